What follows belongs to an exercise in optimizing a design on an open flow for small area, a short achievable clock period and few clock cycles; a production flow would make more cautious choices. In this exercise RTL edits were held to simulation tests only and were not proved equivalent to the original. The runs stand in the order in which they began. Some may have run side by side, so a run need not build on the results above it, and the first need not be the original design. Some runs may be left out. An edit can pass the tests and still lose a function that they never use.

==> config.mk <==
export PLATFORM = sky130hd
export DESIGN_NAME = nzaa_layer
export DESIGN_NICKNAME = nzaa_layer
export VERILOG_FILES = /design/flow/design.v
export SDC_FILE = /design/flow/constraint.sdc
export NUM_CORES = 4
export LEC_CHECK = 0
export CAP_MARGIN = 20
export CORE_MARGIN = 2
export CORE_UTILIZATION = 40
export PLACE_DENSITY = 0.6
export SLEW_MARGIN = 20
==> constraint.sdc <==
create_clock -name core_clock -period 10.0 [get_ports {clk}]
set_input_delay 2.0000 -clock core_clock [delete_from_list [all_inputs] [get_ports {clk}]]
set_output_delay 2.0000 -clock core_clock [all_outputs]
set_load 0.01 [all_outputs]
==> design.v <==
module multiple(a,b,product,clk,rst,en,done);
  input[15:0] a;
  input[15:0] b;
  input clk;
  input rst;
  input en;
  output done;
  output reg [31:0] product;
  reg[31:0] tmp_p;
  reg[1:0] current_state;
  reg[1:0] next_state;
  parameter IDLE = 2'b00, MUL = 2'b01, CPS = 2'b10, OUT = 2'b11;
  assign done = (current_state == OUT);
  always @(posedge clk or negedge rst)
    begin
      if (!rst)
        current_state <= IDLE;
      else
        current_state <= next_state;
    end
  always @(current_state,en)
    begin
      next_state = IDLE;
      case (current_state)
        IDLE:
          if (en)
            next_state = MUL;
          else
            next_state = IDLE;
        MUL:
          next_state = CPS;
        CPS:
          next_state = OUT;
        OUT:
          next_state = IDLE;
      endcase
    end
  always @(posedge clk or negedge rst)
    begin
      if (!rst)
        begin
          tmp_p <= 32'h00000000;
          product <= 32'h00000000;
        end
      else
        begin
          case (next_state)
            MUL:
              begin
                tmp_p <= a[14:0]*b[14:0];
              end
            CPS:
              begin
                tmp_p[31] <= a[15] ^ b[15];
              end
            OUT:
              product <= tmp_p;
            default: ;
          endcase
        end
    end
  endmodule
module adder (a,b,cin,cout,sum,clk,rst,en,done);
  input [31:0] a,b;
  input cin;
  input clk;
  input rst;
  input en;
  output cout;
  output done;
  output reg [31:0] sum;
  reg[31:0] c_a;
  reg[31:0] c_b;
  reg sig;
  reg [2:0] current_state;
  reg [2:0] next_state;
  reg [31:0] c_sum;
  parameter IDLE = 3'b000, CPS1 = 3'b001, ADD = 3'b010, CPS2 = 3'b011, OUT = 3'b100;
  assign cout = sig;
  assign done = (current_state == OUT);
  always @(posedge clk or negedge rst)
    begin
      if(!rst)
        current_state <= IDLE;
      else
        current_state <= next_state;
    end
  always @(current_state,en)
    begin
      next_state = IDLE;
      case (current_state)
        IDLE:
          begin
            if (en)
              next_state = CPS1;
            else
              next_state = IDLE;
          end
        CPS1: next_state = ADD;
        ADD:  next_state = CPS2;
        CPS2: next_state = OUT;
        OUT:  next_state = IDLE;
        default: next_state = IDLE;
      endcase
    end
  always @(posedge clk or negedge rst)
    begin
      if (!rst)
        begin
          sum <= 32'h0;
          c_a <= 32'h0;
          c_b <= 32'h0;
          c_sum <= 32'h0;
          sig <= 1'b0;
        end
      else
        begin
          case (next_state)
              CPS1:  
                begin
                  if (a[31])
                    c_a <= 1'b1 + {1'b1,~a[30:0]};
                  else c_a <= a;
                  if (b[31])
                    c_b <= 1'b1 + {1'b1,~b[30:0]};
                  else c_b <= b;
                end
              ADD:
                begin
                  {sig,c_sum} <= c_a + c_b + cin;
                end
              CPS2:  
                begin
                  if (c_sum[31])
                    sum <= 1'b1 + {1'b1,~c_sum[30:0]};
                  else sum <= c_sum;
                end
              default: ;
            endcase
        end
    end
  endmodule
module fifo (clk,rst,r_en,w_en,data_in,data_out,fifo_empty,fifo_full);
  parameter CAP_WIDTH = 2;
  parameter D_WIDTH = 36;
  input clk;
  input rst;
  input r_en;
  input w_en;
  input[D_WIDTH-1:0] data_in;
  output reg[D_WIDTH-1:0] data_out;
  output wire fifo_empty;
  output wire fifo_full;
  reg[CAP_WIDTH-1:0] read_ptr,write_ptr;
  reg[CAP_WIDTH:0] counter;
  reg[D_WIDTH-1:0] data_mem [2**CAP_WIDTH-1:0];
  wire do_w = w_en && !fifo_full;
  wire do_r = r_en && !fifo_empty;
  always @(posedge clk or negedge rst)
  begin
    if (!rst)
      begin
        read_ptr <= 0;
        write_ptr <= 0;
        counter <= 0;
        data_out <= 0;
      end
    else
      begin
        if (do_w)
          write_ptr <= write_ptr + 1'b1;
        if (do_r)
          begin
            data_out <= data_mem[read_ptr];
            read_ptr <= read_ptr + 1'b1;
          end
        counter <= counter + do_w - do_r;
      end
  end
  always @(posedge clk)
  begin
    if (do_w)
      data_mem[write_ptr] <= data_in;
  end
  assign fifo_empty = (counter == 0);
  assign fifo_full = (counter == 2**CAP_WIDTH);
endmodule
module process_unit(
  clk,
  rst,
  fetch_enable,    
  read_buffer_en,  
  q_data,          
  dest_data_in,    
  row_out,
  dest_data_out,
  write_en,
  busy
);
parameter IDLE = 3'b000, FETCH = 3'b001, GET = 3'b010, MUL = 3'b011, ACC = 3'b100;
input clk;
input rst;
input fetch_enable;
output read_buffer_en;
input[35:0] q_data;
input[31:0] dest_data_in;
output reg[3:0] row_out;
output[31:0] dest_data_out;
output write_en;
output busy;
reg[2:0] current_state;
reg[2:0] next_state;
reg[15:0] a_m;
reg[15:0] b_m;
reg[31:0] sum_m;
wire[31:0] product_m;
wire[31:0] sum_o;
wire cout;
wire mul_done, add_done;
reg mul_en;
assign busy = (current_state != IDLE);
assign read_buffer_en = (current_state == IDLE) && fetch_enable;
wire acc_en = (current_state == MUL) && mul_done;
assign write_en = (current_state == ACC) && add_done;
assign dest_data_out = sum_o;
always @(posedge clk or negedge rst)
begin
  if (!rst)
    current_state <= IDLE;
  else
    current_state <= next_state;
end
always @(*)
begin
  next_state = current_state;
  case (current_state)
    IDLE:  if (fetch_enable) next_state = FETCH;
    FETCH: next_state = GET;
    GET:   next_state = MUL;
    MUL:   if (mul_done) next_state = ACC;
    ACC:   if (add_done) next_state = IDLE;
    default: next_state = IDLE;
  endcase
end
always @(posedge clk or negedge rst)
begin
  if (!rst)
    begin
      a_m <= 16'h0;
      b_m <= 16'h0;
      sum_m <= 32'h0;
      row_out <= 4'h0;
      mul_en <= 1'b0;
    end
  else
    begin
      mul_en <= 1'b0;
      case (current_state)
        FETCH:
        begin
          a_m <= q_data[35:20];
          b_m <= q_data[19:4];
          row_out <= q_data[3:0];
        end
        GET:
        begin
          sum_m <= dest_data_in;
          mul_en <= 1'b1;
        end
        default: ;
      endcase
    end
end
multiple mul1 (.a(a_m),.b(b_m),.product(product_m),.clk(clk),.rst(rst),.en(mul_en),.done(mul_done));
adder add1(.a(sum_m),.b(product_m),.cin(1'b0),.cout(cout),.sum(sum_o),.clk(clk),.rst(rst),.en(acc_en),.done(add_done));
endmodule
module nzaa_layer(
  clk,
  rst_n,
  ld_en,
  ld_sel,
  ld_addr,
  ld_data,
  start,
  n_in,
  a_in,
  bias,
  need_act,
  done,
  y
);
  parameter IDLE = 3'd0, COL = 3'd1, FETCH_VZ = 3'd2, SEND = 3'd3, WAIT = 3'd4, DONE = 3'd5;
  input clk;
  input rst_n;
  input ld_en;
  input[1:0] ld_sel;      
  input[4:0] ld_addr;
  input[15:0] ld_data;
  input start;
  input[4:0] n_in;        
  input[255:0] a_in;      
  input[15:0] bias;
  input need_act;
  output reg done;
  output[255:0] y;        
  reg[15:0] v_ram [0:31];
  reg[3:0]  z_ram [0:31];
  reg[5:0]  p_ram [0:16];
  reg[31:0] acc   [0:15];
  reg[255:0] a_reg;
  reg[4:0] ncol;
  reg act;
  reg[2:0] state;
  reg[4:0] col;
  reg[5:0] k;
  reg[5:0] kend;
  reg[3:0] r;        
  reg[3:0] row;
  reg[15:0] v_r;
  wire[3:0] empty, full, pop, wr, busy;
  wire[35:0] qd0, qd1, qd2, qd3;
  wire[3:0] row0, row1, row2, row3;
  wire[31:0] wd0, wd1, wd2, wd3;
  wire[15:0] a_col = a_reg[col[3:0]*16 +: 16];
  wire[35:0] item = {a_col, v_r, row};
  wire send_ok = (state == SEND) && !full[row[1:0]];
  wire[3:0] push = send_ok ? (4'b0001 << row[1:0]) : 4'b0000;
  wire accept = start && (state == IDLE || state == DONE);
  always @(posedge clk)
  begin
    if (ld_en && ld_sel == 2'd0)
      v_ram[ld_addr] <= ld_data;
    if (ld_en && ld_sel == 2'd1)
      z_ram[ld_addr] <= ld_data[3:0];
    if (ld_en && ld_sel == 2'd2 && ld_addr <= 5'd16)
      p_ram[ld_addr] <= ld_data[5:0];
  end
  always @(posedge clk or negedge rst_n)
  begin
    if (!rst_n)
      begin
        state <= IDLE;
        done <= 1'b0;
        col <= 5'd0;
        k <= 6'd0;
        kend <= 6'd0;
        r <= 4'd15;
        row <= 4'd0;
        v_r <= 16'd0;
        ncol <= 5'd0;
        act <= 1'b0;
      end
    else
      begin
        if (accept)
          begin
            ncol <= n_in;
            act <= need_act;
            col <= 5'd0;
            done <= 1'b0;
            state <= COL;
          end
        else
          case (state)
            COL:
              if (col == ncol)
                state <= WAIT;
              else
                begin
                  k <= p_ram[col];
                  kend <= p_ram[col + 1'b1];
                  r <= 4'd15;
                  state <= FETCH_VZ;
                end
            FETCH_VZ:
              if (k == kend)
                begin
                  col <= col + 1'b1;
                  state <= COL;
                end
              else
                begin
                  row <= r + 4'd1 + z_ram[k[4:0]];
                  v_r <= v_ram[k[4:0]];
                  state <= SEND;
                end
            SEND:
              if (send_ok)
                begin
                  r <= row;
                  k <= k + 1'b1;
                  state <= FETCH_VZ;
                end
            WAIT:
              if (&empty && !(|busy))
                begin
                  done <= 1'b1;
                  state <= DONE;
                end
            default: ;
          endcase
      end
  end
  always @(posedge clk)
  begin
    if (accept)
      a_reg <= a_in;
  end
  integer i;
  always @(posedge clk)
  begin
    for (i = 0; i < 16; i = i + 1)
      begin
        if (accept)
          acc[i] <= {bias[15], 7'b0, bias[14:0], 9'b0};
        else if (wr[i % 4] && ((i % 4 == 0 ? row0 : i % 4 == 1 ? row1 : i % 4 == 2 ? row2 : row3) == i))
          acc[i] <= (i % 4 == 0 ? wd0 : i % 4 == 1 ? wd1 : i % 4 == 2 ? wd2 : wd3);
      end
  end
  genvar j;
  generate
    for (j = 0; j < 16; j = j + 1)
      begin : out
        assign y[16*j +: 16] = (act && acc[j][31]) ? 16'h0000 : {acc[j][31], acc[j][23:9]};
      end
  endgenerate
  fifo PU0_buffer(.clk(clk),.rst(rst_n),.w_en(push[0]),.data_in(item),.data_out(qd0),.fifo_full(full[0]),.fifo_empty(empty[0]),.r_en(pop[0]));
  fifo PU1_buffer(.clk(clk),.rst(rst_n),.w_en(push[1]),.data_in(item),.data_out(qd1),.fifo_full(full[1]),.fifo_empty(empty[1]),.r_en(pop[1]));
  fifo PU2_buffer(.clk(clk),.rst(rst_n),.w_en(push[2]),.data_in(item),.data_out(qd2),.fifo_full(full[2]),.fifo_empty(empty[2]),.r_en(pop[2]));
  fifo PU3_buffer(.clk(clk),.rst(rst_n),.w_en(push[3]),.data_in(item),.data_out(qd3),.fifo_full(full[3]),.fifo_empty(empty[3]),.r_en(pop[3]));
  process_unit PU0(.clk(clk),.rst(rst_n),.fetch_enable(~empty[0]),.read_buffer_en(pop[0]),.q_data(qd0),.dest_data_in(acc[{row0[3:2], 2'd0}]),.row_out(row0),.dest_data_out(wd0),.write_en(wr[0]),.busy(busy[0]));
  process_unit PU1(.clk(clk),.rst(rst_n),.fetch_enable(~empty[1]),.read_buffer_en(pop[1]),.q_data(qd1),.dest_data_in(acc[{row1[3:2], 2'd1}]),.row_out(row1),.dest_data_out(wd1),.write_en(wr[1]),.busy(busy[1]));
  process_unit PU2(.clk(clk),.rst(rst_n),.fetch_enable(~empty[2]),.read_buffer_en(pop[2]),.q_data(qd2),.dest_data_in(acc[{row2[3:2], 2'd2}]),.row_out(row2),.dest_data_out(wd2),.write_en(wr[2]),.busy(busy[2]));
  process_unit PU3(.clk(clk),.rst(rst_n),.fetch_enable(~empty[3]),.read_buffer_en(pop[3]),.q_data(qd3),.dest_data_in(acc[{row3[3:2], 2'd3}]),.row_out(row3),.dest_data_out(wd3),.write_en(wr[3]),.busy(busy[3]));
endmodule
==> run.sh <==
#!/bin/bash
# synth_recipe.tcl (not shown) runs the flow's synth.tcl, then flattens the netlist and writes it again
# the make line also repeats each setting of config.mk as NAME=value (left out here)
make -C /OpenROAD-flow-scripts/flow DESIGN_CONFIG=/design/flow/config.mk WORK_HOME=/design/flow/orfs CLKGATE_MAP_FILE= SYNTH_SCRIPT=/design/flow/synth_recipe.tcl finish
==> results.ini, run 1 <==
[outcome]
status=timing/DRC/antenna clean

[floorplan]
floorplan.initialDensity_pct=40.2
design.die.area_mm2=0.442
floorplan.die.height_um=665
io-pin-count=562
core_region_area_mm2=0.435
die_width_um=665
rows=242

[routing]
via_count=107115
drt-pass1-iter-count=5
drtAntennaViolNets=0
wl_per_cell_um=22.3
routed-wl-met3_um=24700
post_drt_via_cell_ratio=5.25
route.met2.wl_um=208000
top_layer=met5
wl_met1_um=208000
remaining_drc_errors=0
totalWireLength_um=455000
initialDrtViolationCount=8168

[sta]
grt_setup_unrepaired=false
worstMarginPinSlew_ns=1.26
timing.final.max_slew_violations=0
count_of_endpoints_failing_hold_in_the_final_timing_report=0
setup_viol_count_final=0
fin_tns_setup_ns=0
clock-skew-final_ns=0.0495
period_needed_ns=6.82
worst_slew_margin_rel_pct=16.0
layout_setup_ws_ns=3.18
clock.fmax_mhz=147
post_route_fraction_of_the_period_consumed_by_the_critical_path_pct=68.2

[logic_synthesis]
synth.cells.most_frequent=sky130_fd_sc_hd__nand2_1 (2041), sky130_fd_sc_hd__edfxtp_1 (1830), sky130_fd_sc_hd__dfrtp_1 (1287)
post_synth.cell_area_avg_um2=12.5
yosysTopAreaCellShare_pct=31.5
synth_area_leader_cell=sky130_fd_sc_hd__edfxtp_1
yosysMostFrequentCell=sky130_fd_sc_hd__nand2_1
ys.warnings.count=7
post_synth_main_area_contributors=sky130_fd_sc_hd__edfxtp_1 (31%), sky130_fd_sc_hd__dfrtp_1 (18%), sky130_fd_sc_hd__fa_1 (7.8%), sky130_fd_sc_hd__mux4_2 (7.3%), sky130_fd_sc_hd__nand2_1 (4.4%)
synth-seq-area-share_pct=52.9
synth_async_sr_flop_share_pct=38.2
most_used_flip_flop_cell_after_synthesis=sky130_fd_sc_hd__edfxtp_1
synthDistinctLibCells=83
mapped_area_mm2=0.175
postSynthRegisterBits=3377
post_synth_inst_count=13915
synth-edff-count=1830

[clocking]
cts-buffers-inserted=361
h-tree-depth=5
cts.repair.resized=0
tritoncts=done
cts_sinks=3377
cts_root_buf=sky130_fd_sc_hd__clkbuf_16
worst_setup_hold_path_clk_slew_ns=0.06
holdBufCountCts=0
clock_tree.buffer_depth=4
cts.repair_timing.setup_buffer_count=0
worst_skew_pair.late_latency_ns=0.94

[global_routing]
grt_overflow=0
initial_antenna_violation_count=23
grt_pass1_vias=107210
grt_first_pass_wirelength_um=692000
grt_use_total_pct=20.4
grt_start_max_net_pins=170

[critical_path]
timing.critical_path.to_type=flip-flop
crit_required_ns=10.81
r2r_cells=23
startpoint_type=flip-flop
worstReg2RegEnd=PU0.mul1.tmp_p[26]
critical_path.startpoint=PU0.b_m[0]
worstPathBufferInverterCount=6
critical_path.cell_chain=and2_1, fa_1, inv_1, fa_1, inv_1, fa_1, inv_1, fa_1, inv_1, fa_1, inv_1, fa_1, inv_1, ha_1, o21a_1, o21ai_0, o311ai_1, a221oi_1, o211ai_1, o211ai_1, o311ai_1, xor2_1, mux2_2
worst_path_max_delay_cell=sky130_fd_sc_hd__o311ai_1
worst-endpoint-arrival_ns=7.63
worst-path-max-fanout=16
startpoint_of_the_worst_register_to_register_path=PU0.b_m[0]
largest_stage_delay_on_the_critical_path_ns=0.57
ff2ff_setup_slack_ns=3.18
setup.worst_path.class=reg2reg
worst_path_top_cell_family_by_delay=adder cells

[min_path]
whs_endpoint=acc[3][24]
min_path_cells=2
hold_path_class=reg2reg
worst_hold_startpoint=acc[3][24]

[placed_design]
place_hpwl_um=321000
finalWeightedCongestion=0.909
numPortBuffers=561
placement.setup.worst_slack_ns=3.18

[finish]
multi_input_area_mm2=0.0763
area.growth.synth_to_final_pct=13.8
register_area_mm2=0.0924
nNetsFinal=15888
fillerInstances=38997
drive_above_1_share_pct=14.2

[job]
max_cap_viol_count=0

worst max-delay path by stage:
stage | to | slack [ns] | cells after the start
5_1_grt | PU0.mul1.tmp_p[26] | 2.74 | 23
2_1_floorplan | a_reg[0] | 2.94 | 7
4_1_cts | PU0.mul1.tmp_p[26] | 3.15 | 23
6_report | PU0.mul1.tmp_p[26] | 3.18 | 23
3_3_place_gp | PU0.mul1.tmp_p[26] | 3.18 | 23
3_5_place_dp | PU0.mul1.tmp_p[26] | 3.18 | 23
kinds of logic after synthesis:
group           after synthesis  synth area share, %
simple gates               3899                 10.3
compound gates             1805                 6.07
fa+ha+maj                  1242                 11.8
buf+inv                    1631                 3.51
xor+xnor                    588                 2.95
flops                      3377                 52.9
mux                        1373                 12.4
final cells by class:
class	instances	area share, %
Antenna cell	15	0.0189
Clock buffer	509	5.20
Clock inverter	154	0.868
Inverter	956	1.81
Multi-Input combinational cell	8907	38.4
Sequential cell	3377	46.5
Tap cell	5734	3.61
Timing Repair Buffer	738	3.55
layout by cell type (no fill, tap or decap), types with 29 or more instances in the layout:
cell                                 n
sky130_fd_sc_hd__a211oi_1           29
sky130_fd_sc_hd__a21o_1            112
sky130_fd_sc_hd__a21oi_1           638
sky130_fd_sc_hd__and2_1            762
sky130_fd_sc_hd__buf_4             165
sky130_fd_sc_hd__clkbuf_1           88
sky130_fd_sc_hd__clkbuf_16         374
sky130_fd_sc_hd__clkbuf_8           47
sky130_fd_sc_hd__clkdlybuf4s50_1   547
sky130_fd_sc_hd__clkinv_2           59
sky130_fd_sc_hd__dfrtp_1          1265
sky130_fd_sc_hd__dfxtp_1           256
sky130_fd_sc_hd__edfxtp_1         1830
sky130_fd_sc_hd__fa_1              677
sky130_fd_sc_hd__ha_1              564
sky130_fd_sc_hd__inv_1             953
sky130_fd_sc_hd__mux2_2            639
sky130_fd_sc_hd__mux2i_1           170
sky130_fd_sc_hd__mux4_2            564
sky130_fd_sc_hd__nand2_1          2036
sky130_fd_sc_hd__nand2b_1           45
sky130_fd_sc_hd__nand3_1            75
sky130_fd_sc_hd__nand4_1            34
sky130_fd_sc_hd__nor2_1            515
sky130_fd_sc_hd__nor2b_1            50
sky130_fd_sc_hd__nor3_1             62
sky130_fd_sc_hd__o21ai_0           618
sky130_fd_sc_hd__o31ai_1           113
sky130_fd_sc_hd__o41ai_1            47
sky130_fd_sc_hd__or3_1              59
sky130_fd_sc_hd__or4_1              71
sky130_fd_sc_hd__xnor2_1           166
sky130_fd_sc_hd__xor2_1            422
routing by layer:
layer	global-route usage (%)	vias up
met4	5.88	14
li1	-	49580
met3	3.08	591
met2	32.2	2719
met1	29.2	54211
met5	0	-
per-stage QoR:
stage	cells	cell area, um2	utilization [%]	hold WS [ns]
CTS	20373	199000	45.7	0.450
floorplan	13915	175000	-	0.429
global route	20382	199000	45.7	0.470
detailed placement	19710	186000	42.9	0.443
global placement	19710	186000	42.9	0.435
finish	20390	199000	45.7	0.450
tightest hold or removal path, stage by stage (launching register included):
cell and delay (ns):
sky130_fd_sc_hd__dfxtp_1 0.31, sky130_fd_sc_hd__nand2_1 0.05, sky130_fd_sc_hd__a21oi_1 0.05
Testbench counts, summed over its fixed seeds: cycles 24,210.
Power of run 1 is not shown: default switching activity piles up to over one toggle a cycle in this logic, so the estimate is an artifact.
==> inputs of run 2 (changes only) <==
==> design.v (replaced) <==
module multiple(a, b, product);
  input  [14:0] a;
  input  [14:0] b;
  output [29:0] product;
  assign product = a * b;
endmodule
module adder(acc, hit, sign, mag, sum);
  input  [31:0] acc;
  input         hit;
  input         sign;
  input  [29:0] mag;
  output [31:0] sum;
  wire s = hit & sign;
  wire [31:0] b = hit ? {s, s, mag ^ {30{s}}} : 32'd0;
  wire [32:0] t = {acc, 1'b1} + {b, s};
  assign sum = t[32:1];
endmodule
module process_unit(acc, act, y);
  input  [31:0] acc;
  input         act;
  output [15:0] y;
  wire neg = acc[31];
  wire [14:0] dec = acc[23:9] - {14'd0, (acc[8:0] == 9'd0)};
  wire [14:0] mag = neg ? ~dec : acc[23:9];
  assign y = (act && neg) ? 16'h0000 : {neg, mag};
endmodule
module nzaa_layer(
  clk,
  rst_n,
  ld_en,
  ld_sel,
  ld_addr,
  ld_data,
  start,
  n_in,
  a_in,
  bias,
  need_act,
  done,
  y
);
  input clk;
  input rst_n;
  input ld_en;
  input[1:0] ld_sel;      
  input[4:0] ld_addr;
  input[15:0] ld_data;
  input start;
  input[4:0] n_in;        
  input[255:0] a_in;      
  input[15:0] bias;
  input need_act;
  output reg done;
  output[255:0] y;        
  reg[15:0] v_ram [0:31];
  reg[3:0]  z_ram [0:31];
  reg[5:0]  p_ram [0:16];
  always @(posedge clk)
  begin
    if (ld_en && ld_sel == 2'd0)
      v_ram[ld_addr] <= ld_data;
    if (ld_en && ld_sel == 2'd1)
      z_ram[ld_addr] <= ld_data[3:0];
    if (ld_en && ld_sel == 2'd2 && ld_addr <= 5'd16)
      p_ram[ld_addr] <= ld_data[5:0];
  end
  reg busy;               
  reg pre;                
  reg fetching;
  reg[255:0] a_reg;
  reg[4:0] ncol;
  reg act;
  reg[15:0] breg;
  reg[2:0] g;             
  reg[3:0] pmask;         
  reg[3:0] r_prev;        
  reg[3:0] c_prev;        
  wire accept = start && !busy;
  wire[5:0] p0 = p_ram[0];
  wire[5:0] pe = p_ram[ncol];
  reg[15:0] colm;         
  integer i;
  always @(*)
    for (i = 0; i < 16; i = i + 1)
      colm[i] = (i < ncol);
  wire[4:0] kl0 = {g, 2'd0};
  wire[4:0] kl1 = {g, 2'd1};
  wire[4:0] kl2 = {g, 2'd2};
  wire[4:0] kl3 = {g, 2'd3};
  wire[19:0] kk = {kl3, kl2, kl1, kl0};
  reg[3:0]  lv;           
  reg[3:0]  first;        
  reg[15:0] col;          
  reg[15:0] row;
  reg[3:0]  ep, iss;
  reg[3:0]  rp, cp, cnt, zk;
  reg[4:0]  kx;
  reg cs, cf, blk;
  integer l, m;
  always @(*)
  begin
    rp = r_prev;
    cp = c_prev;
    blk = 1'b0;
    for (l = 0; l < 4; l = l + 1)
      begin
        kx = kk[5*l +: 5];
        lv[l] = ({1'b0, kx} >= p0) && ({1'b0, kx} < pe);
        first[l] = ({1'b0, kx} == p0);
        cnt = 4'd0;
        for (i = 1; i < 16; i = i + 1)
          if (colm[i] && p_ram[i] <= {1'b0, kx})
            cnt = cnt + 4'd1;
        col[4*l +: 4] = cnt;
        cs = first[l] || (cnt != cp);
        zk = z_ram[kx];
        row[4*l +: 4] = cs ? zk : rp + 4'd1 + zk;
        rp = row[4*l +: 4];
        cp = cnt;
      end
    ep = pmask & lv;
    for (l = 0; l < 4; l = l + 1)
      begin
        cf = 1'b0;
        for (m = 0; m < l; m = m + 1)
          if (ep[m] && row[4*m +: 4] == row[4*l +: 4])
            cf = 1'b1;
        blk = blk | (ep[l] & cf);
        iss[l] = ep[l] & ~blk;
      end
  end
  wire grp_done = (ep & ~iss) == 4'd0;
  wire[5:0] nk = {g + 3'd1, 2'd0} + (g == 3'd7 ? 6'd32 : 6'd0);
  wire last_grp = (nk >= pe);
  wire emit_last = fetching && grp_done && last_grp;
  always @(posedge clk or negedge rst_n)
  begin
    if (!rst_n)
      begin
        busy <= 1'b0;
        pre <= 1'b0;
        fetching <= 1'b0;
        done <= 1'b0;
        g <= 3'd0;
        pmask <= 4'd0;
        r_prev <= 4'd0;
        c_prev <= 4'd0;
        ncol <= 5'd0;
        act <= 1'b0;
      end
    else
      begin
        pre <= accept;
        if (accept)
          begin
            busy <= 1'b1;
            done <= 1'b0;
            fetching <= 1'b1;
            ncol <= (n_in > 5'd16) ? 5'd16 : n_in;
            act <= need_act;
            g <= p_ram[0][5] ? 3'd7 : p_ram[0][4:2];
            pmask <= 4'hf;
          end
        else
          begin
            if (fetching)
              begin
                if (grp_done)
                  begin
                    g <= g + 3'd1;
                    pmask <= 4'hf;
                    r_prev <= row[15:12];
                    c_prev <= col[15:12];
                    if (last_grp)
                      fetching <= 1'b0;
                  end
                else
                  pmask <= ep & ~iss;
              end
            if (plast)
              begin
                busy <= 1'b0;
                done <= 1'b1;
              end
          end
      end
  end
  always @(posedge clk)
  begin
    if (accept)
      begin
        a_reg <= a_in;
        breg <= bias;
      end
  end
  reg[3:0] mvld;
  reg mlast;
  reg[59:0] ma, mb;
  reg[3:0] ms;
  reg[15:0] mr;
  reg[15:0] al, vl;
  always @(posedge clk or negedge rst_n)
  begin
    if (!rst_n)
      begin
        mvld <= 4'd0;
        mlast <= 1'b0;
      end
    else
      begin
        mvld <= fetching ? iss : 4'd0;
        mlast <= emit_last;
      end
  end
  always @(posedge clk)
  begin
    for (l = 0; l < 4; l = l + 1)
      begin
        al = a_reg[16*col[4*l +: 4] +: 16];
        vl = v_ram[kk[5*l +: 5]];
        ma[15*l +: 15] <= al[14:0];
        mb[15*l +: 15] <= vl[14:0];
        ms[l] <= al[15] ^ vl[15];
      end
    mr <= row;
  end
  reg[3:0] pvld;
  reg plast;
  reg[119:0] pp;
  reg[3:0] ps;
  reg[15:0] pr;
  wire[29:0] prod0, prod1, prod2, prod3;
  multiple mul0(.a(ma[14:0]),  .b(mb[14:0]),  .product(prod0));
  multiple mul1(.a(ma[29:15]), .b(mb[29:15]), .product(prod1));
  multiple mul2(.a(ma[44:30]), .b(mb[44:30]), .product(prod2));
  multiple mul3(.a(ma[59:45]), .b(mb[59:45]), .product(prod3));
  always @(posedge clk or negedge rst_n)
  begin
    if (!rst_n)
      begin
        pvld <= 4'd0;
        plast <= 1'b0;
      end
    else
      begin
        pvld <= mvld;
        plast <= mlast;
      end
  end
  always @(posedge clk)
  begin
    pp <= {prod3, prod2, prod1, prod0};
    ps <= ms;
    pr <= mr;
  end
  wire[31:0] bmag = {8'd0, breg[14:0], 9'd0};
  wire[31:0] btc = breg[15] ? (~bmag + 32'd1) : bmag;
  reg[31:0] acc [0:15];
  genvar j;
  generate
    for (j = 0; j < 16; j = j + 1)
      begin : rows
        wire[3:0] h;
        assign h[0] = pvld[0] && pr[3:0]   == j;
        assign h[1] = pvld[1] && pr[7:4]   == j;
        assign h[2] = pvld[2] && pr[11:8]  == j;
        assign h[3] = pvld[3] && pr[15:12] == j;
        wire hit = |h;
        wire sg = |(h & ps);
        wire[29:0] mg = ({30{h[0]}} & pp[29:0]) | ({30{h[1]}} & pp[59:30]) |
                        ({30{h[2]}} & pp[89:60]) | ({30{h[3]}} & pp[119:90]);
        wire[31:0] sum;
        adder add(.acc(acc[j]), .hit(hit), .sign(sg), .mag(mg), .sum(sum));
        always @(posedge clk)
          acc[j] <= pre ? btc : sum;
        process_unit outc(.acc(acc[j]), .act(act), .y(y[16*j +: 16]));
      end
  endgenerate
endmodule
==> results.ini, run 2 <==
[routing]
top_layer=met5
via_count=126621
post_drt_via_cell_ratio=5.96
wl_per_cell_um=26.4
remaining_drc_errors=0
routed-wl-met3_um=58400
totalWireLength_um=560000
drtAntennaViolNets=0
route.met2.wl_um=242000
drt-pass1-iter-count=10
wl_met1_um=225000
initialDrtViolationCount=13891

[finish]
register_area_mm2=0.0499
drive_above_1_share_pct=15.4
layout_commonest_cell=sky130_fd_sc_hd__nand2_1
fin_area_mm2=0.180
nNetsFinal=18094
final_cell_mix=sky130_fd_sc_hd__nand2_1 (1263), sky130_fd_sc_hd__inv_1 (1120), sky130_fd_sc_hd__edfxtp_1 (1104)
area.growth.synth_to_final_pct=19.5
fillerInstances=34449
layout.cells.non_filler=21247
multi_input_area_mm2=0.0967

[clocking]
worst_skew_pair.late_latency_ns=1.01
worst_setup_hold_path_clk_slew_ns=0.06
clock_tree.buffer_depth=4
tritoncts=done
h-tree-depth=4
cts_root_buf=sky130_fd_sc_hd__clkbuf_16
cts_sinks=1931
cts-buffers-inserted=224

[logic_synthesis]
synth-seq-area-share_pct=33.1
synth.cells.most_frequent=sky130_fd_sc_hd__nand2_1 (1313), sky130_fd_sc_hd__inv_1 (1144), sky130_fd_sc_hd__edfxtp_1 (1104)
synth_async_sr_flop_share_pct=1.81
synth-edff-count=1104
synth_area_leader_cell=sky130_fd_sc_hd__edfxtp_1
synthDistinctLibCells=103
post_synth_main_area_contributors=sky130_fd_sc_hd__edfxtp_1 (22%), sky130_fd_sc_hd__dfxtp_1 (11%), sky130_fd_sc_hd__fa_1 (9.1%), sky130_fd_sc_hd__ha_1 (8.7%), sky130_fd_sc_hd__xnor2_1 (5.5%)
yosysMostFrequentCell=sky130_fd_sc_hd__nand2_1
mapped_area_mm2=0.151
postSynthRegisterBits=1931
ys.warnings.count=3
post_synth_inst_count=15089
most_used_flip_flop_cell_after_synthesis=sky130_fd_sc_hd__edfxtp_1
yosysTopAreaCellShare_pct=22.0
post_synth.cell_area_avg_um2=10.0

[sta]
grt_setup_unrepaired=true
worstMarginPinSlew_ns=1.20
layout_setup_ws_ns=-3.81
setup_viol_count_final=100
worst_slew_margin_rel_pct=20.3
period_needed_ns=13.81
timing.final.max_slew_violations=0
whs_ns=0.306
post_route_fraction_of_the_period_consumed_by_the_critical_path_pct=138
clock-skew-final_ns=0.181
count_of_endpoints_failing_hold_in_the_final_timing_report=0
clock.fmax_mhz=72.4

[global_routing]
grt_pass1_vias=120400
grt_first_pass_wirelength_um=808000
grt_start_max_net_pins=177
grt_overflow=0
initial_antenna_violation_count=38
grt_use_total_pct=28.2

[outcome]
failed_layout_checks=setup timing
status=complete, but fails checks

[placed_design]
finalWeightedCongestion=0.986
place_hpwl_um=389000
numPortBuffers=561
post-place-cells=20531
post_dp_cell_area_mm2=0.166

[critical_path]
largest_stage_delay_on_the_critical_path_ns=0.51
crit_required_ns=10.86
startpoint_type=flip-flop
worst-endpoint-arrival_ns=14.67
worstPathBufferInverterCount=54
setup.worst_path.class=reg2reg
worst-path-max-fanout=12
cp_common_cell=sky130_fd_sc_hd__buf_4
worst_path_max_delay_cell=sky130_fd_sc_hd__a211oi_1
timing.critical_path.to_type=flip-flop
worst_path_top_cell_family_by_delay=buffers and inverters

[floorplan]
io-pin-count=562
core_region_area_mm2=0.376
floorplan.initialDensity_pct=40.2
floorplan.die.height_um=618
rows=225
design.die.area_mm2=0.382
die_width_um=618

[job]
max_cap_viol_count=0

[min_path]
hold_path_class=reg2reg

==> run 2: cell count changes in the layout (fill, tap and decap cells not counted), moves of 485 or more <==
cell,delta
sky130_fd_sc_hd__mux2_2,-631
sky130_fd_sc_hd__buf_4,+786
sky130_fd_sc_hd__dfxtp_1,+528
sky130_fd_sc_hd__edfxtp_1,-726
sky130_fd_sc_hd__xnor2_1,+765
sky130_fd_sc_hd__a22o_1,+485
sky130_fd_sc_hd__a221oi_1,+513
sky130_fd_sc_hd__dfrtp_1,-1237
sky130_fd_sc_hd__nand2_1,-773
==> run 2: stage by stage <==
| stage | setup TNS (ns) | util [%] | setup slack (ns) |
|---|---|---|---|
| after floorplan | -312.92 | - | -4.44 |
| after global placement | -182.00 | 44.3 | -3.93 |
| after detailed placement | -191.54 | 44.3 | -4.05 |
| after CTS | -103.69 | 47.4 | -3.39 |
| after global routing | -161.86 | 48.0 | -4.29 |
| final | -123.20 | 48.0 | -3.81 |
==> run 2: area by class of cell <==
cell class,count,share of cell area (%)
repair buffers,1665,8.61
multi-input cells,11071,53.6
well taps,4994,3.46
flip-flops and latches,1931,27.7
diodes,10,0.0139
clock buffers,287,3.37
clock inverters,128,0.800
inverters,1161,2.43
==> run 2: worst reg2reg max path: cells and delay by family, from the launching register on <==
kind	cells	cell delay [ns]
buf+inv	54	6.74
fa+ha+maj	5	1.70
mux	6	1.58
compound gates	6	1.24
xor+xnor	6	1.23
simple gates	5	0.93
flops	1	0.43
==> run 2: worst paths after layout <==
path / slack, ns / to / cells after the start / from
max in group asynchronous: 8.07 / g[0] / 2 / rst_n
setup / recovery: -3.81 / c_prev[0] / 82 / g[1]
hold / removal: 0.31 / pr[6] / 0 / mr[6]
setup reg to reg: -3.81 / c_prev[0] / 82 / g[1]
hold reg to reg: 0.31 / pr[6] / 0 / mr[6]
min in group asynchronous: 1.18 / act / 2 / rst_n
==> run 2: routing by layer <==
metal | up-vias | GRT usage, %
li1 | 56530 | -
met1 | 62035 | 36.9
met2 | 6432 | 42.9
met3 | 1606 | 7.47
met4 | 18 | 14.4
met5 | - | 0.189
==> run 2: kinds of logic after synthesis <==
family	Yosys count	share of synthesized area, %
buf+inv	2176	5.43
other cells	1	0.00249
mux	577	6.69
xor+xnor	1262	7.70
compound gates	3741	17.3
flops	1931	33.1
fa+ha+maj	1735	17.8
simple gates	3666	12.0
==> run 2: repair_timing <==
| item | 4_1_cts | 5_1_grt |
|---|---|---|
| buffers inserted | 193 | 85 |
| resized for setup | 436 | 278 |
| hold buffers | 0 | 0 |
| cloned | 32 | 12 |
| setup endpoints to repair | 98 | 100 |
| pin swaps | 205 | 174 |
Testbench counts for the RTL of run 2, summed over its fixed seeds: cycles 2,370.
Power of run 2 is left out for the same reason.
==> inputs of run 3 (changes only) <==
==> design.v (replaced) <==
module multiple(a, s1, s2, ng, sum, carry);
  input  [14:0] a;
  input  [7:0] s1;
  input  [7:0] s2;
  input  [7:0] ng;
  output [29:0] sum;
  output [29:0] carry;
  wire pp_0_0 = ((s1[0] & a[0]) | (s2[0] & 1'b0)) ^ ng[0];
  wire pp_0_1 = ((s1[0] & a[1]) | (s2[0] & a[0])) ^ ng[0];
  wire pp_0_2 = ((s1[0] & a[2]) | (s2[0] & a[1])) ^ ng[0];
  wire pp_0_3 = ((s1[0] & a[3]) | (s2[0] & a[2])) ^ ng[0];
  wire pp_0_4 = ((s1[0] & a[4]) | (s2[0] & a[3])) ^ ng[0];
  wire pp_0_5 = ((s1[0] & a[5]) | (s2[0] & a[4])) ^ ng[0];
  wire pp_0_6 = ((s1[0] & a[6]) | (s2[0] & a[5])) ^ ng[0];
  wire pp_0_7 = ((s1[0] & a[7]) | (s2[0] & a[6])) ^ ng[0];
  wire pp_0_8 = ((s1[0] & a[8]) | (s2[0] & a[7])) ^ ng[0];
  wire pp_0_9 = ((s1[0] & a[9]) | (s2[0] & a[8])) ^ ng[0];
  wire pp_0_10 = ((s1[0] & a[10]) | (s2[0] & a[9])) ^ ng[0];
  wire pp_0_11 = ((s1[0] & a[11]) | (s2[0] & a[10])) ^ ng[0];
  wire pp_0_12 = ((s1[0] & a[12]) | (s2[0] & a[11])) ^ ng[0];
  wire pp_0_13 = ((s1[0] & a[13]) | (s2[0] & a[12])) ^ ng[0];
  wire pp_0_14 = ((s1[0] & a[14]) | (s2[0] & a[13])) ^ ng[0];
  wire pp_0_15 = ((s1[0] & 1'b0) | (s2[0] & a[14])) ^ ng[0];
  wire pp_1_0 = ((s1[1] & a[0]) | (s2[1] & 1'b0)) ^ ng[1];
  wire pp_1_1 = ((s1[1] & a[1]) | (s2[1] & a[0])) ^ ng[1];
  wire pp_1_2 = ((s1[1] & a[2]) | (s2[1] & a[1])) ^ ng[1];
  wire pp_1_3 = ((s1[1] & a[3]) | (s2[1] & a[2])) ^ ng[1];
  wire pp_1_4 = ((s1[1] & a[4]) | (s2[1] & a[3])) ^ ng[1];
  wire pp_1_5 = ((s1[1] & a[5]) | (s2[1] & a[4])) ^ ng[1];
  wire pp_1_6 = ((s1[1] & a[6]) | (s2[1] & a[5])) ^ ng[1];
  wire pp_1_7 = ((s1[1] & a[7]) | (s2[1] & a[6])) ^ ng[1];
  wire pp_1_8 = ((s1[1] & a[8]) | (s2[1] & a[7])) ^ ng[1];
  wire pp_1_9 = ((s1[1] & a[9]) | (s2[1] & a[8])) ^ ng[1];
  wire pp_1_10 = ((s1[1] & a[10]) | (s2[1] & a[9])) ^ ng[1];
  wire pp_1_11 = ((s1[1] & a[11]) | (s2[1] & a[10])) ^ ng[1];
  wire pp_1_12 = ((s1[1] & a[12]) | (s2[1] & a[11])) ^ ng[1];
  wire pp_1_13 = ((s1[1] & a[13]) | (s2[1] & a[12])) ^ ng[1];
  wire pp_1_14 = ((s1[1] & a[14]) | (s2[1] & a[13])) ^ ng[1];
  wire pp_1_15 = ((s1[1] & 1'b0) | (s2[1] & a[14])) ^ ng[1];
  wire pp_2_0 = ((s1[2] & a[0]) | (s2[2] & 1'b0)) ^ ng[2];
  wire pp_2_1 = ((s1[2] & a[1]) | (s2[2] & a[0])) ^ ng[2];
  wire pp_2_2 = ((s1[2] & a[2]) | (s2[2] & a[1])) ^ ng[2];
  wire pp_2_3 = ((s1[2] & a[3]) | (s2[2] & a[2])) ^ ng[2];
  wire pp_2_4 = ((s1[2] & a[4]) | (s2[2] & a[3])) ^ ng[2];
  wire pp_2_5 = ((s1[2] & a[5]) | (s2[2] & a[4])) ^ ng[2];
  wire pp_2_6 = ((s1[2] & a[6]) | (s2[2] & a[5])) ^ ng[2];
  wire pp_2_7 = ((s1[2] & a[7]) | (s2[2] & a[6])) ^ ng[2];
  wire pp_2_8 = ((s1[2] & a[8]) | (s2[2] & a[7])) ^ ng[2];
  wire pp_2_9 = ((s1[2] & a[9]) | (s2[2] & a[8])) ^ ng[2];
  wire pp_2_10 = ((s1[2] & a[10]) | (s2[2] & a[9])) ^ ng[2];
  wire pp_2_11 = ((s1[2] & a[11]) | (s2[2] & a[10])) ^ ng[2];
  wire pp_2_12 = ((s1[2] & a[12]) | (s2[2] & a[11])) ^ ng[2];
  wire pp_2_13 = ((s1[2] & a[13]) | (s2[2] & a[12])) ^ ng[2];
  wire pp_2_14 = ((s1[2] & a[14]) | (s2[2] & a[13])) ^ ng[2];
  wire pp_2_15 = ((s1[2] & 1'b0) | (s2[2] & a[14])) ^ ng[2];
  wire pp_3_0 = ((s1[3] & a[0]) | (s2[3] & 1'b0)) ^ ng[3];
  wire pp_3_1 = ((s1[3] & a[1]) | (s2[3] & a[0])) ^ ng[3];
  wire pp_3_2 = ((s1[3] & a[2]) | (s2[3] & a[1])) ^ ng[3];
  wire pp_3_3 = ((s1[3] & a[3]) | (s2[3] & a[2])) ^ ng[3];
  wire pp_3_4 = ((s1[3] & a[4]) | (s2[3] & a[3])) ^ ng[3];
  wire pp_3_5 = ((s1[3] & a[5]) | (s2[3] & a[4])) ^ ng[3];
  wire pp_3_6 = ((s1[3] & a[6]) | (s2[3] & a[5])) ^ ng[3];
  wire pp_3_7 = ((s1[3] & a[7]) | (s2[3] & a[6])) ^ ng[3];
  wire pp_3_8 = ((s1[3] & a[8]) | (s2[3] & a[7])) ^ ng[3];
  wire pp_3_9 = ((s1[3] & a[9]) | (s2[3] & a[8])) ^ ng[3];
  wire pp_3_10 = ((s1[3] & a[10]) | (s2[3] & a[9])) ^ ng[3];
  wire pp_3_11 = ((s1[3] & a[11]) | (s2[3] & a[10])) ^ ng[3];
  wire pp_3_12 = ((s1[3] & a[12]) | (s2[3] & a[11])) ^ ng[3];
  wire pp_3_13 = ((s1[3] & a[13]) | (s2[3] & a[12])) ^ ng[3];
  wire pp_3_14 = ((s1[3] & a[14]) | (s2[3] & a[13])) ^ ng[3];
  wire pp_3_15 = ((s1[3] & 1'b0) | (s2[3] & a[14])) ^ ng[3];
  wire pp_4_0 = ((s1[4] & a[0]) | (s2[4] & 1'b0)) ^ ng[4];
  wire pp_4_1 = ((s1[4] & a[1]) | (s2[4] & a[0])) ^ ng[4];
  wire pp_4_2 = ((s1[4] & a[2]) | (s2[4] & a[1])) ^ ng[4];
  wire pp_4_3 = ((s1[4] & a[3]) | (s2[4] & a[2])) ^ ng[4];
  wire pp_4_4 = ((s1[4] & a[4]) | (s2[4] & a[3])) ^ ng[4];
  wire pp_4_5 = ((s1[4] & a[5]) | (s2[4] & a[4])) ^ ng[4];
  wire pp_4_6 = ((s1[4] & a[6]) | (s2[4] & a[5])) ^ ng[4];
  wire pp_4_7 = ((s1[4] & a[7]) | (s2[4] & a[6])) ^ ng[4];
  wire pp_4_8 = ((s1[4] & a[8]) | (s2[4] & a[7])) ^ ng[4];
  wire pp_4_9 = ((s1[4] & a[9]) | (s2[4] & a[8])) ^ ng[4];
  wire pp_4_10 = ((s1[4] & a[10]) | (s2[4] & a[9])) ^ ng[4];
  wire pp_4_11 = ((s1[4] & a[11]) | (s2[4] & a[10])) ^ ng[4];
  wire pp_4_12 = ((s1[4] & a[12]) | (s2[4] & a[11])) ^ ng[4];
  wire pp_4_13 = ((s1[4] & a[13]) | (s2[4] & a[12])) ^ ng[4];
  wire pp_4_14 = ((s1[4] & a[14]) | (s2[4] & a[13])) ^ ng[4];
  wire pp_4_15 = ((s1[4] & 1'b0) | (s2[4] & a[14])) ^ ng[4];
  wire pp_5_0 = ((s1[5] & a[0]) | (s2[5] & 1'b0)) ^ ng[5];
  wire pp_5_1 = ((s1[5] & a[1]) | (s2[5] & a[0])) ^ ng[5];
  wire pp_5_2 = ((s1[5] & a[2]) | (s2[5] & a[1])) ^ ng[5];
  wire pp_5_3 = ((s1[5] & a[3]) | (s2[5] & a[2])) ^ ng[5];
  wire pp_5_4 = ((s1[5] & a[4]) | (s2[5] & a[3])) ^ ng[5];
  wire pp_5_5 = ((s1[5] & a[5]) | (s2[5] & a[4])) ^ ng[5];
  wire pp_5_6 = ((s1[5] & a[6]) | (s2[5] & a[5])) ^ ng[5];
  wire pp_5_7 = ((s1[5] & a[7]) | (s2[5] & a[6])) ^ ng[5];
  wire pp_5_8 = ((s1[5] & a[8]) | (s2[5] & a[7])) ^ ng[5];
  wire pp_5_9 = ((s1[5] & a[9]) | (s2[5] & a[8])) ^ ng[5];
  wire pp_5_10 = ((s1[5] & a[10]) | (s2[5] & a[9])) ^ ng[5];
  wire pp_5_11 = ((s1[5] & a[11]) | (s2[5] & a[10])) ^ ng[5];
  wire pp_5_12 = ((s1[5] & a[12]) | (s2[5] & a[11])) ^ ng[5];
  wire pp_5_13 = ((s1[5] & a[13]) | (s2[5] & a[12])) ^ ng[5];
  wire pp_5_14 = ((s1[5] & a[14]) | (s2[5] & a[13])) ^ ng[5];
  wire pp_5_15 = ((s1[5] & 1'b0) | (s2[5] & a[14])) ^ ng[5];
  wire pp_6_0 = ((s1[6] & a[0]) | (s2[6] & 1'b0)) ^ ng[6];
  wire pp_6_1 = ((s1[6] & a[1]) | (s2[6] & a[0])) ^ ng[6];
  wire pp_6_2 = ((s1[6] & a[2]) | (s2[6] & a[1])) ^ ng[6];
  wire pp_6_3 = ((s1[6] & a[3]) | (s2[6] & a[2])) ^ ng[6];
  wire pp_6_4 = ((s1[6] & a[4]) | (s2[6] & a[3])) ^ ng[6];
  wire pp_6_5 = ((s1[6] & a[5]) | (s2[6] & a[4])) ^ ng[6];
  wire pp_6_6 = ((s1[6] & a[6]) | (s2[6] & a[5])) ^ ng[6];
  wire pp_6_7 = ((s1[6] & a[7]) | (s2[6] & a[6])) ^ ng[6];
  wire pp_6_8 = ((s1[6] & a[8]) | (s2[6] & a[7])) ^ ng[6];
  wire pp_6_9 = ((s1[6] & a[9]) | (s2[6] & a[8])) ^ ng[6];
  wire pp_6_10 = ((s1[6] & a[10]) | (s2[6] & a[9])) ^ ng[6];
  wire pp_6_11 = ((s1[6] & a[11]) | (s2[6] & a[10])) ^ ng[6];
  wire pp_6_12 = ((s1[6] & a[12]) | (s2[6] & a[11])) ^ ng[6];
  wire pp_6_13 = ((s1[6] & a[13]) | (s2[6] & a[12])) ^ ng[6];
  wire pp_6_14 = ((s1[6] & a[14]) | (s2[6] & a[13])) ^ ng[6];
  wire pp_6_15 = ((s1[6] & 1'b0) | (s2[6] & a[14])) ^ ng[6];
  wire pp_7_0 = ((s1[7] & a[0]) | (s2[7] & 1'b0)) ^ ng[7];
  wire pp_7_1 = ((s1[7] & a[1]) | (s2[7] & a[0])) ^ ng[7];
  wire pp_7_2 = ((s1[7] & a[2]) | (s2[7] & a[1])) ^ ng[7];
  wire pp_7_3 = ((s1[7] & a[3]) | (s2[7] & a[2])) ^ ng[7];
  wire pp_7_4 = ((s1[7] & a[4]) | (s2[7] & a[3])) ^ ng[7];
  wire pp_7_5 = ((s1[7] & a[5]) | (s2[7] & a[4])) ^ ng[7];
  wire pp_7_6 = ((s1[7] & a[6]) | (s2[7] & a[5])) ^ ng[7];
  wire pp_7_7 = ((s1[7] & a[7]) | (s2[7] & a[6])) ^ ng[7];
  wire pp_7_8 = ((s1[7] & a[8]) | (s2[7] & a[7])) ^ ng[7];
  wire pp_7_9 = ((s1[7] & a[9]) | (s2[7] & a[8])) ^ ng[7];
  wire pp_7_10 = ((s1[7] & a[10]) | (s2[7] & a[9])) ^ ng[7];
  wire pp_7_11 = ((s1[7] & a[11]) | (s2[7] & a[10])) ^ ng[7];
  wire pp_7_12 = ((s1[7] & a[12]) | (s2[7] & a[11])) ^ ng[7];
  wire pp_7_13 = ((s1[7] & a[13]) | (s2[7] & a[12])) ^ ng[7];
  wire pp_7_14 = ((s1[7] & a[14]) | (s2[7] & a[13])) ^ ng[7];
  wire pp_7_15 = ((s1[7] & 1'b0) | (s2[7] & a[14])) ^ ng[7];
  wire hs1 = pp_0_10 ^ pp_1_8;
  wire hc2 = pp_0_10 & pp_1_8;
  wire hs3 = pp_0_11 ^ pp_1_9;
  wire hc4 = pp_0_11 & pp_1_9;
  wire fs5 = pp_0_12 ^ pp_1_10 ^ pp_2_8;
  wire fc6 = (pp_0_12 & pp_1_10) | (pp_0_12 & pp_2_8) | (pp_1_10 & pp_2_8);
  wire hs7 = pp_3_6 ^ pp_4_4;
  wire hc8 = pp_3_6 & pp_4_4;
  wire fs9 = pp_0_13 ^ pp_1_11 ^ pp_2_9;
  wire fc10 = (pp_0_13 & pp_1_11) | (pp_0_13 & pp_2_9) | (pp_1_11 & pp_2_9);
  wire hs11 = pp_3_7 ^ pp_4_5;
  wire hc12 = pp_3_7 & pp_4_5;
  wire fs13 = pp_0_14 ^ pp_1_12 ^ pp_2_10;
  wire fc14 = (pp_0_14 & pp_1_12) | (pp_0_14 & pp_2_10) | (pp_1_12 & pp_2_10);
  wire fs15 = pp_3_8 ^ pp_4_6 ^ pp_5_4;
  wire fc16 = (pp_3_8 & pp_4_6) | (pp_3_8 & pp_5_4) | (pp_4_6 & pp_5_4);
  wire hs17 = pp_6_2 ^ pp_7_0;
  wire hc18 = pp_6_2 & pp_7_0;
  wire fs19 = pp_0_15 ^ pp_1_13 ^ pp_2_11;
  wire fc20 = (pp_0_15 & pp_1_13) | (pp_0_15 & pp_2_11) | (pp_1_13 & pp_2_11);
  wire fs21 = pp_3_9 ^ pp_4_7 ^ pp_5_5;
  wire fc22 = (pp_3_9 & pp_4_7) | (pp_3_9 & pp_5_5) | (pp_4_7 & pp_5_5);
  wire hs23 = pp_6_3 ^ pp_7_1;
  wire hc24 = pp_6_3 & pp_7_1;
  wire fs25 = ~ng[0] ^ pp_1_14 ^ pp_2_12;
  wire fc26 = (~ng[0] & pp_1_14) | (~ng[0] & pp_2_12) | (pp_1_14 & pp_2_12);
  wire fs27 = pp_3_10 ^ pp_4_8 ^ pp_5_6;
  wire fc28 = (pp_3_10 & pp_4_8) | (pp_3_10 & pp_5_6) | (pp_4_8 & pp_5_6);
  wire fs29 = pp_6_4 ^ pp_7_2 ^ 1'b1;
  wire fc30 = (pp_6_4 & pp_7_2) | (pp_6_4 & 1'b1) | (pp_7_2 & 1'b1);
  wire fs31 = pp_1_15 ^ pp_2_13 ^ pp_3_11;
  wire fc32 = (pp_1_15 & pp_2_13) | (pp_1_15 & pp_3_11) | (pp_2_13 & pp_3_11);
  wire fs33 = pp_4_9 ^ pp_5_7 ^ pp_6_5;
  wire fc34 = (pp_4_9 & pp_5_7) | (pp_4_9 & pp_6_5) | (pp_5_7 & pp_6_5);
  wire hs35 = pp_7_3 ^ 1'b1;
  wire hc36 = pp_7_3 & 1'b1;
  wire fs37 = ~ng[1] ^ pp_2_14 ^ pp_3_12;
  wire fc38 = (~ng[1] & pp_2_14) | (~ng[1] & pp_3_12) | (pp_2_14 & pp_3_12);
  wire fs39 = pp_4_10 ^ pp_5_8 ^ pp_6_6;
  wire fc40 = (pp_4_10 & pp_5_8) | (pp_4_10 & pp_6_6) | (pp_5_8 & pp_6_6);
  wire fs41 = pp_2_15 ^ pp_3_13 ^ pp_4_11;
  wire fc42 = (pp_2_15 & pp_3_13) | (pp_2_15 & pp_4_11) | (pp_3_13 & pp_4_11);
  wire hs43 = pp_5_9 ^ pp_6_7;
  wire hc44 = pp_5_9 & pp_6_7;
  wire fs45 = ~ng[2] ^ pp_3_14 ^ pp_4_12;
  wire fc46 = (~ng[2] & pp_3_14) | (~ng[2] & pp_4_12) | (pp_3_14 & pp_4_12);
  wire hs47 = pp_3_15 ^ pp_4_13;
  wire hc48 = pp_3_15 & pp_4_13;
  wire hs49 = pp_0_6 ^ pp_1_4;
  wire hc50 = pp_0_6 & pp_1_4;
  wire hs51 = pp_0_7 ^ pp_1_5;
  wire hc52 = pp_0_7 & pp_1_5;
  wire fs53 = pp_0_8 ^ pp_1_6 ^ pp_2_4;
  wire fc54 = (pp_0_8 & pp_1_6) | (pp_0_8 & pp_2_4) | (pp_1_6 & pp_2_4);
  wire hs55 = pp_3_2 ^ pp_4_0;
  wire hc56 = pp_3_2 & pp_4_0;
  wire fs57 = pp_0_9 ^ pp_1_7 ^ pp_2_5;
  wire fc58 = (pp_0_9 & pp_1_7) | (pp_0_9 & pp_2_5) | (pp_1_7 & pp_2_5);
  wire hs59 = pp_3_3 ^ pp_4_1;
  wire hc60 = pp_3_3 & pp_4_1;
  wire fs61 = hs1 ^ pp_2_6 ^ pp_3_4;
  wire fc62 = (hs1 & pp_2_6) | (hs1 & pp_3_4) | (pp_2_6 & pp_3_4);
  wire fs63 = pp_4_2 ^ pp_5_0 ^ ng[5];
  wire fc64 = (pp_4_2 & pp_5_0) | (pp_4_2 & ng[5]) | (pp_5_0 & ng[5]);
  wire fs65 = hc2 ^ hs3 ^ pp_2_7;
  wire fc66 = (hc2 & hs3) | (hc2 & pp_2_7) | (hs3 & pp_2_7);
  wire fs67 = pp_3_5 ^ pp_4_3 ^ pp_5_1;
  wire fc68 = (pp_3_5 & pp_4_3) | (pp_3_5 & pp_5_1) | (pp_4_3 & pp_5_1);
  wire fs69 = hc4 ^ fs5 ^ hs7;
  wire fc70 = (hc4 & fs5) | (hc4 & hs7) | (fs5 & hs7);
  wire fs71 = pp_5_2 ^ pp_6_0 ^ ng[6];
  wire fc72 = (pp_5_2 & pp_6_0) | (pp_5_2 & ng[6]) | (pp_6_0 & ng[6]);
  wire fs73 = fc6 ^ hc8 ^ fs9;
  wire fc74 = (fc6 & hc8) | (fc6 & fs9) | (hc8 & fs9);
  wire fs75 = hs11 ^ pp_5_3 ^ pp_6_1;
  wire fc76 = (hs11 & pp_5_3) | (hs11 & pp_6_1) | (pp_5_3 & pp_6_1);
  wire fs77 = fc10 ^ hc12 ^ fs13;
  wire fc78 = (fc10 & hc12) | (fc10 & fs13) | (hc12 & fs13);
  wire fs79 = fs15 ^ hs17 ^ ng[7];
  wire fc80 = (fs15 & hs17) | (fs15 & ng[7]) | (hs17 & ng[7]);
  wire fs81 = fc14 ^ fc16 ^ hc18;
  wire fc82 = (fc14 & fc16) | (fc14 & hc18) | (fc16 & hc18);
  wire fs83 = fs19 ^ fs21 ^ hs23;
  wire fc84 = (fs19 & fs21) | (fs19 & hs23) | (fs21 & hs23);
  wire fs85 = fc20 ^ fc22 ^ hc24;
  wire fc86 = (fc20 & fc22) | (fc20 & hc24) | (fc22 & hc24);
  wire fs87 = fs25 ^ fs27 ^ fs29;
  wire fc88 = (fs25 & fs27) | (fs25 & fs29) | (fs27 & fs29);
  wire fs89 = fc26 ^ fc28 ^ fc30;
  wire fc90 = (fc26 & fc28) | (fc26 & fc30) | (fc28 & fc30);
  wire fs91 = fs31 ^ fs33 ^ hs35;
  wire fc92 = (fs31 & fs33) | (fs31 & hs35) | (fs33 & hs35);
  wire fs93 = fc32 ^ fc34 ^ hc36;
  wire fc94 = (fc32 & fc34) | (fc32 & hc36) | (fc34 & hc36);
  wire fs95 = fs37 ^ fs39 ^ pp_7_4;
  wire fc96 = (fs37 & fs39) | (fs37 & pp_7_4) | (fs39 & pp_7_4);
  wire fs97 = fc38 ^ fc40 ^ fs41;
  wire fc98 = (fc38 & fc40) | (fc38 & fs41) | (fc40 & fs41);
  wire fs99 = hs43 ^ pp_7_5 ^ 1'b1;
  wire fc100 = (hs43 & pp_7_5) | (hs43 & 1'b1) | (pp_7_5 & 1'b1);
  wire fs101 = fc42 ^ hc44 ^ fs45;
  wire fc102 = (fc42 & hc44) | (fc42 & fs45) | (hc44 & fs45);
  wire fs103 = pp_5_10 ^ pp_6_8 ^ pp_7_6;
  wire fc104 = (pp_5_10 & pp_6_8) | (pp_5_10 & pp_7_6) | (pp_6_8 & pp_7_6);
  wire fs105 = fc46 ^ hs47 ^ pp_5_11;
  wire fc106 = (fc46 & hs47) | (fc46 & pp_5_11) | (hs47 & pp_5_11);
  wire fs107 = pp_6_9 ^ pp_7_7 ^ 1'b1;
  wire fc108 = (pp_6_9 & pp_7_7) | (pp_6_9 & 1'b1) | (pp_7_7 & 1'b1);
  wire fs109 = hc48 ^ ~ng[3] ^ pp_4_14;
  wire fc110 = (hc48 & ~ng[3]) | (hc48 & pp_4_14) | (~ng[3] & pp_4_14);
  wire fs111 = pp_5_12 ^ pp_6_10 ^ pp_7_8;
  wire fc112 = (pp_5_12 & pp_6_10) | (pp_5_12 & pp_7_8) | (pp_6_10 & pp_7_8);
  wire fs113 = pp_4_15 ^ pp_5_13 ^ pp_6_11;
  wire fc114 = (pp_4_15 & pp_5_13) | (pp_4_15 & pp_6_11) | (pp_5_13 & pp_6_11);
  wire hs115 = pp_7_9 ^ 1'b1;
  wire hc116 = pp_7_9 & 1'b1;
  wire fs117 = ~ng[4] ^ pp_5_14 ^ pp_6_12;
  wire fc118 = (~ng[4] & pp_5_14) | (~ng[4] & pp_6_12) | (pp_5_14 & pp_6_12);
  wire hs119 = pp_5_15 ^ pp_6_13;
  wire hc120 = pp_5_15 & pp_6_13;
  wire hs121 = pp_0_4 ^ pp_1_2;
  wire hc122 = pp_0_4 & pp_1_2;
  wire hs123 = pp_0_5 ^ pp_1_3;
  wire hc124 = pp_0_5 & pp_1_3;
  wire fs125 = hs49 ^ pp_2_2 ^ pp_3_0;
  wire fc126 = (hs49 & pp_2_2) | (hs49 & pp_3_0) | (pp_2_2 & pp_3_0);
  wire fs127 = hc50 ^ hs51 ^ pp_2_3;
  wire fc128 = (hc50 & hs51) | (hc50 & pp_2_3) | (hs51 & pp_2_3);
  wire fs129 = hc52 ^ fs53 ^ hs55;
  wire fc130 = (hc52 & fs53) | (hc52 & hs55) | (fs53 & hs55);
  wire fs131 = fc54 ^ hc56 ^ fs57;
  wire fc132 = (fc54 & hc56) | (fc54 & fs57) | (hc56 & fs57);
  wire fs133 = fc58 ^ hc60 ^ fs61;
  wire fc134 = (fc58 & hc60) | (fc58 & fs61) | (hc60 & fs61);
  wire fs135 = fc62 ^ fc64 ^ fs65;
  wire fc136 = (fc62 & fc64) | (fc62 & fs65) | (fc64 & fs65);
  wire fs137 = fc66 ^ fc68 ^ fs69;
  wire fc138 = (fc66 & fc68) | (fc66 & fs69) | (fc68 & fs69);
  wire fs139 = fc70 ^ fc72 ^ fs73;
  wire fc140 = (fc70 & fc72) | (fc70 & fs73) | (fc72 & fs73);
  wire fs141 = fc74 ^ fc76 ^ fs77;
  wire fc142 = (fc74 & fc76) | (fc74 & fs77) | (fc76 & fs77);
  wire fs143 = fc78 ^ fc80 ^ fs81;
  wire fc144 = (fc78 & fc80) | (fc78 & fs81) | (fc80 & fs81);
  wire fs145 = fc82 ^ fc84 ^ fs85;
  wire fc146 = (fc82 & fc84) | (fc82 & fs85) | (fc84 & fs85);
  wire fs147 = fc86 ^ fc88 ^ fs89;
  wire fc148 = (fc86 & fc88) | (fc86 & fs89) | (fc88 & fs89);
  wire fs149 = fc90 ^ fc92 ^ fs93;
  wire fc150 = (fc90 & fc92) | (fc90 & fs93) | (fc92 & fs93);
  wire fs151 = fc94 ^ fc96 ^ fs97;
  wire fc152 = (fc94 & fc96) | (fc94 & fs97) | (fc96 & fs97);
  wire fs153 = fc98 ^ fc100 ^ fs101;
  wire fc154 = (fc98 & fc100) | (fc98 & fs101) | (fc100 & fs101);
  wire fs155 = fc102 ^ fc104 ^ fs105;
  wire fc156 = (fc102 & fc104) | (fc102 & fs105) | (fc104 & fs105);
  wire fs157 = fc106 ^ fc108 ^ fs109;
  wire fc158 = (fc106 & fc108) | (fc106 & fs109) | (fc108 & fs109);
  wire fs159 = fc110 ^ fc112 ^ fs113;
  wire fc160 = (fc110 & fc112) | (fc110 & fs113) | (fc112 & fs113);
  wire fs161 = fc114 ^ hc116 ^ fs117;
  wire fc162 = (fc114 & hc116) | (fc114 & fs117) | (hc116 & fs117);
  wire fs163 = fc118 ^ hs119 ^ pp_7_11;
  wire fc164 = (fc118 & hs119) | (fc118 & pp_7_11) | (hs119 & pp_7_11);
  wire fs165 = hc120 ^ ~ng[5] ^ pp_6_14;
  wire fc166 = (hc120 & ~ng[5]) | (hc120 & pp_6_14) | (~ng[5] & pp_6_14);
  wire hs167 = pp_6_15 ^ pp_7_13;
  wire hc168 = pp_6_15 & pp_7_13;
  wire hs169 = pp_0_2 ^ pp_1_0;
  wire hc170 = pp_0_2 & pp_1_0;
  wire hs171 = pp_0_3 ^ pp_1_1;
  wire hc172 = pp_0_3 & pp_1_1;
  wire fs173 = hs121 ^ pp_2_0 ^ ng[2];
  wire fc174 = (hs121 & pp_2_0) | (hs121 & ng[2]) | (pp_2_0 & ng[2]);
  wire fs175 = hc122 ^ hs123 ^ pp_2_1;
  wire fc176 = (hc122 & hs123) | (hc122 & pp_2_1) | (hs123 & pp_2_1);
  wire fs177 = hc124 ^ fs125 ^ ng[3];
  wire fc178 = (hc124 & fs125) | (hc124 & ng[3]) | (fs125 & ng[3]);
  wire fs179 = fc126 ^ fs127 ^ pp_3_1;
  wire fc180 = (fc126 & fs127) | (fc126 & pp_3_1) | (fs127 & pp_3_1);
  wire fs181 = fc128 ^ fs129 ^ ng[4];
  wire fc182 = (fc128 & fs129) | (fc128 & ng[4]) | (fs129 & ng[4]);
  wire fs183 = fc130 ^ fs131 ^ hs59;
  wire fc184 = (fc130 & fs131) | (fc130 & hs59) | (fs131 & hs59);
  wire fs185 = fc132 ^ fs133 ^ fs63;
  wire fc186 = (fc132 & fs133) | (fc132 & fs63) | (fs133 & fs63);
  wire fs187 = fc134 ^ fs135 ^ fs67;
  wire fc188 = (fc134 & fs135) | (fc134 & fs67) | (fs135 & fs67);
  wire fs189 = fc136 ^ fs137 ^ fs71;
  wire fc190 = (fc136 & fs137) | (fc136 & fs71) | (fs137 & fs71);
  wire fs191 = fc138 ^ fs139 ^ fs75;
  wire fc192 = (fc138 & fs139) | (fc138 & fs75) | (fs139 & fs75);
  wire fs193 = fc140 ^ fs141 ^ fs79;
  wire fc194 = (fc140 & fs141) | (fc140 & fs79) | (fs141 & fs79);
  wire fs195 = fc142 ^ fs143 ^ fs83;
  wire fc196 = (fc142 & fs143) | (fc142 & fs83) | (fs143 & fs83);
  wire fs197 = fc144 ^ fs145 ^ fs87;
  wire fc198 = (fc144 & fs145) | (fc144 & fs87) | (fs145 & fs87);
  wire fs199 = fc146 ^ fs147 ^ fs91;
  wire fc200 = (fc146 & fs147) | (fc146 & fs91) | (fs147 & fs91);
  wire fs201 = fc148 ^ fs149 ^ fs95;
  wire fc202 = (fc148 & fs149) | (fc148 & fs95) | (fs149 & fs95);
  wire fs203 = fc150 ^ fs151 ^ fs99;
  wire fc204 = (fc150 & fs151) | (fc150 & fs99) | (fs151 & fs99);
  wire fs205 = fc152 ^ fs153 ^ fs103;
  wire fc206 = (fc152 & fs153) | (fc152 & fs103) | (fs153 & fs103);
  wire fs207 = fc154 ^ fs155 ^ fs107;
  wire fc208 = (fc154 & fs155) | (fc154 & fs107) | (fs155 & fs107);
  wire fs209 = fc156 ^ fs157 ^ fs111;
  wire fc210 = (fc156 & fs157) | (fc156 & fs111) | (fs157 & fs111);
  wire fs211 = fc158 ^ fs159 ^ hs115;
  wire fc212 = (fc158 & fs159) | (fc158 & hs115) | (fs159 & hs115);
  wire fs213 = fc160 ^ fs161 ^ pp_7_10;
  wire fc214 = (fc160 & fs161) | (fc160 & pp_7_10) | (fs161 & pp_7_10);
  wire fs215 = fc162 ^ fs163 ^ 1'b1;
  wire fc216 = (fc162 & fs163) | (fc162 & 1'b1) | (fs163 & 1'b1);
  wire fs217 = fc164 ^ fs165 ^ pp_7_12;
  wire fc218 = (fc164 & fs165) | (fc164 & pp_7_12) | (fs165 & pp_7_12);
  wire fs219 = fc166 ^ hs167 ^ 1'b1;
  wire fc220 = (fc166 & hs167) | (fc166 & 1'b1) | (hs167 & 1'b1);
  wire fs221 = hc168 ^ ~ng[6] ^ pp_7_14;
  wire fc222 = (hc168 & ~ng[6]) | (hc168 & pp_7_14) | (~ng[6] & pp_7_14);
  wire hs223 = pp_7_15 ^ 1'b1;
  wire hc224 = pp_7_15 & 1'b1;
  assign sum[0] = pp_0_0;
  assign carry[0] = ng[0];
  assign sum[1] = pp_0_1;
  assign carry[1] = 1'b0;
  assign sum[2] = hs169;
  assign carry[2] = ng[1];
  assign sum[3] = hc170;
  assign carry[3] = hs171;
  assign sum[4] = hc172;
  assign carry[4] = fs173;
  assign sum[5] = fc174;
  assign carry[5] = fs175;
  assign sum[6] = fc176;
  assign carry[6] = fs177;
  assign sum[7] = fc178;
  assign carry[7] = fs179;
  assign sum[8] = fc180;
  assign carry[8] = fs181;
  assign sum[9] = fc182;
  assign carry[9] = fs183;
  assign sum[10] = fc184;
  assign carry[10] = fs185;
  assign sum[11] = fc186;
  assign carry[11] = fs187;
  assign sum[12] = fc188;
  assign carry[12] = fs189;
  assign sum[13] = fc190;
  assign carry[13] = fs191;
  assign sum[14] = fc192;
  assign carry[14] = fs193;
  assign sum[15] = fc194;
  assign carry[15] = fs195;
  assign sum[16] = fc196;
  assign carry[16] = fs197;
  assign sum[17] = fc198;
  assign carry[17] = fs199;
  assign sum[18] = fc200;
  assign carry[18] = fs201;
  assign sum[19] = fc202;
  assign carry[19] = fs203;
  assign sum[20] = fc204;
  assign carry[20] = fs205;
  assign sum[21] = fc206;
  assign carry[21] = fs207;
  assign sum[22] = fc208;
  assign carry[22] = fs209;
  assign sum[23] = fc210;
  assign carry[23] = fs211;
  assign sum[24] = fc212;
  assign carry[24] = fs213;
  assign sum[25] = fc214;
  assign carry[25] = fs215;
  assign sum[26] = fc216;
  assign carry[26] = fs217;
  assign sum[27] = fc218;
  assign carry[27] = fs219;
  assign sum[28] = fc220;
  assign carry[28] = fs221;
  assign sum[29] = fc222;
  assign carry[29] = hs223;
endmodule
module adder(acc, hit, sign, mag, sum);
  input  [31:0] acc;
  input         hit;
  input         sign;
  input  [29:0] mag;
  output [31:0] sum;
  wire s = hit & sign;
  wire [31:0] b = hit ? {s, s, mag ^ {30{s}}} : 32'd0;
  wire [32:0] t = {acc, 1'b1} + {b, s};
  assign sum = t[32:1];
endmodule
module process_unit(acc, act, y);
  input  [31:0] acc;
  input         act;
  output [15:0] y;
  wire neg = acc[31];
  wire [14:0] dec = acc[23:9] - {14'd0, (acc[8:0] == 9'd0)};
  wire [14:0] mag = neg ? ~dec : acc[23:9];
  assign y = (act && neg) ? 16'h0000 : {neg, mag};
endmodule
module nzaa_layer(
  clk,
  rst_n,
  ld_en,
  ld_sel,
  ld_addr,
  ld_data,
  start,
  n_in,
  a_in,
  bias,
  need_act,
  done,
  y
);
  input clk;
  input rst_n;
  input ld_en;
  input[1:0] ld_sel;      
  input[4:0] ld_addr;
  input[15:0] ld_data;
  input start;
  input[4:0] n_in;        
  input[255:0] a_in;      
  input[15:0] bias;
  input need_act;
  output reg done;
  output[255:0] y;        
  reg[15:0] v_ram [0:31];
  reg[3:0]  zp_ram [0:31];    
  reg[5:0]  p_ram [0:16];
  always @(posedge clk)
  begin
    if (ld_en && ld_sel == 2'd0)
      v_ram[ld_addr] <= ld_data;
    if (ld_en && ld_sel == 2'd1)
      zp_ram[ld_addr] <= ld_data[3:0] + 4'd1;
    if (ld_en && ld_sel == 2'd2 && ld_addr <= 5'd16)
      p_ram[ld_addr] <= ld_data[5:0];
  end
  integer i, l, m;
  reg[3:0] ecol [0:31];
  reg[31:0] ecs;
  reg[127:0] ec;          
  reg[3:0] c1;
  reg[15:0] lo;
  reg run;
  integer e, ei, e2;
  always @(*)
    for (e = 0; e < 32; e = e + 1)
      begin
        run = 1'b1;
        lo = 16'd0;
        for (ei = 1; ei < 16; ei = ei + 1)
          begin
            run = run && (p_ram[ei] <= e);
            lo[ei] = run;
          end
        c1[3] = lo[8];
        c1[2] = (lo[4] & ~lo[8]) | lo[12];
        c1[1] = (lo[2] & ~lo[4]) | (lo[6] & ~lo[8]) | (lo[10] & ~lo[12]) | lo[14];
        c1[0] = (lo[1] & ~lo[2]) | (lo[3] & ~lo[4]) | (lo[5] & ~lo[6]) | (lo[7] & ~lo[8]) |
                (lo[9] & ~lo[10]) | (lo[11] & ~lo[12]) | (lo[13] & ~lo[14]) | lo[15];
        ec[4*e +: 4] = c1;
      end
  always @(posedge clk)
    for (e2 = 0; e2 < 32; e2 = e2 + 1)
      begin
        ecol[e2] <= ec[4*e2 +: 4];
        ecs[e2] <= (p_ram[0] == e2) || (e2 > 0 && ec[4*e2 +: 4] != ec[4*((e2 + 31) % 32) +: 4]);
      end
  reg busy;               
  reg pre;                
  reg fetching;
  reg[255:0] a_reg;
  reg act;
  reg[15:0] breg;
  reg[5:0] pe;            
  reg[2:0] g;             
  reg[7:0] gsel;          
  reg[3:0] r_last;        
  reg hold;               
  reg plast;
  wire accept = start && !busy;
  wire[4:0] n_cl = (n_in > 5'd16) ? 5'd16 : n_in;
  wire[5:0] p0 = p_ram[0];
  reg[3:0]  lv, cs;
  reg[15:0] zp, rr;
  reg[63:0] al_all, vl_all;
  reg[3:0]  c;
  reg[4:0]  kx;
  reg[5:0]  feq_n;
  reg[95:0] bs_all;       
  reg[15:0] vb;
  reg[3:0]  z01, z12, z23, z012, z123, z0123;
  always @(*)
  begin
    for (l = 0; l < 4; l = l + 1)
      begin
        kx = {g, l[1:0]};
        lv[l] = ({1'b0, kx} >= p0) && ({1'b0, kx} < pe);
        cs[l] = 1'b0;
        zp[4*l +: 4] = 4'd0;
        c = 4'd0;
        vl_all[16*l +: 16] = 16'd0;
        for (i = 0; i < 8; i = i + 1)
          if (gsel[i])
            begin
              cs[l] = cs[l] | ecs[4*i + l];
              zp[4*l +: 4] = zp[4*l +: 4] | zp_ram[4*i + l];
              c = c | ecol[4*i + l];
              vl_all[16*l +: 16] = vl_all[16*l +: 16] | v_ram[4*i + l];
            end
        al_all[16*l +: 16] = a_reg[16*c +: 16];
        vb = {vl_all[16*l +: 15], 1'b0};
        for (i = 0; i < 8; i = i + 1)
          begin
            bs_all[24*l + i]      = vb[2*i + 1] ^ vb[2*i];
            bs_all[24*l + 8 + i]  = (i == 7) ? (vb[15] & vb[14]) :
                                    (vb[2*i + 2] & ~vb[2*i + 1] & ~vb[2*i]) | (~vb[2*i + 2] & vb[2*i + 1] & vb[2*i]);
            bs_all[24*l + 16 + i] = (i == 7) ? 1'b0 : vb[2*i + 2];
          end
      end
    z01 = zp[3:0] + zp[7:4];
    z12 = zp[7:4] + zp[11:8];
    z23 = zp[11:8] + zp[15:12];
    z012 = z01 + zp[11:8];
    z123 = z12 + zp[15:12];
    z0123 = z01 + z23;
    rr[3:0]   = cs[0] ? zp[3:0] : r_last + zp[3:0];
    rr[7:4]   = cs[1] ? zp[7:4] : cs[0] ? z01 : r_last + z01;
    rr[11:8]  = cs[2] ? zp[11:8] : cs[1] ? z12 : cs[0] ? z012 : r_last + z012;
    rr[15:12] = cs[3] ? zp[15:12] : cs[2] ? z23 : cs[1] ? z123 : cs[0] ? z0123 : r_last + z0123;
    feq_n[0] = (rr[3:0] == rr[7:4]);
    feq_n[1] = (rr[3:0] == rr[11:8]);
    feq_n[2] = (rr[7:4] == rr[11:8]);
    feq_n[3] = (rr[3:0] == rr[15:12]);
    feq_n[4] = (rr[7:4] == rr[15:12]);
    feq_n[5] = (rr[11:8] == rr[15:12]);
  end
  wire[5:0] nk = {g + 3'd1, 2'd0} + (g == 3'd7 ? 6'd32 : 6'd0);
  wire last_grp = (nk >= pe);
  reg[3:0] pm;            
  reg flast;              
  reg[59:0] fa;
  reg[95:0] fb;
  reg[3:0] fs;
  reg[15:0] frr;
  reg[5:0] feq;           
  reg[3:0] iss;
  reg blk;
  always @(*)
  begin
    iss[0] = pm[0];
    blk = pm[1] & pm[0] & feq[0];
    iss[1] = pm[1] & ~blk;
    blk = blk | (pm[2] & ((pm[0] & feq[1]) | (pm[1] & feq[2])));
    iss[2] = pm[2] & ~blk;
    blk = blk | (pm[3] & ((pm[0] & feq[3]) | (pm[1] & feq[4]) | (pm[2] & feq[5])));
    iss[3] = pm[3] & ~blk;
    hold = (pm & ~iss) != 4'd0;
  end
  wire fadv = fetching && !accept;    
  always @(posedge clk or negedge rst_n)
  begin
    if (!rst_n)
      begin
        busy <= 1'b0;
        pre <= 1'b0;
        fetching <= 1'b0;
        done <= 1'b0;
        g <= 3'd0;
        gsel <= 8'd0;
        r_last <= 4'd0;
        act <= 1'b0;
        pm <= 4'd0;
        flast <= 1'b0;
      end
    else
      begin
        pre <= accept;
        if (accept)
          begin
            busy <= 1'b1;
            done <= 1'b0;
            fetching <= 1'b1;
            act <= need_act;
            g <= p_ram[0][5] ? 3'd7 : p_ram[0][4:2];
            gsel <= p_ram[0][5] ? 8'h80 : (8'd1 << p_ram[0][4:2]);
          end
        else if (plast)
          begin
            busy <= 1'b0;
            done <= 1'b1;
          end
        if (hold)
          pm <= pm & ~iss;
        else
          begin
            pm <= fadv ? lv : 4'd0;
            flast <= fadv && last_grp;
            if (fadv)
              begin
                g <= g + 3'd1;
                gsel <= {gsel[6:0], gsel[7]};
                r_last <= rr[15:12];
                if (last_grp)
                  fetching <= 1'b0;
              end
          end
      end
  end
  always @(posedge clk)
  begin
    if (!busy)
      begin
        a_reg <= a_in;
        breg <= bias;
        pe <= p_ram[n_cl];
      end
    if (!hold)
      begin
        for (l = 0; l < 4; l = l + 1)
          begin
            fa[15*l +: 15] <= al_all[16*l +: 15];
            fs[l] <= al_all[16*l + 15] ^ vl_all[16*l + 15];
          end
        fb <= bs_all;
        frr <= rr;
        feq <= feq_n;
      end
  end
  wire[29:0] ms0, mc0, ms1, mc1, ms2, mc2, ms3, mc3;
  multiple mul0(.a(fa[14:0]),  .s1(fb[7:0]),   .s2(fb[15:8]),  .ng(fb[23:16]), .sum(ms0), .carry(mc0));
  multiple mul1(.a(fa[29:15]), .s1(fb[31:24]), .s2(fb[39:32]), .ng(fb[47:40]), .sum(ms1), .carry(mc1));
  multiple mul2(.a(fa[44:30]), .s1(fb[55:48]), .s2(fb[63:56]), .ng(fb[71:64]), .sum(ms2), .carry(mc2));
  multiple mul3(.a(fa[59:45]), .s1(fb[79:72]), .s2(fb[87:80]), .ng(fb[95:88]), .sum(ms3), .carry(mc3));
  reg[3:0] mvld;
  reg mlast;
  reg[119:0] msum, mcar;
  reg[3:0] msg;
  reg[15:0] mrow;
  always @(posedge clk or negedge rst_n)
  begin
    if (!rst_n)
      begin
        mvld <= 4'd0;
        mlast <= 1'b0;
      end
    else
      begin
        mvld <= iss;
        mlast <= flast && !hold;
      end
  end
  always @(posedge clk)
  begin
    msum <= {ms3, ms2, ms1, ms0};
    mcar <= {mc3, mc2, mc1, mc0};
    msg <= fs;
    mrow <= frr;
  end
  reg[3:0] pvld;
  reg[119:0] pp;
  reg[3:0] ps;
  reg[63:0] phit;         
  always @(posedge clk or negedge rst_n)
  begin
    if (!rst_n)
      begin
        plast <= 1'b0;
        phit <= 64'd0;
      end
    else
      begin
        plast <= mlast;
        for (l = 0; l < 4; l = l + 1)
          for (i = 0; i < 16; i = i + 1)
            phit[16*l + i] <= mvld[l] && (mrow[4*l +: 4] == ((i + 1) % 16));
      end
  end
  always @(posedge clk)
  begin
    for (l = 0; l < 4; l = l + 1)
      pp[30*l +: 30] <= msum[30*l +: 30] + mcar[30*l +: 30];
    ps <= msg;
  end
  wire[31:0] bmag = {8'd0, breg[14:0], 9'd0};
  wire[31:0] btc = breg[15] ? (~bmag + 32'd1) : bmag;
  reg[31:0] acc [0:15];
  genvar j;
  generate
    for (j = 0; j < 16; j = j + 1)
      begin : rows
        wire[3:0] h = {phit[48 + j], phit[32 + j], phit[16 + j], phit[j]};
        wire hit = |h;
        wire sg = |(h & ps);
        wire[29:0] mg = ({30{h[0]}} & pp[29:0]) | ({30{h[1]}} & pp[59:30]) |
                        ({30{h[2]}} & pp[89:60]) | ({30{h[3]}} & pp[119:90]);
        wire[31:0] sum;
        adder add(.acc(acc[j]), .hit(hit), .sign(sg), .mag(mg), .sum(sum));
        always @(posedge clk)
          acc[j] <= pre ? btc : sum;
        process_unit outc(.acc(acc[j]), .act(act), .y(y[16*j +: 16]));
      end
  endgenerate
endmodule
==> results.ini, run 3 <==
[outcome]
status=timing/DRC/antenna clean

[logic_synthesis]
synth.cells.most_frequent=sky130_fd_sc_hd__nand2_1 (1391), sky130_fd_sc_hd__xnor2_1 (1308), sky130_fd_sc_hd__clkbuf_1 (1231)
muxShareOfSynthArea_pct=0.962
synthDistinctLibCells=93
synth_adder_area_share_pct=10.5
postSynthRegisterBits=2345
post_synth_inst_count=17232
ys.warnings.count=5
synth-compound-area-share_pct=25.2
synth_area_leader_cell=sky130_fd_sc_hd__edfxtp_1
synth-edff-count=1198
post_synth.cell_area_avg_um2=9.29
yosysMostFrequentCell=sky130_fd_sc_hd__nand2_1
synth-seq-area-share_pct=37.1
synth_async_sr_flop_share_pct=4.05
synthesized_area_fraction_occupied_by_xor_and_xnor_cells_pct=9.20
most_used_flip_flop_cell_after_synthesis=sky130_fd_sc_hd__edfxtp_1
combinational_family_with_the_most_area_after_synthesis=compound AO/OA/AOI/OAI gates
synthSimpleGateAreaFrac_pct=12.0
mapped_area_mm2=0.160
yosysTopAreaCellShare_pct=22.5
post_synth_main_area_contributors=sky130_fd_sc_hd__edfxtp_1 (22%), sky130_fd_sc_hd__dfxtp_1 (13%), sky130_fd_sc_hd__xnor2_1 (7.2%), sky130_fd_sc_hd__ha_1 (6.2%), sky130_fd_sc_hd__fa_1 (4.3%)

[job]
max_cap_viol_count=0

[routing]
drtAntennaViolNets=0
post_drt_via_cell_ratio=6.39
initialDrtViolationCount=19897
remaining_drc_errors=0
totalWireLength_um=681000
wl_per_cell_um=30.1
via_count=144421
drt-pass1-iter-count=14

[clocking]
cts.repair_timing.setup_buffer_count=0
cts_sinks=2345
clock_tree.buffer_depth=4
tritoncts=done
cts-buffers-inserted=284
worst_skew_pair.late_latency_ns=0.98
cts.repair.resized=0
worst_setup_hold_path_clk_slew_ns=0.06
holdBufCountCts=0
cts_root_buf=sky130_fd_sc_hd__clkbuf_16
h-tree-depth=5

[finish]
final_cell_mix=sky130_fd_sc_hd__nand2_1 (1373), sky130_fd_sc_hd__xnor2_1 (1307), sky130_fd_sc_hd__edfxtp_1 (1198)
fin_area_mm2=0.180
nNetsFinal=18518
fillerInstances=38296
drive_above_1_share_pct=6.41
area.growth.synth_to_final_pct=12.4
layout_commonest_cell=sky130_fd_sc_hd__nand2_1

[sta]
worstMarginPinSlew_ns=1.28
count_of_endpoints_failing_hold_in_the_final_timing_report=0
grt_setup_unrepaired=false
timing.final.max_slew_violations=0
worst_slew_margin_rel_pct=14.3
post_route_fraction_of_the_period_consumed_by_the_critical_path_pct=71.4
clock.fmax_mhz=140
setup_viol_count_final=0
period_needed_ns=7.14
fin_tns_setup_ns=0
clock-skew-final_ns=0.115

[critical_path]
critical_path.cell_chain=nor4_1, nand2_1, nor4_1, ha_1, ha_1, inv_1, or3_1, or3_1, or3_1, or3_1, or3_1, o41ai_1, nand2_1, o21ai_0, clkdlybuf4s50_1
setup.worst_path.class=reg2out
largest_stage_delay_on_the_critical_path_ns=0.56
worst-path-max-fanout=4
startpoint_type=flip-flop
worst_path_max_delay_cell=sky130_fd_sc_hd__clkdlybuf4s50_1
worst-endpoint-arrival_ns=5.14
cp_common_cell=sky130_fd_sc_hd__or3_1
timing.critical_path.to_type=output pin
crit_required_ns=8.00

[placed_design]
post_dp_cell_area_mm2=0.170
place_hpwl_um=472000
numPortBuffers=561
finalWeightedCongestion=1.03

[global_routing]
grt_start_max_net_pins=189
grt_first_pass_wirelength_um=964000
initial_antenna_violation_count=34
grt_overflow=0
grt_pass1_vias=133753
grt_use_total_pct=32.2

[floorplan]
floorplan.initialDensity_pct=40.2
io-pin-count=562
rows=232
core_region_area_mm2=0.399
die_width_um=637
design.die.area_mm2=0.406
floorplan.die.height_um=637

[min_path]
hold_path_class=reg2reg

run 3: cell types whose count changed in the layout (fill, tap and decap cells not counted), sizes merged, moves of 322 or more:
cell and delta:
inv -374, mux4 -322, xnor2 +346, a22oi +852, fa -346, buf -697, a21oi +336
run 3: worst paths after layout:
| kind | from | slack, ns | cells past startpoint | to |
|---|---|---|---|---|
| min in group asynchronous | rst_n | 1.08 | 1 | act |
| worst min register to register | fs[0] | 0.30 | 0 | msg[0] |
| max in group asynchronous | rst_n | 7.60 | 2 | phit[27] |
| worst max register to register | phit[6] | 4.14 | 14 | acc[6][26] |
| worst min-delay path | fs[0] | 0.30 | 0 | msg[0] |
| worst max-delay path | acc[15][7] | 2.86 | 15 | y[254] |
run 3: layer usage:
metal | vias up | share of wire [%] | global-route usage [%] | wire length (um)
met1 | 69883 | 39 | 41.3 | 268000
met5 | - | 0.076 | 0.662 | 518
li1 | 63705 | - | - | -
met2 | 8688 | 43 | 48.4 | 292000
met4 | 35 | 6.9 | 18.4 | 47000
met3 | 2110 | 11 | 9.13 | 74100
run 3: final cells by class:
cell class | count | area [um2] | area share (%)
Clock buffer | 371 | 7910 | 4.40
Inverter | 764 | 2880 | 1.60
Tap cell | 5265 | 6590 | 3.66
Multi-Input combinational cell | 12736 | 92800 | 51.6
Timing Repair Buffer | 950 | 8530 | 4.74
Clock inverter | 150 | 1670 | 0.930
Antenna cell | 28 | 70.1 | 0.0389
Sequential cell | 2345 | 59500 | 33.0
run 3: critical path, delay by kind of cell, from the launching register on:
family | cells | cell delay, ns
DFF | 1 | 0.32
adders and majority gates | 2 | 0.44
buffers and inverters | 2 | 0.62
and+or+nand+nor | 9 | 2.49
AOI/OAI and AO/OA | 2 | 0.37
run 3: stage by stage:
stage | setup slack (ns) | hold slack, ns | util (%) | instances
floorplan | 1.79 | 0.310 | - | 17232
global placement | 3.69 | 0.313 | 42.7 | 22059
detailed placement | 3.82 | 0.317 | 42.7 | 22060
finish | 2.86 | 0.297 | 45.1 | 22609
CTS | 2.81 | 0.307 | 45.1 | 22581
global route | 2.46 | 0.313 | 45.1 | 22587
run 3: cells by family (layout without fill, tap and decap cells):
group / count (synthesis) / in the layout
AND/OR/NAND/NOR: 3987 / 3987
multiplexers: 132 / 132
flip-flops: 2345 / 2345
adder cells (fa/ha/maj): 1140 / 1140
XOR/XNOR: 1680 / 1680
buffers and inverters: 2151 / 2235
AO/OA/AOI/OAI: 5797 / 5797
other: 0 / 28
Testbench counts for the RTL of run 3, summed over its fixed seeds: cycles 2,562.
Power of run 3 is not shown: the default activity estimate is doubtful for this run.
==> inputs of run 4 (changes only) <==
--- a/design.v
+++ b/design.v
@@ -429,14 +429,40 @@
   wire [32:0] t = {acc, 1'b1} + {b, s};
   assign sum = t[32:1];
 endmodule
-module process_unit(acc, act, y);
+module process_unit(acc, lo, grp, nz, act, y);
   input  [31:0] acc;
+  input         lo;
+  input  [2:0]  grp;
+  input         nz;
   input         act;
   output [15:0] y;
   wire neg = acc[31];
-  wire [14:0] dec = acc[23:9] - {14'd0, (acc[8:0] == 9'd0)};
-  wire [14:0] mag = neg ? ~dec : acc[23:9];
-  assign y = (act && neg) ? 16'h0000 : {neg, mag};
+  wire zero = act & (neg | nz);
+  wire [3:0] below = {lo | grp[0] | grp[1] | grp[2], lo | grp[0] | grp[1], lo | grp[0], lo};
+  wire [14:0] mag;
+  genvar k, i;
+  generate
+    for (k = 0; k < 4; k = k + 1)
+      begin : g
+        for (i = 0; i < 4; i = i + 1)
+          begin : b
+            if (4*k + i < 15)
+              begin : o
+                wire part;
+                if (i == 0)
+                  begin : p0
+                    assign part = 1'b0;
+                  end
+                else
+                  begin : pn
+                    assign part = |acc[9 + 4*k +: i];
+                  end
+                assign mag[4*k + i] = acc[9 + 4*k + i] ^ (neg & (below[k] | part));
+              end
+          end
+      end
+  endgenerate
+  assign y = zero ? 16'h0000 : {neg | nz, mag};
 endmodule
 module nzaa_layer(
   clk,
@@ -521,9 +547,14 @@
   reg[3:0] r_last;        
   reg hold;               
   reg plast;
+  reg pw;                 
   wire accept = start && !busy;
   wire[4:0] n_cl = (n_in > 5'd16) ? 5'd16 : n_in;
   wire[5:0] p0 = p_ram[0];
+  wire[2:0] g0 = p0[5] ? 3'd7 : p0[4:2];
+  wire[255:0] a_src = busy ? a_reg : a_in;
+  wire[5:0] pe_src = busy ? pe : p_ram[n_cl];
+  wire fadv = busy ? fetching : (start && !pw);    
   reg[3:0]  lv, cs;
   reg[15:0] zp, rr;
   reg[63:0] al_all, vl_all;
@@ -538,7 +569,7 @@
     for (l = 0; l < 4; l = l + 1)
       begin
         kx = {g, l[1:0]};
-        lv[l] = ({1'b0, kx} >= p0) && ({1'b0, kx} < pe);
+        lv[l] = ({1'b0, kx} >= p0) && ({1'b0, kx} < pe_src);
         cs[l] = 1'b0;
         zp[4*l +: 4] = 4'd0;
         c = 4'd0;
@@ -551,7 +582,7 @@
               c = c | ecol[4*i + l];
               vl_all[16*l +: 16] = vl_all[16*l +: 16] | v_ram[4*i + l];
             end
-        al_all[16*l +: 16] = a_reg[16*c +: 16];
+        al_all[16*l +: 16] = a_src[16*c +: 16];
         vb = {vl_all[16*l +: 15], 1'b0};
         for (i = 0; i < 8; i = i + 1)
           begin
@@ -579,7 +610,7 @@
     feq_n[5] = (rr[11:8] == rr[15:12]);
   end
   wire[5:0] nk = {g + 3'd1, 2'd0} + (g == 3'd7 ? 6'd32 : 6'd0);
-  wire last_grp = (nk >= pe);
+  wire last_grp = (g == 3'd7) || (busy && nk >= pe);
   reg[3:0] pm;            
   reg flast;              
   reg[59:0] fa;
@@ -600,7 +631,6 @@
     iss[3] = pm[3] & ~blk;
     hold = (pm & ~iss) != 4'd0;
   end
-  wire fadv = fetching && !accept;    
   always @(posedge clk or negedge rst_n)
   begin
     if (!rst_n)
@@ -615,18 +645,17 @@
         act <= 1'b0;
         pm <= 4'd0;
         flast <= 1'b0;
+        pw <= 1'b1;             
       end
     else
       begin
         pre <= accept;
+        pw <= ld_en && ld_sel == 2'd2 && ld_addr <= 5'd16;
         if (accept)
           begin
             busy <= 1'b1;
             done <= 1'b0;
-            fetching <= 1'b1;
             act <= need_act;
-            g <= p_ram[0][5] ? 3'd7 : p_ram[0][4:2];
-            gsel <= p_ram[0][5] ? 8'h80 : (8'd1 << p_ram[0][4:2]);
           end
         else if (plast)
           begin
@@ -640,13 +669,19 @@
             pm <= fadv ? lv : 4'd0;
             flast <= fadv && last_grp;
             if (fadv)
-              begin
-                g <= g + 3'd1;
-                gsel <= {gsel[6:0], gsel[7]};
-                r_last <= rr[15:12];
-                if (last_grp)
-                  fetching <= 1'b0;
-              end
+              r_last <= rr[15:12];
+          end
+        if (fadv && !hold)
+          begin
+            g <= last_grp ? g0 : g + 3'd1;
+            gsel <= last_grp ? (8'd1 << g0) : {gsel[6:0], gsel[7]};
+            fetching <= !last_grp;
+          end
+        else if (!busy)
+          begin
+            g <= g0;
+            gsel <= 8'd1 << g0;
+            fetching <= accept;
           end
       end
   end
@@ -675,32 +710,6 @@
   multiple mul1(.a(fa[29:15]), .s1(fb[31:24]), .s2(fb[39:32]), .ng(fb[47:40]), .sum(ms1), .carry(mc1));
   multiple mul2(.a(fa[44:30]), .s1(fb[55:48]), .s2(fb[63:56]), .ng(fb[71:64]), .sum(ms2), .carry(mc2));
   multiple mul3(.a(fa[59:45]), .s1(fb[79:72]), .s2(fb[87:80]), .ng(fb[95:88]), .sum(ms3), .carry(mc3));
-  reg[3:0] mvld;
-  reg mlast;
-  reg[119:0] msum, mcar;
-  reg[3:0] msg;
-  reg[15:0] mrow;
-  always @(posedge clk or negedge rst_n)
-  begin
-    if (!rst_n)
-      begin
-        mvld <= 4'd0;
-        mlast <= 1'b0;
-      end
-    else
-      begin
-        mvld <= iss;
-        mlast <= flast && !hold;
-      end
-  end
-  always @(posedge clk)
-  begin
-    msum <= {ms3, ms2, ms1, ms0};
-    mcar <= {mc3, mc2, mc1, mc0};
-    msg <= fs;
-    mrow <= frr;
-  end
-  reg[3:0] pvld;
   reg[119:0] pp;
   reg[3:0] ps;
   reg[63:0] phit;         
@@ -713,21 +722,23 @@
       end
     else
       begin
-        plast <= mlast;
+        plast <= flast && !hold;
         for (l = 0; l < 4; l = l + 1)
           for (i = 0; i < 16; i = i + 1)
-            phit[16*l + i] <= mvld[l] && (mrow[4*l +: 4] == ((i + 1) % 16));
+            phit[16*l + i] <= iss[l] && (frr[4*l +: 4] == ((i + 1) % 16));
       end
   end
   always @(posedge clk)
   begin
-    for (l = 0; l < 4; l = l + 1)
-      pp[30*l +: 30] <= msum[30*l +: 30] + mcar[30*l +: 30];
-    ps <= msg;
+    pp <= {ms3 + mc3, ms2 + mc2, ms1 + mc1, ms0 + mc0};
+    ps <= fs;
   end
   wire[31:0] bmag = {8'd0, breg[14:0], 9'd0};
   wire[31:0] btc = breg[15] ? (~bmag + 32'd1) : bmag;
   reg[31:0] acc [0:15];
+  reg[15:0] nz;
+  reg[15:0] lo9;          
+  reg[47:0] grp;          
   genvar j;
   generate
     for (j = 0; j < 16; j = j + 1)
@@ -740,8 +751,13 @@
         wire[31:0] sum;
         adder add(.acc(acc[j]), .hit(hit), .sign(sg), .mag(mg), .sum(sum));
         always @(posedge clk)
-          acc[j] <= pre ? btc : sum;
-        process_unit outc(.acc(acc[j]), .act(act), .y(y[16*j +: 16]));
+          begin
+            acc[j] <= pre ? btc : sum;
+            nz[j] <= pre ? (breg == 16'h8000) : (nz[j] & ~hit);
+            lo9[j] <= pre ? 1'b0 : |sum[8:0];
+            grp[3*j +: 3] <= pre ? {|btc[20:17], |btc[16:13], |btc[12:9]} : {|sum[20:17], |sum[16:13], |sum[12:9]};
+          end
+        process_unit outc(.acc(acc[j]), .lo(lo9[j]), .grp(grp[3*j +: 3]), .nz(nz[j]), .act(act), .y(y[16*j +: 16]));
       end
   endgenerate
 endmodule
==> results.ini, run 4 <==
[placed_design]
place_hpwl_um=475000
finalWeightedCongestion=1.09
numPortBuffers=561

[critical_path]
worst-path-max-fanout=34
setup.worst_path.class=reg2reg
startpoint_of_the_worst_register_to_register_path=phit[54]
worst-endpoint-arrival_ns=7.19
critical_path.startpoint=phit[54]
startpoint_type=flip-flop
timing.critical_path.to_type=flip-flop
worst_path_max_delay_cell=sky130_fd_sc_hd__dfrtp_1
worstReg2RegEnd=acc[6][29]
crit_required_ns=10.81
ff2ff_setup_slack_ns=3.62
timing.critical_path.to=acc[6][29]
r2r_cells=15
critical_path.cell_chain=a22oi_1, nand2_2, xnor2_1, fa_1, a21oi_1, o21ai_0, a2111oi_0, o41ai_1, a211oi_1, o31ai_1, o41ai_1, o21bai_1, a21oi_1, xor2_1, o21ai_0
largest_stage_delay_on_the_critical_path_ns=1.12

[logic_synthesis]
mapped_area_mm2=0.157
yosysTopAreaCellShare_pct=17.9
synth-seq-area-share_pct=33.9
synthDistinctLibCells=111
ys.warnings.count=5
synth.cells.most_frequent=sky130_fd_sc_hd__xnor2_1 (1392), sky130_fd_sc_hd__nand2_1 (1333), sky130_fd_sc_hd__nor2_1 (1268)
post_synth_main_area_contributors=sky130_fd_sc_hd__edfxtp_1 (18%), sky130_fd_sc_hd__dfxtp_1 (15%), sky130_fd_sc_hd__xnor2_1 (7.8%), sky130_fd_sc_hd__ha_1 (6.1%), sky130_fd_sc_hd__fa_1 (4.4%)
yosysMostFrequentCell=sky130_fd_sc_hd__xnor2_1
most_used_flip_flop_cell_after_synthesis=sky130_fd_sc_hd__dfxtp_1
synth-edff-count=936
post_synth_inst_count=17543
synth_async_sr_flop_share_pct=4.20
synth_area_leader_cell=sky130_fd_sc_hd__edfxtp_1
postSynthRegisterBits=2165
post_synth.cell_area_avg_um2=8.94

[sta]
timing.final.max_slew_violations=0
post_route_fraction_of_the_period_consumed_by_the_critical_path_pct=63.8
count_of_endpoints_failing_hold_in_the_final_timing_report=0
worst_slew_margin_rel_pct=12.4
period_needed_ns=6.38
fin_tns_setup_ns=0
setup_viol_count_final=0
clock.fmax_mhz=157
worstMarginPinSlew_ns=1.31
clock-skew-final_ns=0.0881
grt_setup_unrepaired=false

[clocking]
cts-buffers-inserted=242
clock_tree.buffer_depth=4
cts.repair_timing.setup_buffer_count=0
tritoncts=done
h-tree-depth=4
cts_root_buf=sky130_fd_sc_hd__clkbuf_16
worst_skew_pair.late_latency_ns=1.04
worst_setup_hold_path_clk_slew_ns=0.06
holdBufCountCts=0
cts.repair.resized=0
cts_sinks=2165

[outcome]
status=timing/DRC/antenna clean

[global_routing]
grt_pass1_vias=132273
use_met3_pct=9.36
met1_usage_in_global_routing_pct=41.9
busiest_layer=met2
met2_usage_pct=47.4
grt_start_max_net_pins=150
initial_antenna_violation_count=62
grt_use_total_pct=32.3
grt_first_pass_wirelength_um=950000
grt_overflow=0

[floorplan]
core_region_area_mm2=0.390
io-pin-count=562
die_width_um=630
floorplan.initialDensity_pct=40.2
design.die.area_mm2=0.397
rows=229
floorplan.die.height_um=630

[min_path]
hold_path_class=reg2reg

[finish]
layout_commonest_cell=sky130_fd_sc_hd__xnor2_1
nNetsFinal=18751
drive_above_1_share_pct=7.22
final_cell_mix=sky130_fd_sc_hd__xnor2_1 (1391), sky130_fd_sc_hd__nand2_1 (1314), sky130_fd_sc_hd__nor2_1 (1249)
area.growth.synth_to_final_pct=12.0
fin_util_pct=45.1

[routing]
initialDrtViolationCount=18679
remaining_drc_errors=0
drtAntennaViolNets=0
post_drt_via_cell_ratio=6.30
totalWireLength_um=669000
drt-pass1-iter-count=13
wl_per_cell_um=29.4
via_count=143551

[job]
max_cap_viol_count=0

## run 4: worst min path at each step
| stage | from | to | cells past startpoint |
|---|---|---|---|
| 3_5_place_dp | fs[1] | ps[1] | 0 |
| 3_3_place_gp | fs[1] | ps[1] | 0 |
| 2_1_floorplan | fs[0] | ps[0] | 0 |
| 4_1_cts | fs[1] | ps[1] | 0 |
| 5_1_grt | fs[1] | ps[1] | 0 |
| 6_report | fs[1] | ps[1] | 0 |
## run 4: layer usage
| layer | share of wire (%) | wire length, um | vias up |
|---|---|---|---|
| met5 | 0.051 | 338 | - |
| met4 | 7.1 | 47600 | 34 |
| met3 | 11 | 75000 | 2002 |
| met2 | 42 | 279000 | 8636 |
| met1 | 40 | 268000 | 69096 |
| li1 | - | - | 63783 |
## run 4: layout make-up
type | count | area [um2]
fillers | 37887 | 214000
multi-input cells | 13178 | 95500
flip-flops and latches | 2165 | 53300
repair buffers | 969 | 8710
clock buffers | 304 | 6640
well taps | 5197 | 6500
inverters | 789 | 2970
clock inverters | 148 | 1900
diodes | 33 | 82.6
## run 4: critical path: cells and delay by family (launching register included)
family	cells	cell delay, ns
AO/OA/AOI/OAI	11	3.34
flip-flops	1	1.12
AND/OR/NAND/NOR	1	0.85
adder cells (fa/ha/maj)	1	0.49
XOR/XNOR	2	0.40
## run 4: cells by family after synthesis
logic type / synth area share [%]
AOI/OAI and AO/OA: 25.4
xor gates and xnor gates: 10.6
adders and majority gates: 10.4
buffers and inverters: 5.29
DFF: 33.9
muxes: 2.39
and+or+nand+nor: 11.9
## run 4: stage by stage
stage | worst slack (ns) | hold WS [ns] | cells | cell area (um2)
finish | 3.62 | 0.342 | 22783 | 176000
global route | 3.44 | 0.349 | 22753 | 175000
CTS | 3.92 | 0.344 | 22750 | 175000
detailed placement | 3.15 | 0.329 | 22298 | 167000
global placement | 3.14 | 0.329 | 22298 | 167000
floorplan | 2.64 | 0.323 | 17543 | 157000
Testbench counts for the RTL of run 4, summed over its fixed seeds: cycles 2,210.
Power of run 4 is left out: the tool's default activity adds up to more than one toggle a clock period on the data nets, which glitch-free logic cannot reach.
==> inputs of run 5 (changes only) <==
--- a/config.mk
+++ b/config.mk
@@ -9,4 +9,5 @@
 export CORE_MARGIN = 2
 export CORE_UTILIZATION = 40
 export PLACE_DENSITY = 0.6
+export SETUP_SLACK_MARGIN = 4.4
 export SLEW_MARGIN = 20
==> results.ini, run 5 <==
[placed_design]
numPortBuffers=561
place_hpwl_um=478000
placement.setup.worst_slack_ns=3.33
post_dp_cell_area_mm2=0.167
finalWeightedCongestion=1.05

[routing]
wl_met1_um=272000
route.met2.wl_um=284000
wl_per_cell_um=29.4
remaining_drc_errors=0
initialDrtViolationCount=19258
drtAntennaViolNets=0
routed-wl-met3_um=77200
via_count=146023
drt-pass1-iter-count=10
totalWireLength_um=682000
top_layer=met5
post_drt_via_cell_ratio=6.30

[finish]
nNetsFinal=19146
final_cell_mix=sky130_fd_sc_hd__xnor2_1 (1391), sky130_fd_sc_hd__nand2_1 (1317), sky130_fd_sc_hd__nor2_1 (1239)
area.growth.synth_to_final_pct=14.4
drive_above_1_share_pct=9.34
fin_util_pct=46.0
layout_commonest_cell=sky130_fd_sc_hd__xnor2_1
fin_area_mm2=0.179

[logic_synthesis]
post_synth_inst_count=17543
synth_area_leader_cell=sky130_fd_sc_hd__edfxtp_1
most_used_flip_flop_cell_after_synthesis=sky130_fd_sc_hd__dfxtp_1
yosysTopAreaCellShare_pct=17.9
ys.warnings.count=5
yosysMostFrequentCell=sky130_fd_sc_hd__xnor2_1
mapped_area_mm2=0.157
synthDistinctLibCells=111
postSynthRegisterBits=2165
post_synth_main_area_contributors=sky130_fd_sc_hd__edfxtp_1 (18%), sky130_fd_sc_hd__dfxtp_1 (15%), sky130_fd_sc_hd__xnor2_1 (7.8%), sky130_fd_sc_hd__ha_1 (6.1%), sky130_fd_sc_hd__fa_1 (4.4%)
synth-seq-area-share_pct=33.9
synth-edff-count=936
synth_async_sr_flop_share_pct=4.20
post_synth.cell_area_avg_um2=8.94
synth.cells.most_frequent=sky130_fd_sc_hd__xnor2_1 (1392), sky130_fd_sc_hd__nand2_1 (1333), sky130_fd_sc_hd__nor2_1 (1268)

[critical_path]
crit_required_ns=10.56
worst-endpoint-arrival_ns=6.16
worst-path-max-fanout=62
worstPathBufferInverterCount=4
worst_path_top_cell_family_by_delay=buffers and inverters
setup.worst_path.class=reg2reg
startpoint_type=flip-flop
ff2ff_setup_slack_ns=4.41
critical_path.cell_chain=buf_4, buf_4, a22oi_1, nand4_1, buf_4, buf_6, nor2_1, a21oi_1, o21ai_0, o21ai_0, o21ai_0
timing.critical_path.to_type=flip-flop
worst_path_max_delay_cell=sky130_fd_sc_hd__dfrtp_4
largest_stage_delay_on_the_critical_path_ns=0.84

[sta]
post_route_fraction_of_the_period_consumed_by_the_critical_path_pct=55.9
fin_tns_setup_ns=0
period_needed_ns=5.59
count_of_endpoints_failing_hold_in_the_final_timing_report=0
layout_setup_ws_ns=4.41
setup_viol_count_final=0
grt_setup_unrepaired=true
worst_slew_margin_rel_pct=9.98
clock.fmax_mhz=179
timing.final.max_slew_violations=0
clock-skew-final_ns=0.0584
worstMarginPinSlew_ns=1.34

[floorplan]
floorplan.initialDensity_pct=40.2
design.die.area_mm2=0.397
rows=229
io-pin-count=562
die_width_um=630
core_region_area_mm2=0.390
floorplan.die.height_um=630

[clocking]
worst_skew_pair.late_latency_ns=0.96
cts_sinks=2165
cts_root_buf=sky130_fd_sc_hd__clkbuf_16
cts-buffers-inserted=262
worst_setup_hold_path_clk_slew_ns=0.06
tritoncts=done
h-tree-depth=5
clock_tree.buffer_depth=4

[global_routing]
grt_use_total_pct=32.8
grt_overflow=0
grt_start_max_net_pins=129
initial_antenna_violation_count=73
grt_pass1_vias=133743
grt_first_pass_wirelength_um=964000

[min_path]
hold_path_class=reg2reg

[job]
max_cap_viol_count=0

[outcome]
status=timing/DRC/antenna clean

-- run 5: metrics by stage --
stage | instances | hold WS (ns)
global route | 23151 | 0.342
detailed placement | 22287 | 0.333
global placement | 22286 | 0.328
floorplan | 17543 | 0.323
CTS | 22972 | 0.329
finish | 23183 | 0.331
-- run 5: timing repair --
action / 4_1_cts / 5_1_grt
gates resized for setup: 17 / 62
endpoints found under the setup margin: 78 / 152
hold buffers: 0 / 0
buffers inserted: 214 / 171
pin swaps: 0 / 5
-- run 5: cell families after synthesis --
logic type	share of synthesized area (%)
AND/OR/NAND/NOR	11.9
multiplexers	2.39
flip-flops	33.9
buffers and inverters	5.29
XOR/XNOR	10.6
adder cells (fa/ha/maj)	10.4
AO/OA/AOI/OAI	25.4
-- run 5: final timing paths --
kind | depth (start not counted) | startpoint | endpoint
setup / recovery | 11 | gsel[1] | fa[44]
hold / removal | 0 | fs[2] | ps[2]
setup reg to reg | 11 | gsel[1] | fa[44]
hold reg to reg | 0 | fs[2] | ps[2]
max in group asynchronous | 2 | rst_n | phit[32]
min in group asynchronous | 1 | rst_n | gsel[4]
-- run 5: layout make-up --
type	instances	area (um2)
tap	5197	6500
sequential	2165	53300
clock inverter	133	1500
clock buffer	338	7190
antenna	39	97.6
multi-input combinational	13178	95700
fill	37490	210000
timing repair buffer	1344	12000
inverter	789	3000
-- run 5: metal layers --
metal / vias up / GRT usage [%]
met1: 70207 / 42.7
li1: 64605 / -
met5: - / 0.471
met2: 9009 / 48.4
met4: 53 / 19.5
met3: 2149 / 9.10
-- run 5: worst register-to-register path, cell delays in order (launching register included) --
cell and delay, ns:
sky130_fd_sc_hd__dfrtp_4 0.84, sky130_fd_sc_hd__buf_4 0.50, sky130_fd_sc_hd__buf_4 0.63, sky130_fd_sc_hd__a22oi_1 0.23
sky130_fd_sc_hd__nand4_1 0.15, sky130_fd_sc_hd__buf_4 0.60, sky130_fd_sc_hd__buf_6 0.61, sky130_fd_sc_hd__nor2_1 0.11
sky130_fd_sc_hd__a21oi_1 0.12, sky130_fd_sc_hd__o21ai_0 0.14, sky130_fd_sc_hd__o21ai_0 0.81, sky130_fd_sc_hd__o21ai_0 0.47
Power of run 5 is left out for the same reason.

what the ideal ports hide:
The results above use ideal ports. As a check the final layouts listed here were re-extracted and re-timed, cells and wires unchanged.
Step 1 sets driving cells, clkbuf_16 on the clock port and buf_2 on the other inputs (assumed; they add their load-dependent delay and slew).
Step 2 moves the port delays by t, midway between the first and last clock arrival at a register: inputs arrive t later, outputs are due t later. That takes back most of the time a late clock gives input paths.
Slacks: no drivers / after step 1 / after step 2; pairs: no drivers / after step 1.
| run | t (ns) | slack for setup (ns) | hold slack, ns | worst setup path after step 2 | clock arrival spread, ns |
|---|---|---|---|---|---|
| run 1 | 1.030 | 3.176 / 3.176 / 3.176 | 0.450 / 0.450 / 0.450 | register to register | 0.065 / 0.065 |
| run 2 | 1.028 | -3.812 / -3.812 / -3.812 | 0.306 / 0.306 / 0.306 | register to register | 0.185 / 0.185 |
| run 3 | 1.038 | 2.862 / 2.743 / 3.781 | 0.297 / 0.297 / 0.297 | register to output | 0.119 / 0.119 |
| run 4 | 1.103 | 3.625 / 3.625 / 2.988 | 0.342 / 0.342 / 0.342 | input to register | 0.104 / 0.104 |
| run 5 | 1.053 | 4.408 / 4.408 / 3.783 | 0.331 / 0.331 / 0.331 | input to register | 0.078 / 0.078 |
For run 4, which loses most, drivers alone change the setup slack by 0.000 ns; drivers and shift together by -0.637 ns.
